This is an optimization exercise on Yosys and OpenROAD, whose aim is small area, a short achievable clock period and few clock cycles per item, not a production implementation.
RTL that was checked went through simulation tests only; none was proved equivalent to the original.
The runs stand in the order in which they began. Some may have run side by side, so a run need not build on the results above it, and the first need not be the original design.
Not every run is shown, and edits may drop behaviour that the tests do not exercise.
The RTL of run 2 was laid out without a check of its function.
No activity file was given, so power comes from the tool's default toggle rates.

==> design.v <==
module CONVCOR(	
	clk, 
	rst_n, 
	in_valid, 
	in_a,
	in_b,
	in_mode,	
	out_valid, 
	out
);
input              clk;
input              rst_n;
input              in_valid;
input signed    [15:0]     in_a;
input signed	[15:0]     in_b;
input 	           in_mode;
output  reg        out_valid;
output  reg [35:0] out;
reg signed[7:0] at0[1:0],at1[1:0],at2[1:0];
reg signed[7:0] bt0[1:0],bt1[1:0],bt2[1:0];
reg [3:0] counter1,counter2,counter;
reg mode;
reg flag;
wire signed [17:0] out0_0 = (at0[0]*bt0[0])-(at0[1]*bt0[1]);
wire signed [17:0] out0_1 = (at0[0]*bt0[1])+(at0[1]*bt0[0]);
wire signed [17:0] out1_0 = ((at0[0]*bt1[0])-(at0[1]*bt1[1]))
			+((at1[0]*bt0[0])-(at1[1]*bt0[1]));
wire signed [17:0] out1_1 = ((at0[0]*bt1[1])+(at0[1]*bt1[0]))
			+((at1[0]*bt0[1])+(at1[1]*bt0[0]));
wire signed [17:0] out2_0 = ((at0[0]*bt2[0])-(at0[1]*bt2[1]))
			+((at1[0]*bt1[0])-(at1[1]*bt1[1]))
			+((at2[0]*bt0[0])-(at2[1]*bt0[1]));
wire signed [17:0] out2_1 = ((at0[0]*bt2[1])+(at0[1]*bt2[0]))
			+((at1[0]*bt1[1])+(at1[1]*bt1[0]))
			+((at2[0]*bt0[1])+(at2[1]*bt0[0]));
wire signed [17:0] out3_0 = ((at1[0]*bt2[0])-(at1[1]*bt2[1]))
			+((at2[0]*bt1[0])-(at2[1]*bt1[1]));
wire signed [17:0] out3_1 = ((at1[0]*bt2[1])+(at1[1]*bt2[0]))
			+((at2[0]*bt1[1])+(at2[1]*bt1[0]));
wire signed [17:0] out4_0 = (at2[0]*bt2[0])-(at2[1]*bt2[1]);
wire signed [17:0] out4_1 = (at2[0]*bt2[1])+(at2[1]*bt2[0]);
wire signed [17:0] outc_0 = (at0[0]*bt0[0])+(at0[1]*bt0[1])+(at1[0]*bt1[0])
			+(at1[1]*bt1[1])+(at2[0]*bt2[0])+(at2[1]*bt2[1]);
wire signed [17:0] outc_1 = (at0[1]*bt0[0])-(at0[0]*bt0[1])+(at1[1]*bt1[0])
			-(at1[0]*bt1[1])+(at2[1]*bt2[0])-(at2[0]*bt2[1]);
always@(posedge clk)
begin
	if(rst_n==0)
	begin
		out_valid<=1'b0;
		out<=36'd0;
		counter<=0;
		counter1<=0;
		counter2<=0;
		flag<=0;
	end
	else if(flag==0)
	begin
		if(in_mode==0)
		begin
		mode<=0;
		end
		else if(in_mode==1)
		begin
		mode<=1;
		end
		if(in_valid==1&&counter1==0)
		begin
		{at0[0],at0[1]}<=in_a;
		{bt0[0],bt0[1]}<=in_b;
		counter1<=counter1+1;
		end
		else if(in_valid==1&&counter1==1)
		begin
		{at1[0],at1[1]}<=in_a;
		{bt1[0],bt1[1]}<=in_b;
		counter1<=counter1+1;
		end
		else if(in_valid==1&&counter1==2)
		begin
		{at2[0],at2[1]}<=in_a;
		{bt2[0],bt2[1]}<=in_b;
		counter1<=counter1+1;
		flag<=1;
		end
	end
	else
	begin
		if(mode==0)
		begin
			if(in_valid==0&&counter2==0)
			begin
			out<={out0_0,out0_1};
			counter2<=counter2+1;
			out_valid<=1;
			end
			else if(in_valid==0&&counter2==1)
			begin
			out<={out1_0,out1_1};
			counter2<=counter2+1;
			out_valid<=1;
			end
			else if(in_valid==0&&counter2==2)
			begin
			out<={out2_0,out2_1};
			counter2<=counter2+1;
			out_valid<=1;
			end
			else if(in_valid==0&&counter2==3)
			begin
			out<={out3_0,out3_1};
			counter2<=counter2+1;
			out_valid<=1;
			end
			else if(in_valid==0&&counter2==4)
			begin
			out<={out4_0,out4_1};
			counter2<=counter2+1;
			out_valid<=1;
			end
			else if(counter2==5)
			begin
			out_valid<=0;
			counter<=0;
			out<=0;
			counter1<=0;
			counter2<=0;
			flag<=0;
			end
		end
		else if(mode==1)
		begin
			if(counter==0)
			begin
			out<={outc_0,outc_1};
			out_valid<=1;
			counter<=counter+1;
			end
			else if(counter==1)
			begin
			out_valid<=0;
			counter<=0;
			out<=0;
			counter1<=0;
			counter2<=0;
			flag<=0;
			end
		end
	end
end
endmodule
==> run.sh <==
#!/bin/bash
# synth_recipe.tcl (not shown) runs the flow's synth.tcl, then flattens the netlist and writes it again
# the make line also repeats each setting of config.mk as NAME=value (left out here)
make -C /OpenROAD-flow-scripts/flow DESIGN_CONFIG=/design/flow/config.mk WORK_HOME=/design/flow/orfs CLKGATE_MAP_FILE= SYNTH_SCRIPT=/design/flow/synth_recipe.tcl finish
==> config.mk <==
export PLATFORM = sky130hd
export DESIGN_NAME = CONVCOR
export DESIGN_NICKNAME = CONVCOR
export VERILOG_FILES = /design/flow/design.v
export SDC_FILE = /design/flow/constraint.sdc
export NUM_CORES = 4
export LEC_CHECK = 0
export CAP_MARGIN = 20
export CORE_MARGIN = 2
export CORE_UTILIZATION = 40
export PLACE_DENSITY = 0.6
export SLEW_MARGIN = 20
==> constraint.sdc <==
create_clock -name core_clock -period 13.0 [get_ports {clk}]
set_input_delay 2.6000 -clock core_clock [delete_from_list [all_inputs] [get_ports {clk}]]
set_output_delay 2.6000 -clock core_clock [all_outputs]
set_load 0.01 [all_outputs]
==> impl_metrics.toml, run 1 <==
[floorplan]
die_y_um = 529
num_io_pins = 73
std_cell_rows = 192
start_util_pct = 40.2
core_um2 = 274000
die-area_um2 = 280000
fp.dieW_um = 529

[final_layout]
layout-drive-gt1-share_pct = 2.48
regArea_um2 = 3910
nets = 15300
utilization_pct = 42.3
multi_input_area_um2 = 92600
area_delta_synth_final_pct = 5.19
fillCellCount = 26900

[sta]
setup_tns_ns = 0
rsz0062_at_grt = "no"
period_minus_slack_ns = 11.57
clock.fmax_ghz = 0.0865
finalSetupViolations = 0
finalHoldViolations = 0
tightestPinTransition_ns = 1.21
clock_skew_ns = 0.0290
final-max-slew-violation-count = 0
slew_headroom_pct = 19.3
finalCritPeriodShare_pct = 89.0

[grt]
first_global_vias = 81700
grt_max_degree = 51
antenna_found_initial = 39
grt_pass1_wl_um = 588000
grt_overflow = 0
grt_use_total_pct = 29.5

[flow_run]
drv_cap = 0

[clock_network]
cts_setup_buffers = 0
cts_buffer_depth = 2
numCtsBuffers = 17
cts_root_buf = "clkbuf_16"
htree_num_levels = 4
cts_sinks = 147
clk_pin_slew_ns = 0.10
cts_tree = "built"
cts.repair.resized = 0
insertion_delay_ns = 0.61
ctsHoldBuffers = 0

[synth]
synth.cell_area_um2 = 110000
syn_area_per_cell_um2 = 9.44
synth_fp_nets = 15600
synth_edf_count = 97
synthDistinctLibCells = 83
post-synth-top-count-cell = "inv_1"
ys_seq_elements = 147
ys_async_sr_fraction_pct = 0
synth.largest_area_cell = "fa_1"
synth_ff_type = "edfxtp_1"
synth_area_leaders = "fa_1 (50%), ha_1 (12%), inv_1 (11%), and2_1 (6.4%), nand2_1 (3.4%)"
yosys_warnings = 7
synth_cells = 11700
netlist_top_cells_count = "inv_1 (3,114), fa_1 (2,769), and2_1 (1,119), ha_1 (1,091), nand2_1 (1,008)"
yosys.area.top_type_share_pct = 50.3
ys_seq_area_share_pct = 3.55

[critical_path]
crit_path_end_kind = "register"
crit_type = "register to register"
critPathLaunchType = "register"
cp_slowest_cell = "edfxtp_1"
cp_max_fo = 15
crit_top_cell = "fa_1"
worstPathRequired_ns = 13.46
critPathMaxStageDelay_ns = 0.82
worst_ep_arrival_time_ns = 12.03

[route]
vias = 78900
finalWirelength_um = 398000
wl_per_cell_um = 26.4
drc = 0
antenna_left = 0
viasPerCell = 5.23
drtPass1Iterations = 6
drt-initial-drc-count = 8781

[placement]
hpwl_um = 316000
port_buffers = 72
routabilityCongestion = 1.02

[status]
run_status = "complete, no violations"

[worst_hold_path]
hold_path.class = "register to register"
[cell usage in the layout, fill, tap and decap left out, types with 20 or more instances in the layout]
cell type	count
a21o_1	78
a21oi_1	237
a221oi_1	21
a31oi_1	20
and2_1	1119
buf_4	187
clkdlybuf4s50_1	71
dfxtp_1	50
diode_2	27
edfxtp_1	97
fa_1	2769
ha_1	1091
inv_1	3112
nand2_1	1008
nand2b_1	211
nand3_1	38
nor2_1	235
nor2b_1	20
nor3_1	40
o211ai_1	23
o21a_1	34
o21ai_0	149
o21bai_1	70
xnor2_1	378
xor2_1	113
[critical path, delay by kind of cell, from the launching register on]
kind | cells | cell delay [ns]
AO/OA/AOI/OAI | 12 | 2.18
XOR/XNOR | 2 | 0.72
adder cells (fa/ha/maj) | 15 | 6.40
buffers and inverters | 6 | 0.61
flip-flops | 1 | 0.82
AND/OR/NAND/NOR | 4 | 0.66
[sequential cells by signal (all words and copies together) (netlist names)]
register / cells
mode: 1
out: 36
out_valid: 1
counter1: 4
counter: 4
bt1: 16
counter2: 4
at0: 16
bt2: 16
flag: 1
bt0: 16
at2: 16
at1: 16
[per-layer routing]
metal  up-vias  GRT usage (%)  part of all wire [%]
li1      33500              -                     -
met1     40500           41.3                    41
met2      4313           42.0                    41
met3       580           8.05                    12
met4        10           14.1                   5.9
met5         -          0.294                 0.014
[through the flow]
step	setup WS, ns	instances	hold WS, ns	instance area (um2)
5_1_grt	0.863	15000	0.503	116000
4_1_cts	1.42	15000	0.472	116000
6_report	1.43	15100	0.466	116000
2_1_floorplan	2.65	11700	0.437	110000
3_3_place_gp	1.45	15000	0.457	115000
3_5_place_dp	1.47	15000	0.462	115000
[logic make-up (layout without fill, tap and decap cells)]
family	Yosys count	after routing	share of synthesized area (%)
other	0	27	0
muxes	3	3	0.0273
xor gates and xnor gates	492	492	3.91
and+or+nand+nor	2738	2738	12.7
AOI/OAI and AO/OA	790	790	4.75
DFF	147	147	3.55
adders and majority gates	3860	3860	62.7
buffers and inverters	3638	3426	12.4
[path summary, 6_finish.rpt]
path                                  end                    start  cells past startpoint  slack (ns)
setup reg to reg     out[35]$_SDFFE_PN0P_      at1[0][1]$_DFFE_PP_                     39        1.43
setup / recovery     out[35]$_SDFFE_PN0P_      at1[0][1]$_DFFE_PP_                     39        1.43
hold / removal    counter[2]$_SDFFE_PN0P_  counter[2]$_SDFFE_PN0P_                      2        0.47
hold reg to reg   counter[2]$_SDFFE_PN0P_  counter[2]$_SDFFE_PN0P_                      2        0.47
[area by class of cell]
class,instances,share of cell area (%)
Clock buffer,17,0.367
Clock inverter,15,0.139
Inverter,3115,10.1
Sequential cell,147,3.38
Timing Repair Buffer,279,2.17
Multi-Input combinational cell,7883,79.9
Tap cell,3589,3.87
Antenna cell,27,0.0583
Testbench counts, summed over its fixed seeds: cycles 25,716, items 3,200.
Power of run 1 is left out: the tool's default activity adds up to more than one toggle a clock period on the data nets, which glitch-free logic cannot reach.
==> inputs of run 2 (changes only) <==
==> design.v (replaced) <==
module CONVCOR(
	clk,
	rst_n,
	in_valid,
	in_a,
	in_b,
	in_mode,
	out_valid,
	out
);
input              clk;
input              rst_n;
input              in_valid;
input      [15:0]  in_a;
input      [15:0]  in_b;
input              in_mode;
output reg         out_valid;
output reg [35:0]  out;
reg s0, s1, s2, s3, s4, s5, s6;
reg mode;
reg [15:0] a0, a1, a2;
reg [15:0] b0, b1, b2;      
reg signed [16:0] pre, pim;
wire [15:0] in_bx = {in_b[15:8], in_b[7:0] ^ {8{in_mode}}};
wire [15:0] m1a = (s1 | s3&~mode | s4)     ? a0 :
                  (s2 | s5)                ? a1 : a2;
wire [15:0] m1b = s1                       ? b0 :
                  (s2 | s3&~mode)          ? b1 : b2;
wire [15:0] m2a = (s3 & ~mode) ? a1 : (s4 | s5) ? a2 : 16'd0;
wire [15:0] m2b = s5 ? b1 : b0;
wire signed [7:0] m1ar = m1a[15:8], m1ai = m1a[7:0];
wire signed [7:0] m1br = m1b[15:8], m1bi = m1b[7:0];
wire signed [7:0] m2ar = m2a[15:8], m2ai = m2a[7:0];
wire signed [7:0] m2br = m2b[15:8], m2bi = m2b[7:0];
wire c = mode;
wire gp = (s2 & mode) | (s3 & mode) | s4;
wire signed [8:0]  c1r = c ? {m1ar[7], m1ar} : 9'sd0;
wire signed [8:0]  c1i = c ? {m1ai[7], m1ai} : 9'sd0;
wire signed [16:0] gpre = gp ? pre : 17'sd0;
wire signed [16:0] gpim = gp ? pim : 17'sd0;
wire signed [17:0] sre = m1ar*m1br - m1ai*m1bi - c1i + m2ar*m2br - m2ai*m2bi + gpre;
wire signed [17:0] sim = m1ar*m1bi + c1r + m1ai*m1br + m2ar*m2bi + m2ai*m2br + gpim;
always @(posedge clk) begin
	if (!rst_n) begin
		s0 <= 1'b1; s1 <= 1'b0; s2 <= 1'b0; s3 <= 1'b0;
		s4 <= 1'b0; s5 <= 1'b0; s6 <= 1'b0;
		out_valid <= 1'b0;
	end else begin
		s0 <= (s0 & ~in_valid) | (s3 & mode) | s6;
		s1 <= s0 & in_valid;
		s2 <= s1;
		s3 <= s2;
		s4 <= s3 & ~mode;
		s5 <= s4;
		s6 <= s5;
		out_valid <= (s2 & ~mode) | s3 | s4 | s5 | s6;
	end
end
always @(posedge clk) begin
	if (s0) begin
		a0 <= in_a; b0 <= in_bx; mode <= in_mode;
	end
	if (s1) begin
		a1 <= in_a; b1 <= in_bx;
	end
	if (s2) begin
		a2 <= in_a; b2 <= in_bx;
	end
	if (s1 | s2) begin
		pre <= sre[16:0];
		pim <= sim[16:0];
	end
	if (s2)
		out <= {{1{pre[16]}}, pre, {1{pim[16]}}, pim};
	else
		out <= {sre, sim};
end
endmodule
==> run 2 against run 1 <==
Still clean. Setup slack improved by 2.0 ns. Utilization up 1.8 points. Non-clock buffer count decreased by 158. Cell count decreased by 73%. Fmax increased by 21%. Clock skew shrank 0.0020 ns. Wire length down 77%.
==> impl_metrics.toml, run 2 <==
[status]
run_status = "complete, no violations"

[sta]
setup_tns_ns = 0
timing.hold.ws_ns = 0.484
finalCritPeriodShare_pct = 73.3
slew_headroom_pct = 20.2
rsz0062_at_grt = "no"
finalHoldViolations = 0
clock_skew_ns = 0.0271
period_minus_slack_ns = 9.52
final-max-slew-violation-count = 0
finalSetupViolations = 0
clock.fmax_ghz = 0.105
tightestPinTransition_ns = 1.17

[synth]
ys_async_sr_fraction_pct = 0
synth_area_leaders = "fa_1 (45%), edfxtp_1 (13%), inv_1 (10%), ha_1 (8.9%), nor2_1 (4.0%)"
ys_seq_elements = 175
synthDistinctLibCells = 67
yosys_warnings = 1
post-synth-top-count-cell = "inv_1"
synth.cell_area_um2 = 30800
yosys.area.top_type_share_pct = 45.3
synth.largest_area_cell = "fa_1"
syn_area_per_cell_um2 = 10.1
synth_cells = 3037
netlist_top_cells_count = "inv_1 (846), fa_1 (697), nor2_1 (329), nand2_1 (253), ha_1 (218)"
ys_seq_area_share_pct = 15.6
synth_ff_type = "edfxtp_1"
synth_fp_nets = 3988
synth_edf_count = 131

[grt]
first_global_vias = 21900
grt_use_total_pct = 25.3
grt_pass1_wl_um = 143000
grt_overflow = 0
antenna_found_initial = 3
grt_max_degree = 48

[clock_network]
ctsHoldBuffers = 0
htree_num_levels = 4
cts.repair.resized = 0
cts_root_buf = "clkbuf_16"
numCtsBuffers = 17
clk_pin_slew_ns = 0.09
cts_buffer_depth = 2
insertion_delay_ns = 0.53
cts_sinks = 175
cts_tree = "built"
cts_setup_buffers = 0

[worst_hold_path]
hp-start = "s6$_SDFF_PN0_"
hold_path.class = "register to register"
min_path_cells = 1
min_to = "s0$_SDFF_PN1_"

[floorplan]
std_cell_rows = 101
num_io_pins = 73
core_um2 = 76100
start_util_pct = 40.5
die_y_um = 282
fp.dieW_um = 282
die-area_um2 = 79300

[critical_path]
worst_ep_arrival_time_ns = 9.79
cp_max_fo = 46
crit_top_cell = "fa_1"
critPathLaunchType = "register"
reg2reg_depth = 28
reg2reg_from = "mode$_DFFE_PP_"
critPathMaxStageDelay_ns = 0.92
cp_slowest_cell = "nor2_1"
r2r-end = "pre[16]$_DFFE_PP_"
worstPathRequired_ns = 13.27
crit_type = "register to register"
crit_path_end_kind = "register"
r2r_slack_ns = 3.48

[route]
wl_per_cell_um = 22.6
drtPass1Iterations = 6
drc = 0
finalWirelength_um = 93500
antenna_left = 0
viasPerCell = 5.02
drt-initial-drc-count = 1677
vias = 20800

[final_layout]
layout_top_registers = "out x36, pim x17, pre x17"
area_delta_synth_final_pct = 8.84
regMostFlops = "out"
final_cell_mix = "inv_1 (846), fa_1 (697), nor2_1 (327), nand2_1 (253), ha_1 (218)"
utilization_pct = 44.1
antenna_cells = 0
layout-drive-gt1-share_pct = 5.72
largest_reg_flops = 36
nets = 4048
stdcell_area_um2 = 33500
layout_commonest_cell = "inv_1"

[placement]
place_area_um2 = 32900
hpwl_um = 73100
port_buffers = 72
routabilityCongestion = 1.05

[flow_run]
drv_cap = 0
==> run 2: cell types whose count changed in the layout (fill, tap and decap cells not counted), moves of 330 or more <==
cell | before | now
and2_1 | 1119 | 45
fa_1 | 2769 | 697
ha_1 | 1091 | 218
inv_1 | 3112 | 846
nand2_1 | 1008 | 253
xnor2_1 | 378 | 48
==> run 2: cell families (layout without fill, tap and decap cells) <==
logic type	count (synthesis)	after routing	synth area share (%)
flip-flops	175	175	15.6
XOR/XNOR	75	75	2.22
multiplexers	90	90	3.14
adder cells (fa/ha/maj)	915	915	54.1
buffers and inverters	928	1001	11.5
AND/OR/NAND/NOR	672	672	9.00
AO/OA/AOI/OAI	182	182	4.37
==> run 2: how the worst max path moves through the flow <==
stage                         startpoint                 to  depth (start not counted)
final                     mode$_DFFE_PP_  pre[16]$_DFFE_PP_                         28
after floorplan            s2$_SDFF_PN0_  pim[16]$_DFFE_PP_                         23
after global routing      mode$_DFFE_PP_  pre[16]$_DFFE_PP_                         28
after global placement    mode$_DFFE_PP_  pre[16]$_DFFE_PP_                         26
after CTS                 mode$_DFFE_PP_    out[32]$_DFF_P_                         26
after detailed placement  mode$_DFFE_PP_  pre[16]$_DFFE_PP_                         26
==> run 2: layout make-up <==
| type | count | area (um2) |
|---|---|---|
| Clock buffer | 18 | 429 |
| Tap cell | 1030 | 1290 |
| Sequential cell | 175 | 4820 |
| Timing Repair Buffer | 121 | 1090 |
| Inverter | 848 | 3180 |
| Clock inverter | 14 | 210 |
| Multi-Input combinational cell | 1934 | 22500 |
| Fill cell | 7373 | 42500 |
==> run 2: critical path: cells and delay by family, from the launching register on <==
kind	cells	cell delay, ns
adder cells (fa/ha/maj)	9	4.40
flip-flops	1	0.36
AND/OR/NAND/NOR	4	1.42
buffers and inverters	9	1.53
XOR/XNOR	1	0.12
AO/OA/AOI/OAI	5	1.43
==> run 2: per-stage QoR <==
step | worst slack [ns] | cells
after floorplan | 4.68 | 3037
after global placement | 3.73 | 4108
after detailed placement | 3.64 | 4108
after CTS | 3.60 | 4140
after global routing | 3.10 | 4140
final | 3.48 | 4140
==> run 2: layer usage <==
layer	vias up	global-route usage (%)	routed length, um
li1	9088	-	-
met5	-	0	11
met1	10600	34.8	37700
met3	177	6.71	9680
met2	914	38.1	41900
met4	2	10.3	4240
Power of run 2 is left out for the same reason.
==> inputs of run 3 (changes only) <==
==> design.v (replaced) <==
module CONVCOR(
	clk,
	rst_n,
	in_valid,
	in_a,
	in_b,
	in_mode,
	out_valid,
	out
);
input              clk;
input              rst_n;
input              in_valid;
input      [15:0]  in_a;
input      [15:0]  in_b;
input              in_mode;
output reg         out_valid;
output reg [35:0]  out;
reg s1, s2, s3, s4, s5, s6, s7, s8, s9, s10;
reg mode;
reg [15:0] a0, a1, a2, b0, b1, b2;
reg [15:0] xa, xb;
reg [17:0] pr_s, pr_c, pi_s, pi_c;
reg acc, vld;
wire [15:0] in_bx = {in_b[15:8], in_b[7:0] ^ {8{in_mode}}};
wire [7:0] xar = xa[15:8];
wire [7:0] xai = xa[7:0];
wire [7:0] xbr = xb[15:8];
wire [7:0] xbi = xb[7:0];
wire cj = mode;
wire tr_0 = (xar[0]&xbr[0]);
wire tr_1 = ~(xai[0]&xbi[0]);
wire tr_2 = ~(cj&xai[0]);
wire tr_3 = (xar[0]&xbr[1]);
wire tr_4 = (xar[1]&xbr[0]);
wire tr_5 = ~(xai[0]&xbi[1]);
wire tr_6 = ~(xai[1]&xbi[0]);
wire tr_7 = ~(cj&xai[1]);
wire tr_8 = (xar[0]&xbr[2]);
wire tr_9 = (xar[1]&xbr[1]);
wire tr_10 = (xar[2]&xbr[0]);
wire tr_11 = ~(xai[0]&xbi[2]);
wire tr_12 = ~(xai[1]&xbi[1]);
wire tr_13 = ~(xai[2]&xbi[0]);
wire tr_14 = ~(cj&xai[2]);
wire tr_15 = (xar[0]&xbr[3]);
wire tr_16 = (xar[1]&xbr[2]);
wire tr_17 = (xar[2]&xbr[1]);
wire tr_18 = (xar[3]&xbr[0]);
wire tr_19 = ~(xai[0]&xbi[3]);
wire tr_20 = ~(xai[1]&xbi[2]);
wire tr_21 = ~(xai[2]&xbi[1]);
wire tr_22 = ~(xai[3]&xbi[0]);
wire tr_23 = ~(cj&xai[3]);
wire tr_24 = (xar[0]&xbr[4]);
wire tr_25 = (xar[1]&xbr[3]);
wire tr_26 = (xar[2]&xbr[2]);
wire tr_27 = (xar[3]&xbr[1]);
wire tr_28 = (xar[4]&xbr[0]);
wire tr_29 = ~(xai[0]&xbi[4]);
wire tr_30 = ~(xai[1]&xbi[3]);
wire tr_31 = ~(xai[2]&xbi[2]);
wire tr_32 = ~(xai[3]&xbi[1]);
wire tr_33 = ~(xai[4]&xbi[0]);
wire tr_34 = ~(cj&xai[4]);
wire tr_35 = (xar[0]&xbr[5]);
wire tr_36 = (xar[1]&xbr[4]);
wire tr_37 = (xar[2]&xbr[3]);
wire tr_38 = (xar[3]&xbr[2]);
wire tr_39 = (xar[4]&xbr[1]);
wire tr_40 = (xar[5]&xbr[0]);
wire tr_41 = ~(xai[0]&xbi[5]);
wire tr_42 = ~(xai[1]&xbi[4]);
wire tr_43 = ~(xai[2]&xbi[3]);
wire tr_44 = ~(xai[3]&xbi[2]);
wire tr_45 = ~(xai[4]&xbi[1]);
wire tr_46 = ~(xai[5]&xbi[0]);
wire tr_47 = ~(cj&xai[5]);
wire tr_48 = (xar[0]&xbr[6]);
wire tr_49 = (xar[1]&xbr[5]);
wire tr_50 = (xar[2]&xbr[4]);
wire tr_51 = (xar[3]&xbr[3]);
wire tr_52 = (xar[4]&xbr[2]);
wire tr_53 = (xar[5]&xbr[1]);
wire tr_54 = (xar[6]&xbr[0]);
wire tr_55 = ~(xai[0]&xbi[6]);
wire tr_56 = ~(xai[1]&xbi[5]);
wire tr_57 = ~(xai[2]&xbi[4]);
wire tr_58 = ~(xai[3]&xbi[3]);
wire tr_59 = ~(xai[4]&xbi[2]);
wire tr_60 = ~(xai[5]&xbi[1]);
wire tr_61 = ~(xai[6]&xbi[0]);
wire tr_62 = ~(cj&xai[6]);
wire tr_63 = ~(xar[0]&xbr[7]);
wire tr_64 = (xar[1]&xbr[6]);
wire tr_65 = (xar[2]&xbr[5]);
wire tr_66 = (xar[3]&xbr[4]);
wire tr_67 = (xar[4]&xbr[3]);
wire tr_68 = (xar[5]&xbr[2]);
wire tr_69 = (xar[6]&xbr[1]);
wire tr_70 = ~(xar[7]&xbr[0]);
wire tr_71 = (xai[0]&xbi[7]);
wire tr_72 = ~(xai[1]&xbi[6]);
wire tr_73 = ~(xai[2]&xbi[5]);
wire tr_74 = ~(xai[3]&xbi[4]);
wire tr_75 = ~(xai[4]&xbi[3]);
wire tr_76 = ~(xai[5]&xbi[2]);
wire tr_77 = ~(xai[6]&xbi[1]);
wire tr_78 = (xai[7]&xbi[0]);
wire tr_79 = (cj&xai[7]);
wire tr_80 = ~(xar[1]&xbr[7]);
wire tr_81 = (xar[2]&xbr[6]);
wire tr_82 = (xar[3]&xbr[5]);
wire tr_83 = (xar[4]&xbr[4]);
wire tr_84 = (xar[5]&xbr[3]);
wire tr_85 = (xar[6]&xbr[2]);
wire tr_86 = ~(xar[7]&xbr[1]);
wire tr_87 = (xai[1]&xbi[7]);
wire tr_88 = ~(xai[2]&xbi[6]);
wire tr_89 = ~(xai[3]&xbi[5]);
wire tr_90 = ~(xai[4]&xbi[4]);
wire tr_91 = ~(xai[5]&xbi[3]);
wire tr_92 = ~(xai[6]&xbi[2]);
wire tr_93 = (xai[7]&xbi[1]);
wire tr_94 = ~(xar[2]&xbr[7]);
wire tr_95 = (xar[3]&xbr[6]);
wire tr_96 = (xar[4]&xbr[5]);
wire tr_97 = (xar[5]&xbr[4]);
wire tr_98 = (xar[6]&xbr[3]);
wire tr_99 = ~(xar[7]&xbr[2]);
wire tr_100 = (xai[2]&xbi[7]);
wire tr_101 = ~(xai[3]&xbi[6]);
wire tr_102 = ~(xai[4]&xbi[5]);
wire tr_103 = ~(xai[5]&xbi[4]);
wire tr_104 = ~(xai[6]&xbi[3]);
wire tr_105 = (xai[7]&xbi[2]);
wire tr_106 = ~(xar[3]&xbr[7]);
wire tr_107 = (xar[4]&xbr[6]);
wire tr_108 = (xar[5]&xbr[5]);
wire tr_109 = (xar[6]&xbr[4]);
wire tr_110 = ~(xar[7]&xbr[3]);
wire tr_111 = (xai[3]&xbi[7]);
wire tr_112 = ~(xai[4]&xbi[6]);
wire tr_113 = ~(xai[5]&xbi[5]);
wire tr_114 = ~(xai[6]&xbi[4]);
wire tr_115 = (xai[7]&xbi[3]);
wire tr_116 = ~(xar[4]&xbr[7]);
wire tr_117 = (xar[5]&xbr[6]);
wire tr_118 = (xar[6]&xbr[5]);
wire tr_119 = ~(xar[7]&xbr[4]);
wire tr_120 = (xai[4]&xbi[7]);
wire tr_121 = ~(xai[5]&xbi[6]);
wire tr_122 = ~(xai[6]&xbi[5]);
wire tr_123 = (xai[7]&xbi[4]);
wire tr_124 = ~(xar[5]&xbr[7]);
wire tr_125 = (xar[6]&xbr[6]);
wire tr_126 = ~(xar[7]&xbr[5]);
wire tr_127 = (xai[5]&xbi[7]);
wire tr_128 = ~(xai[6]&xbi[6]);
wire tr_129 = (xai[7]&xbi[5]);
wire tr_130 = ~(xar[6]&xbr[7]);
wire tr_131 = ~(xar[7]&xbr[6]);
wire tr_132 = (xai[6]&xbi[7]);
wire tr_133 = (xai[7]&xbi[6]);
wire tr_134 = (xar[7]&xbr[7]);
wire tr_135 = ~(xai[7]&xbi[7]);
wire tr_136 = tr_48 ^ tr_49 ^ tr_50;
wire tr_137 = (tr_48 & tr_49) | (tr_48 & tr_50) | (tr_49 & tr_50);
wire tr_138 = 1'b1 ^ tr_63 ^ tr_64;
wire tr_139 = (1'b1 & tr_63) | (1'b1 & tr_64) | (tr_63 & tr_64);
wire tr_140 = tr_65 ^ tr_66 ^ tr_67;
wire tr_141 = (tr_65 & tr_66) | (tr_65 & tr_67) | (tr_66 & tr_67);
wire tr_142 = tr_68 ^ tr_69 ^ tr_70;
wire tr_143 = (tr_68 & tr_69) | (tr_68 & tr_70) | (tr_69 & tr_70);
wire tr_144 = 1'b1 ^ tr_80 ^ tr_81;
wire tr_145 = (1'b1 & tr_80) | (1'b1 & tr_81) | (tr_80 & tr_81);
wire tr_146 = tr_82 ^ tr_83 ^ tr_84;
wire tr_147 = (tr_82 & tr_83) | (tr_82 & tr_84) | (tr_83 & tr_84);
wire tr_148 = tr_85 ^ tr_86;
wire tr_149 = tr_85 & tr_86;
wire tr_150 = tr_94 ^ tr_95 ^ tr_96;
wire tr_151 = (tr_94 & tr_95) | (tr_94 & tr_96) | (tr_95 & tr_96);
wire tr_152 = tr_24 ^ tr_25 ^ tr_26;
wire tr_153 = (tr_24 & tr_25) | (tr_24 & tr_26) | (tr_25 & tr_26);
wire tr_154 = tr_35 ^ tr_36 ^ tr_37;
wire tr_155 = (tr_35 & tr_36) | (tr_35 & tr_37) | (tr_36 & tr_37);
wire tr_156 = tr_38 ^ tr_39 ^ tr_40;
wire tr_157 = (tr_38 & tr_39) | (tr_38 & tr_40) | (tr_39 & tr_40);
wire tr_158 = tr_41 ^ tr_42;
wire tr_159 = tr_41 & tr_42;
wire tr_160 = tr_136 ^ tr_51 ^ tr_52;
wire tr_161 = (tr_136 & tr_51) | (tr_136 & tr_52) | (tr_51 & tr_52);
wire tr_162 = tr_53 ^ tr_54 ^ tr_55;
wire tr_163 = (tr_53 & tr_54) | (tr_53 & tr_55) | (tr_54 & tr_55);
wire tr_164 = tr_56 ^ tr_57 ^ tr_58;
wire tr_165 = (tr_56 & tr_57) | (tr_56 & tr_58) | (tr_57 & tr_58);
wire tr_166 = tr_59 ^ tr_60;
wire tr_167 = tr_59 & tr_60;
wire tr_168 = tr_137 ^ tr_138 ^ tr_140;
wire tr_169 = (tr_137 & tr_138) | (tr_137 & tr_140) | (tr_138 & tr_140);
wire tr_170 = tr_142 ^ tr_71 ^ tr_72;
wire tr_171 = (tr_142 & tr_71) | (tr_142 & tr_72) | (tr_71 & tr_72);
wire tr_172 = tr_73 ^ tr_74 ^ tr_75;
wire tr_173 = (tr_73 & tr_74) | (tr_73 & tr_75) | (tr_74 & tr_75);
wire tr_174 = tr_76 ^ tr_77 ^ tr_78;
wire tr_175 = (tr_76 & tr_77) | (tr_76 & tr_78) | (tr_77 & tr_78);
wire tr_176 = tr_139 ^ tr_141 ^ tr_143;
wire tr_177 = (tr_139 & tr_141) | (tr_139 & tr_143) | (tr_141 & tr_143);
wire tr_178 = tr_144 ^ tr_146 ^ tr_148;
wire tr_179 = (tr_144 & tr_146) | (tr_144 & tr_148) | (tr_146 & tr_148);
wire tr_180 = tr_87 ^ tr_88 ^ tr_89;
wire tr_181 = (tr_87 & tr_88) | (tr_87 & tr_89) | (tr_88 & tr_89);
wire tr_182 = tr_90 ^ tr_91 ^ tr_92;
wire tr_183 = (tr_90 & tr_91) | (tr_90 & tr_92) | (tr_91 & tr_92);
wire tr_184 = tr_145 ^ tr_147 ^ tr_149;
wire tr_185 = (tr_145 & tr_147) | (tr_145 & tr_149) | (tr_147 & tr_149);
wire tr_186 = tr_150 ^ tr_97 ^ tr_98;
wire tr_187 = (tr_150 & tr_97) | (tr_150 & tr_98) | (tr_97 & tr_98);
wire tr_188 = tr_99 ^ tr_100 ^ tr_101;
wire tr_189 = (tr_99 & tr_100) | (tr_99 & tr_101) | (tr_100 & tr_101);
wire tr_190 = tr_102 ^ tr_103 ^ tr_104;
wire tr_191 = (tr_102 & tr_103) | (tr_102 & tr_104) | (tr_103 & tr_104);
wire tr_192 = tr_151 ^ tr_106 ^ tr_107;
wire tr_193 = (tr_151 & tr_106) | (tr_151 & tr_107) | (tr_106 & tr_107);
wire tr_194 = tr_108 ^ tr_109 ^ tr_110;
wire tr_195 = (tr_108 & tr_109) | (tr_108 & tr_110) | (tr_109 & tr_110);
wire tr_196 = tr_111 ^ tr_112 ^ tr_113;
wire tr_197 = (tr_111 & tr_112) | (tr_111 & tr_113) | (tr_112 & tr_113);
wire tr_198 = tr_116 ^ tr_117 ^ tr_118;
wire tr_199 = (tr_116 & tr_117) | (tr_116 & tr_118) | (tr_117 & tr_118);
wire tr_200 = tr_8 ^ tr_9;
wire tr_201 = tr_8 & tr_9;
wire tr_202 = tr_15 ^ tr_16 ^ tr_17;
wire tr_203 = (tr_15 & tr_16) | (tr_15 & tr_17) | (tr_16 & tr_17);
wire tr_204 = tr_18 ^ tr_19 ^ tr_20;
wire tr_205 = (tr_18 & tr_19) | (tr_18 & tr_20) | (tr_19 & tr_20);
wire tr_206 = tr_152 ^ tr_27 ^ tr_28;
wire tr_207 = (tr_152 & tr_27) | (tr_152 & tr_28) | (tr_27 & tr_28);
wire tr_208 = tr_29 ^ tr_30 ^ tr_31;
wire tr_209 = (tr_29 & tr_30) | (tr_29 & tr_31) | (tr_30 & tr_31);
wire tr_210 = tr_32 ^ tr_33;
wire tr_211 = tr_32 & tr_33;
wire tr_212 = tr_153 ^ tr_154 ^ tr_156;
wire tr_213 = (tr_153 & tr_154) | (tr_153 & tr_156) | (tr_154 & tr_156);
wire tr_214 = tr_158 ^ tr_43 ^ tr_44;
wire tr_215 = (tr_158 & tr_43) | (tr_158 & tr_44) | (tr_43 & tr_44);
wire tr_216 = tr_45 ^ tr_46 ^ tr_47;
wire tr_217 = (tr_45 & tr_46) | (tr_45 & tr_47) | (tr_46 & tr_47);
wire tr_218 = tr_155 ^ tr_157 ^ tr_159;
wire tr_219 = (tr_155 & tr_157) | (tr_155 & tr_159) | (tr_157 & tr_159);
wire tr_220 = tr_160 ^ tr_162 ^ tr_164;
wire tr_221 = (tr_160 & tr_162) | (tr_160 & tr_164) | (tr_162 & tr_164);
wire tr_222 = tr_166 ^ tr_61 ^ tr_62;
wire tr_223 = (tr_166 & tr_61) | (tr_166 & tr_62) | (tr_61 & tr_62);
wire tr_224 = tr_161 ^ tr_163 ^ tr_165;
wire tr_225 = (tr_161 & tr_163) | (tr_161 & tr_165) | (tr_163 & tr_165);
wire tr_226 = tr_167 ^ tr_168 ^ tr_170;
wire tr_227 = (tr_167 & tr_168) | (tr_167 & tr_170) | (tr_168 & tr_170);
wire tr_228 = tr_172 ^ tr_174 ^ tr_79;
wire tr_229 = (tr_172 & tr_174) | (tr_172 & tr_79) | (tr_174 & tr_79);
wire tr_230 = tr_169 ^ tr_171 ^ tr_173;
wire tr_231 = (tr_169 & tr_171) | (tr_169 & tr_173) | (tr_171 & tr_173);
wire tr_232 = tr_175 ^ tr_176 ^ tr_178;
wire tr_233 = (tr_175 & tr_176) | (tr_175 & tr_178) | (tr_176 & tr_178);
wire tr_234 = tr_180 ^ tr_182 ^ tr_93;
wire tr_235 = (tr_180 & tr_182) | (tr_180 & tr_93) | (tr_182 & tr_93);
wire tr_236 = tr_177 ^ tr_179 ^ tr_181;
wire tr_237 = (tr_177 & tr_179) | (tr_177 & tr_181) | (tr_179 & tr_181);
wire tr_238 = tr_183 ^ tr_184 ^ tr_186;
wire tr_239 = (tr_183 & tr_184) | (tr_183 & tr_186) | (tr_184 & tr_186);
wire tr_240 = tr_188 ^ tr_190 ^ tr_105;
wire tr_241 = (tr_188 & tr_190) | (tr_188 & tr_105) | (tr_190 & tr_105);
wire tr_242 = tr_185 ^ tr_187 ^ tr_189;
wire tr_243 = (tr_185 & tr_187) | (tr_185 & tr_189) | (tr_187 & tr_189);
wire tr_244 = tr_191 ^ tr_192 ^ tr_194;
wire tr_245 = (tr_191 & tr_192) | (tr_191 & tr_194) | (tr_192 & tr_194);
wire tr_246 = tr_196 ^ tr_114 ^ tr_115;
wire tr_247 = (tr_196 & tr_114) | (tr_196 & tr_115) | (tr_114 & tr_115);
wire tr_248 = tr_193 ^ tr_195 ^ tr_197;
wire tr_249 = (tr_193 & tr_195) | (tr_193 & tr_197) | (tr_195 & tr_197);
wire tr_250 = tr_198 ^ tr_119 ^ tr_120;
wire tr_251 = (tr_198 & tr_119) | (tr_198 & tr_120) | (tr_119 & tr_120);
wire tr_252 = tr_121 ^ tr_122 ^ tr_123;
wire tr_253 = (tr_121 & tr_122) | (tr_121 & tr_123) | (tr_122 & tr_123);
wire tr_254 = tr_199 ^ tr_124 ^ tr_125;
wire tr_255 = (tr_199 & tr_124) | (tr_199 & tr_125) | (tr_124 & tr_125);
wire tr_256 = tr_126 ^ tr_127 ^ tr_128;
wire tr_257 = (tr_126 & tr_127) | (tr_126 & tr_128) | (tr_127 & tr_128);
wire tr_258 = tr_3 ^ tr_4;
wire tr_259 = tr_3 & tr_4;
wire tr_260 = tr_200 ^ tr_10 ^ tr_11;
wire tr_261 = (tr_200 & tr_10) | (tr_200 & tr_11) | (tr_10 & tr_11);
wire tr_262 = tr_12 ^ tr_13;
wire tr_263 = tr_12 & tr_13;
wire tr_264 = tr_201 ^ tr_202 ^ tr_204;
wire tr_265 = (tr_201 & tr_202) | (tr_201 & tr_204) | (tr_202 & tr_204);
wire tr_266 = tr_21 ^ tr_22 ^ tr_23;
wire tr_267 = (tr_21 & tr_22) | (tr_21 & tr_23) | (tr_22 & tr_23);
wire tr_268 = tr_203 ^ tr_205 ^ tr_206;
wire tr_269 = (tr_203 & tr_205) | (tr_203 & tr_206) | (tr_205 & tr_206);
wire tr_270 = tr_208 ^ tr_210 ^ tr_34;
wire tr_271 = (tr_208 & tr_210) | (tr_208 & tr_34) | (tr_210 & tr_34);
wire tr_272 = tr_207 ^ tr_209 ^ tr_211;
wire tr_273 = (tr_207 & tr_209) | (tr_207 & tr_211) | (tr_209 & tr_211);
wire tr_274 = tr_212 ^ tr_214 ^ tr_216;
wire tr_275 = (tr_212 & tr_214) | (tr_212 & tr_216) | (tr_214 & tr_216);
wire tr_276 = tr_213 ^ tr_215 ^ tr_217;
wire tr_277 = (tr_213 & tr_215) | (tr_213 & tr_217) | (tr_215 & tr_217);
wire tr_278 = tr_218 ^ tr_220 ^ tr_222;
wire tr_279 = (tr_218 & tr_220) | (tr_218 & tr_222) | (tr_220 & tr_222);
wire tr_280 = tr_219 ^ tr_221 ^ tr_223;
wire tr_281 = (tr_219 & tr_221) | (tr_219 & tr_223) | (tr_221 & tr_223);
wire tr_282 = tr_224 ^ tr_226 ^ tr_228;
wire tr_283 = (tr_224 & tr_226) | (tr_224 & tr_228) | (tr_226 & tr_228);
wire tr_284 = tr_225 ^ tr_227 ^ tr_229;
wire tr_285 = (tr_225 & tr_227) | (tr_225 & tr_229) | (tr_227 & tr_229);
wire tr_286 = tr_230 ^ tr_232 ^ tr_234;
wire tr_287 = (tr_230 & tr_232) | (tr_230 & tr_234) | (tr_232 & tr_234);
wire tr_288 = tr_231 ^ tr_233 ^ tr_235;
wire tr_289 = (tr_231 & tr_233) | (tr_231 & tr_235) | (tr_233 & tr_235);
wire tr_290 = tr_236 ^ tr_238 ^ tr_240;
wire tr_291 = (tr_236 & tr_238) | (tr_236 & tr_240) | (tr_238 & tr_240);
wire tr_292 = tr_237 ^ tr_239 ^ tr_241;
wire tr_293 = (tr_237 & tr_239) | (tr_237 & tr_241) | (tr_239 & tr_241);
wire tr_294 = tr_242 ^ tr_244 ^ tr_246;
wire tr_295 = (tr_242 & tr_244) | (tr_242 & tr_246) | (tr_244 & tr_246);
wire tr_296 = tr_243 ^ tr_245 ^ tr_247;
wire tr_297 = (tr_243 & tr_245) | (tr_243 & tr_247) | (tr_245 & tr_247);
wire tr_298 = tr_248 ^ tr_250 ^ tr_252;
wire tr_299 = (tr_248 & tr_250) | (tr_248 & tr_252) | (tr_250 & tr_252);
wire tr_300 = tr_249 ^ tr_251 ^ tr_253;
wire tr_301 = (tr_249 & tr_251) | (tr_249 & tr_253) | (tr_251 & tr_253);
wire tr_302 = tr_254 ^ tr_256 ^ tr_129;
wire tr_303 = (tr_254 & tr_256) | (tr_254 & tr_129) | (tr_256 & tr_129);
wire tr_304 = tr_255 ^ tr_257 ^ tr_130;
wire tr_305 = (tr_255 & tr_257) | (tr_255 & tr_130) | (tr_257 & tr_130);
wire tr_306 = tr_131 ^ tr_132 ^ tr_133;
wire tr_307 = (tr_131 & tr_132) | (tr_131 & tr_133) | (tr_132 & tr_133);
wire tr_308 = tr_258 ^ tr_5;
wire tr_309 = tr_258 & tr_5;
wire tr_310 = tr_259 ^ tr_260 ^ tr_262;
wire tr_311 = (tr_259 & tr_260) | (tr_259 & tr_262) | (tr_260 & tr_262);
wire tr_312 = tr_261 ^ tr_263 ^ tr_264;
wire tr_313 = (tr_261 & tr_263) | (tr_261 & tr_264) | (tr_263 & tr_264);
wire tr_314 = tr_265 ^ tr_267 ^ tr_268;
wire tr_315 = (tr_265 & tr_267) | (tr_265 & tr_268) | (tr_267 & tr_268);
wire tr_316 = tr_269 ^ tr_271 ^ tr_272;
wire tr_317 = (tr_269 & tr_271) | (tr_269 & tr_272) | (tr_271 & tr_272);
wire tr_318 = tr_273 ^ tr_275 ^ tr_276;
wire tr_319 = (tr_273 & tr_275) | (tr_273 & tr_276) | (tr_275 & tr_276);
wire tr_320 = tr_277 ^ tr_279 ^ tr_280;
wire tr_321 = (tr_277 & tr_279) | (tr_277 & tr_280) | (tr_279 & tr_280);
wire tr_322 = tr_281 ^ tr_283 ^ tr_284;
wire tr_323 = (tr_281 & tr_283) | (tr_281 & tr_284) | (tr_283 & tr_284);
wire tr_324 = tr_285 ^ tr_287 ^ tr_288;
wire tr_325 = (tr_285 & tr_287) | (tr_285 & tr_288) | (tr_287 & tr_288);
wire tr_326 = tr_289 ^ tr_291 ^ tr_292;
wire tr_327 = (tr_289 & tr_291) | (tr_289 & tr_292) | (tr_291 & tr_292);
wire tr_328 = tr_293 ^ tr_295 ^ tr_296;
wire tr_329 = (tr_293 & tr_295) | (tr_293 & tr_296) | (tr_295 & tr_296);
wire tr_330 = tr_297 ^ tr_299 ^ tr_300;
wire tr_331 = (tr_297 & tr_299) | (tr_297 & tr_300) | (tr_299 & tr_300);
wire tr_332 = tr_301 ^ tr_303 ^ tr_304;
wire tr_333 = (tr_301 & tr_303) | (tr_301 & tr_304) | (tr_303 & tr_304);
wire tr_334 = tr_305 ^ tr_307 ^ tr_134;
wire tr_335 = (tr_305 & tr_307) | (tr_305 & tr_134) | (tr_307 & tr_134);
wire tr_336 = tr_0 ^ tr_1;
wire tr_337 = tr_0 & tr_1;
wire tr_338 = tr_308 ^ tr_6 ^ tr_7;
wire tr_339 = (tr_308 & tr_6) | (tr_308 & tr_7) | (tr_6 & tr_7);
wire tr_340 = tr_309 ^ tr_310 ^ tr_14;
wire tr_341 = (tr_309 & tr_310) | (tr_309 & tr_14) | (tr_310 & tr_14);
wire tr_342 = tr_311 ^ tr_312 ^ tr_266;
wire tr_343 = (tr_311 & tr_312) | (tr_311 & tr_266) | (tr_312 & tr_266);
wire tr_344 = tr_313 ^ tr_314 ^ tr_270;
wire tr_345 = (tr_313 & tr_314) | (tr_313 & tr_270) | (tr_314 & tr_270);
wire tr_346 = tr_315 ^ tr_316 ^ tr_274;
wire tr_347 = (tr_315 & tr_316) | (tr_315 & tr_274) | (tr_316 & tr_274);
wire tr_348 = tr_317 ^ tr_318 ^ tr_278;
wire tr_349 = (tr_317 & tr_318) | (tr_317 & tr_278) | (tr_318 & tr_278);
wire tr_350 = tr_319 ^ tr_320 ^ tr_282;
wire tr_351 = (tr_319 & tr_320) | (tr_319 & tr_282) | (tr_320 & tr_282);
wire tr_352 = tr_321 ^ tr_322 ^ tr_286;
wire tr_353 = (tr_321 & tr_322) | (tr_321 & tr_286) | (tr_322 & tr_286);
wire tr_354 = tr_323 ^ tr_324 ^ tr_290;
wire tr_355 = (tr_323 & tr_324) | (tr_323 & tr_290) | (tr_324 & tr_290);
wire tr_356 = tr_325 ^ tr_326 ^ tr_294;
wire tr_357 = (tr_325 & tr_326) | (tr_325 & tr_294) | (tr_326 & tr_294);
wire tr_358 = tr_327 ^ tr_328 ^ tr_298;
wire tr_359 = (tr_327 & tr_328) | (tr_327 & tr_298) | (tr_328 & tr_298);
wire tr_360 = tr_329 ^ tr_330 ^ tr_302;
wire tr_361 = (tr_329 & tr_330) | (tr_329 & tr_302) | (tr_330 & tr_302);
wire tr_362 = tr_331 ^ tr_332 ^ tr_306;
wire tr_363 = (tr_331 & tr_332) | (tr_331 & tr_306) | (tr_332 & tr_306);
wire tr_364 = tr_333 ^ tr_334 ^ tr_135;
wire tr_365 = (tr_333 & tr_334) | (tr_333 & tr_135) | (tr_334 & tr_135);
wire ti_0 = (xar[0]&xbi[0]);
wire ti_1 = (xai[0]&xbr[0]);
wire ti_2 = (cj&xar[0]);
wire ti_3 = (xar[0]&xbi[1]);
wire ti_4 = (xar[1]&xbi[0]);
wire ti_5 = (xai[0]&xbr[1]);
wire ti_6 = (xai[1]&xbr[0]);
wire ti_7 = (cj&xar[1]);
wire ti_8 = (xar[0]&xbi[2]);
wire ti_9 = (xar[1]&xbi[1]);
wire ti_10 = (xar[2]&xbi[0]);
wire ti_11 = (xai[0]&xbr[2]);
wire ti_12 = (xai[1]&xbr[1]);
wire ti_13 = (xai[2]&xbr[0]);
wire ti_14 = (cj&xar[2]);
wire ti_15 = (xar[0]&xbi[3]);
wire ti_16 = (xar[1]&xbi[2]);
wire ti_17 = (xar[2]&xbi[1]);
wire ti_18 = (xar[3]&xbi[0]);
wire ti_19 = (xai[0]&xbr[3]);
wire ti_20 = (xai[1]&xbr[2]);
wire ti_21 = (xai[2]&xbr[1]);
wire ti_22 = (xai[3]&xbr[0]);
wire ti_23 = (cj&xar[3]);
wire ti_24 = (xar[0]&xbi[4]);
wire ti_25 = (xar[1]&xbi[3]);
wire ti_26 = (xar[2]&xbi[2]);
wire ti_27 = (xar[3]&xbi[1]);
wire ti_28 = (xar[4]&xbi[0]);
wire ti_29 = (xai[0]&xbr[4]);
wire ti_30 = (xai[1]&xbr[3]);
wire ti_31 = (xai[2]&xbr[2]);
wire ti_32 = (xai[3]&xbr[1]);
wire ti_33 = (xai[4]&xbr[0]);
wire ti_34 = (cj&xar[4]);
wire ti_35 = (xar[0]&xbi[5]);
wire ti_36 = (xar[1]&xbi[4]);
wire ti_37 = (xar[2]&xbi[3]);
wire ti_38 = (xar[3]&xbi[2]);
wire ti_39 = (xar[4]&xbi[1]);
wire ti_40 = (xar[5]&xbi[0]);
wire ti_41 = (xai[0]&xbr[5]);
wire ti_42 = (xai[1]&xbr[4]);
wire ti_43 = (xai[2]&xbr[3]);
wire ti_44 = (xai[3]&xbr[2]);
wire ti_45 = (xai[4]&xbr[1]);
wire ti_46 = (xai[5]&xbr[0]);
wire ti_47 = (cj&xar[5]);
wire ti_48 = (xar[0]&xbi[6]);
wire ti_49 = (xar[1]&xbi[5]);
wire ti_50 = (xar[2]&xbi[4]);
wire ti_51 = (xar[3]&xbi[3]);
wire ti_52 = (xar[4]&xbi[2]);
wire ti_53 = (xar[5]&xbi[1]);
wire ti_54 = (xar[6]&xbi[0]);
wire ti_55 = (xai[0]&xbr[6]);
wire ti_56 = (xai[1]&xbr[5]);
wire ti_57 = (xai[2]&xbr[4]);
wire ti_58 = (xai[3]&xbr[3]);
wire ti_59 = (xai[4]&xbr[2]);
wire ti_60 = (xai[5]&xbr[1]);
wire ti_61 = (xai[6]&xbr[0]);
wire ti_62 = (cj&xar[6]);
wire ti_63 = ~(xar[0]&xbi[7]);
wire ti_64 = (xar[1]&xbi[6]);
wire ti_65 = (xar[2]&xbi[5]);
wire ti_66 = (xar[3]&xbi[4]);
wire ti_67 = (xar[4]&xbi[3]);
wire ti_68 = (xar[5]&xbi[2]);
wire ti_69 = (xar[6]&xbi[1]);
wire ti_70 = ~(xar[7]&xbi[0]);
wire ti_71 = ~(xai[0]&xbr[7]);
wire ti_72 = (xai[1]&xbr[6]);
wire ti_73 = (xai[2]&xbr[5]);
wire ti_74 = (xai[3]&xbr[4]);
wire ti_75 = (xai[4]&xbr[3]);
wire ti_76 = (xai[5]&xbr[2]);
wire ti_77 = (xai[6]&xbr[1]);
wire ti_78 = ~(xai[7]&xbr[0]);
wire ti_79 = ~(cj&xar[7]);
wire ti_80 = ~(xar[1]&xbi[7]);
wire ti_81 = (xar[2]&xbi[6]);
wire ti_82 = (xar[3]&xbi[5]);
wire ti_83 = (xar[4]&xbi[4]);
wire ti_84 = (xar[5]&xbi[3]);
wire ti_85 = (xar[6]&xbi[2]);
wire ti_86 = ~(xar[7]&xbi[1]);
wire ti_87 = ~(xai[1]&xbr[7]);
wire ti_88 = (xai[2]&xbr[6]);
wire ti_89 = (xai[3]&xbr[5]);
wire ti_90 = (xai[4]&xbr[4]);
wire ti_91 = (xai[5]&xbr[3]);
wire ti_92 = (xai[6]&xbr[2]);
wire ti_93 = ~(xai[7]&xbr[1]);
wire ti_94 = ~(xar[2]&xbi[7]);
wire ti_95 = (xar[3]&xbi[6]);
wire ti_96 = (xar[4]&xbi[5]);
wire ti_97 = (xar[5]&xbi[4]);
wire ti_98 = (xar[6]&xbi[3]);
wire ti_99 = ~(xar[7]&xbi[2]);
wire ti_100 = ~(xai[2]&xbr[7]);
wire ti_101 = (xai[3]&xbr[6]);
wire ti_102 = (xai[4]&xbr[5]);
wire ti_103 = (xai[5]&xbr[4]);
wire ti_104 = (xai[6]&xbr[3]);
wire ti_105 = ~(xai[7]&xbr[2]);
wire ti_106 = ~(xar[3]&xbi[7]);
wire ti_107 = (xar[4]&xbi[6]);
wire ti_108 = (xar[5]&xbi[5]);
wire ti_109 = (xar[6]&xbi[4]);
wire ti_110 = ~(xar[7]&xbi[3]);
wire ti_111 = ~(xai[3]&xbr[7]);
wire ti_112 = (xai[4]&xbr[6]);
wire ti_113 = (xai[5]&xbr[5]);
wire ti_114 = (xai[6]&xbr[4]);
wire ti_115 = ~(xai[7]&xbr[3]);
wire ti_116 = ~(xar[4]&xbi[7]);
wire ti_117 = (xar[5]&xbi[6]);
wire ti_118 = (xar[6]&xbi[5]);
wire ti_119 = ~(xar[7]&xbi[4]);
wire ti_120 = ~(xai[4]&xbr[7]);
wire ti_121 = (xai[5]&xbr[6]);
wire ti_122 = (xai[6]&xbr[5]);
wire ti_123 = ~(xai[7]&xbr[4]);
wire ti_124 = ~(xar[5]&xbi[7]);
wire ti_125 = (xar[6]&xbi[6]);
wire ti_126 = ~(xar[7]&xbi[5]);
wire ti_127 = ~(xai[5]&xbr[7]);
wire ti_128 = (xai[6]&xbr[6]);
wire ti_129 = ~(xai[7]&xbr[5]);
wire ti_130 = ~(xar[6]&xbi[7]);
wire ti_131 = ~(xar[7]&xbi[6]);
wire ti_132 = ~(xai[6]&xbr[7]);
wire ti_133 = ~(xai[7]&xbr[6]);
wire ti_134 = (xar[7]&xbi[7]);
wire ti_135 = (xai[7]&xbr[7]);
wire ti_136 = ti_48 ^ ti_49 ^ ti_50;
wire ti_137 = (ti_48 & ti_49) | (ti_48 & ti_50) | (ti_49 & ti_50);
wire ti_138 = 1'b1 ^ ti_63 ^ ti_64;
wire ti_139 = (1'b1 & ti_63) | (1'b1 & ti_64) | (ti_63 & ti_64);
wire ti_140 = ti_65 ^ ti_66 ^ ti_67;
wire ti_141 = (ti_65 & ti_66) | (ti_65 & ti_67) | (ti_66 & ti_67);
wire ti_142 = ti_68 ^ ti_69 ^ ti_70;
wire ti_143 = (ti_68 & ti_69) | (ti_68 & ti_70) | (ti_69 & ti_70);
wire ti_144 = 1'b1 ^ ti_80 ^ ti_81;
wire ti_145 = (1'b1 & ti_80) | (1'b1 & ti_81) | (ti_80 & ti_81);
wire ti_146 = ti_82 ^ ti_83 ^ ti_84;
wire ti_147 = (ti_82 & ti_83) | (ti_82 & ti_84) | (ti_83 & ti_84);
wire ti_148 = ti_85 ^ ti_86;
wire ti_149 = ti_85 & ti_86;
wire ti_150 = ti_94 ^ ti_95 ^ ti_96;
wire ti_151 = (ti_94 & ti_95) | (ti_94 & ti_96) | (ti_95 & ti_96);
wire ti_152 = ti_24 ^ ti_25 ^ ti_26;
wire ti_153 = (ti_24 & ti_25) | (ti_24 & ti_26) | (ti_25 & ti_26);
wire ti_154 = ti_35 ^ ti_36 ^ ti_37;
wire ti_155 = (ti_35 & ti_36) | (ti_35 & ti_37) | (ti_36 & ti_37);
wire ti_156 = ti_38 ^ ti_39 ^ ti_40;
wire ti_157 = (ti_38 & ti_39) | (ti_38 & ti_40) | (ti_39 & ti_40);
wire ti_158 = ti_41 ^ ti_42;
wire ti_159 = ti_41 & ti_42;
wire ti_160 = ti_136 ^ ti_51 ^ ti_52;
wire ti_161 = (ti_136 & ti_51) | (ti_136 & ti_52) | (ti_51 & ti_52);
wire ti_162 = ti_53 ^ ti_54 ^ ti_55;
wire ti_163 = (ti_53 & ti_54) | (ti_53 & ti_55) | (ti_54 & ti_55);
wire ti_164 = ti_56 ^ ti_57 ^ ti_58;
wire ti_165 = (ti_56 & ti_57) | (ti_56 & ti_58) | (ti_57 & ti_58);
wire ti_166 = ti_59 ^ ti_60;
wire ti_167 = ti_59 & ti_60;
wire ti_168 = ti_137 ^ ti_138 ^ ti_140;
wire ti_169 = (ti_137 & ti_138) | (ti_137 & ti_140) | (ti_138 & ti_140);
wire ti_170 = ti_142 ^ ti_71 ^ ti_72;
wire ti_171 = (ti_142 & ti_71) | (ti_142 & ti_72) | (ti_71 & ti_72);
wire ti_172 = ti_73 ^ ti_74 ^ ti_75;
wire ti_173 = (ti_73 & ti_74) | (ti_73 & ti_75) | (ti_74 & ti_75);
wire ti_174 = ti_76 ^ ti_77 ^ ti_78;
wire ti_175 = (ti_76 & ti_77) | (ti_76 & ti_78) | (ti_77 & ti_78);
wire ti_176 = ti_139 ^ ti_141 ^ ti_143;
wire ti_177 = (ti_139 & ti_141) | (ti_139 & ti_143) | (ti_141 & ti_143);
wire ti_178 = ti_144 ^ ti_146 ^ ti_148;
wire ti_179 = (ti_144 & ti_146) | (ti_144 & ti_148) | (ti_146 & ti_148);
wire ti_180 = ti_87 ^ ti_88 ^ ti_89;
wire ti_181 = (ti_87 & ti_88) | (ti_87 & ti_89) | (ti_88 & ti_89);
wire ti_182 = ti_90 ^ ti_91 ^ ti_92;
wire ti_183 = (ti_90 & ti_91) | (ti_90 & ti_92) | (ti_91 & ti_92);
wire ti_184 = ti_145 ^ ti_147 ^ ti_149;
wire ti_185 = (ti_145 & ti_147) | (ti_145 & ti_149) | (ti_147 & ti_149);
wire ti_186 = ti_150 ^ ti_97 ^ ti_98;
wire ti_187 = (ti_150 & ti_97) | (ti_150 & ti_98) | (ti_97 & ti_98);
wire ti_188 = ti_99 ^ ti_100 ^ ti_101;
wire ti_189 = (ti_99 & ti_100) | (ti_99 & ti_101) | (ti_100 & ti_101);
wire ti_190 = ti_102 ^ ti_103 ^ ti_104;
wire ti_191 = (ti_102 & ti_103) | (ti_102 & ti_104) | (ti_103 & ti_104);
wire ti_192 = ti_151 ^ ti_106 ^ ti_107;
wire ti_193 = (ti_151 & ti_106) | (ti_151 & ti_107) | (ti_106 & ti_107);
wire ti_194 = ti_108 ^ ti_109 ^ ti_110;
wire ti_195 = (ti_108 & ti_109) | (ti_108 & ti_110) | (ti_109 & ti_110);
wire ti_196 = ti_111 ^ ti_112 ^ ti_113;
wire ti_197 = (ti_111 & ti_112) | (ti_111 & ti_113) | (ti_112 & ti_113);
wire ti_198 = ti_116 ^ ti_117 ^ ti_118;
wire ti_199 = (ti_116 & ti_117) | (ti_116 & ti_118) | (ti_117 & ti_118);
wire ti_200 = ti_8 ^ ti_9;
wire ti_201 = ti_8 & ti_9;
wire ti_202 = ti_15 ^ ti_16 ^ ti_17;
wire ti_203 = (ti_15 & ti_16) | (ti_15 & ti_17) | (ti_16 & ti_17);
wire ti_204 = ti_18 ^ ti_19 ^ ti_20;
wire ti_205 = (ti_18 & ti_19) | (ti_18 & ti_20) | (ti_19 & ti_20);
wire ti_206 = ti_152 ^ ti_27 ^ ti_28;
wire ti_207 = (ti_152 & ti_27) | (ti_152 & ti_28) | (ti_27 & ti_28);
wire ti_208 = ti_29 ^ ti_30 ^ ti_31;
wire ti_209 = (ti_29 & ti_30) | (ti_29 & ti_31) | (ti_30 & ti_31);
wire ti_210 = ti_32 ^ ti_33;
wire ti_211 = ti_32 & ti_33;
wire ti_212 = ti_153 ^ ti_154 ^ ti_156;
wire ti_213 = (ti_153 & ti_154) | (ti_153 & ti_156) | (ti_154 & ti_156);
wire ti_214 = ti_158 ^ ti_43 ^ ti_44;
wire ti_215 = (ti_158 & ti_43) | (ti_158 & ti_44) | (ti_43 & ti_44);
wire ti_216 = ti_45 ^ ti_46 ^ ti_47;
wire ti_217 = (ti_45 & ti_46) | (ti_45 & ti_47) | (ti_46 & ti_47);
wire ti_218 = ti_155 ^ ti_157 ^ ti_159;
wire ti_219 = (ti_155 & ti_157) | (ti_155 & ti_159) | (ti_157 & ti_159);
wire ti_220 = ti_160 ^ ti_162 ^ ti_164;
wire ti_221 = (ti_160 & ti_162) | (ti_160 & ti_164) | (ti_162 & ti_164);
wire ti_222 = ti_166 ^ ti_61 ^ ti_62;
wire ti_223 = (ti_166 & ti_61) | (ti_166 & ti_62) | (ti_61 & ti_62);
wire ti_224 = ti_161 ^ ti_163 ^ ti_165;
wire ti_225 = (ti_161 & ti_163) | (ti_161 & ti_165) | (ti_163 & ti_165);
wire ti_226 = ti_167 ^ ti_168 ^ ti_170;
wire ti_227 = (ti_167 & ti_168) | (ti_167 & ti_170) | (ti_168 & ti_170);
wire ti_228 = ti_172 ^ ti_174 ^ ti_79;
wire ti_229 = (ti_172 & ti_174) | (ti_172 & ti_79) | (ti_174 & ti_79);
wire ti_230 = ti_169 ^ ti_171 ^ ti_173;
wire ti_231 = (ti_169 & ti_171) | (ti_169 & ti_173) | (ti_171 & ti_173);
wire ti_232 = ti_175 ^ ti_176 ^ ti_178;
wire ti_233 = (ti_175 & ti_176) | (ti_175 & ti_178) | (ti_176 & ti_178);
wire ti_234 = ti_180 ^ ti_182 ^ ti_93;
wire ti_235 = (ti_180 & ti_182) | (ti_180 & ti_93) | (ti_182 & ti_93);
wire ti_236 = ti_177 ^ ti_179 ^ ti_181;
wire ti_237 = (ti_177 & ti_179) | (ti_177 & ti_181) | (ti_179 & ti_181);
wire ti_238 = ti_183 ^ ti_184 ^ ti_186;
wire ti_239 = (ti_183 & ti_184) | (ti_183 & ti_186) | (ti_184 & ti_186);
wire ti_240 = ti_188 ^ ti_190 ^ ti_105;
wire ti_241 = (ti_188 & ti_190) | (ti_188 & ti_105) | (ti_190 & ti_105);
wire ti_242 = ti_185 ^ ti_187 ^ ti_189;
wire ti_243 = (ti_185 & ti_187) | (ti_185 & ti_189) | (ti_187 & ti_189);
wire ti_244 = ti_191 ^ ti_192 ^ ti_194;
wire ti_245 = (ti_191 & ti_192) | (ti_191 & ti_194) | (ti_192 & ti_194);
wire ti_246 = ti_196 ^ ti_114 ^ ti_115;
wire ti_247 = (ti_196 & ti_114) | (ti_196 & ti_115) | (ti_114 & ti_115);
wire ti_248 = ti_193 ^ ti_195 ^ ti_197;
wire ti_249 = (ti_193 & ti_195) | (ti_193 & ti_197) | (ti_195 & ti_197);
wire ti_250 = ti_198 ^ ti_119 ^ ti_120;
wire ti_251 = (ti_198 & ti_119) | (ti_198 & ti_120) | (ti_119 & ti_120);
wire ti_252 = ti_121 ^ ti_122 ^ ti_123;
wire ti_253 = (ti_121 & ti_122) | (ti_121 & ti_123) | (ti_122 & ti_123);
wire ti_254 = ti_199 ^ ti_124 ^ ti_125;
wire ti_255 = (ti_199 & ti_124) | (ti_199 & ti_125) | (ti_124 & ti_125);
wire ti_256 = ti_126 ^ ti_127 ^ ti_128;
wire ti_257 = (ti_126 & ti_127) | (ti_126 & ti_128) | (ti_127 & ti_128);
wire ti_258 = ti_3 ^ ti_4;
wire ti_259 = ti_3 & ti_4;
wire ti_260 = ti_200 ^ ti_10 ^ ti_11;
wire ti_261 = (ti_200 & ti_10) | (ti_200 & ti_11) | (ti_10 & ti_11);
wire ti_262 = ti_12 ^ ti_13;
wire ti_263 = ti_12 & ti_13;
wire ti_264 = ti_201 ^ ti_202 ^ ti_204;
wire ti_265 = (ti_201 & ti_202) | (ti_201 & ti_204) | (ti_202 & ti_204);
wire ti_266 = ti_21 ^ ti_22 ^ ti_23;
wire ti_267 = (ti_21 & ti_22) | (ti_21 & ti_23) | (ti_22 & ti_23);
wire ti_268 = ti_203 ^ ti_205 ^ ti_206;
wire ti_269 = (ti_203 & ti_205) | (ti_203 & ti_206) | (ti_205 & ti_206);
wire ti_270 = ti_208 ^ ti_210 ^ ti_34;
wire ti_271 = (ti_208 & ti_210) | (ti_208 & ti_34) | (ti_210 & ti_34);
wire ti_272 = ti_207 ^ ti_209 ^ ti_211;
wire ti_273 = (ti_207 & ti_209) | (ti_207 & ti_211) | (ti_209 & ti_211);
wire ti_274 = ti_212 ^ ti_214 ^ ti_216;
wire ti_275 = (ti_212 & ti_214) | (ti_212 & ti_216) | (ti_214 & ti_216);
wire ti_276 = ti_213 ^ ti_215 ^ ti_217;
wire ti_277 = (ti_213 & ti_215) | (ti_213 & ti_217) | (ti_215 & ti_217);
wire ti_278 = ti_218 ^ ti_220 ^ ti_222;
wire ti_279 = (ti_218 & ti_220) | (ti_218 & ti_222) | (ti_220 & ti_222);
wire ti_280 = ti_219 ^ ti_221 ^ ti_223;
wire ti_281 = (ti_219 & ti_221) | (ti_219 & ti_223) | (ti_221 & ti_223);
wire ti_282 = ti_224 ^ ti_226 ^ ti_228;
wire ti_283 = (ti_224 & ti_226) | (ti_224 & ti_228) | (ti_226 & ti_228);
wire ti_284 = ti_225 ^ ti_227 ^ ti_229;
wire ti_285 = (ti_225 & ti_227) | (ti_225 & ti_229) | (ti_227 & ti_229);
wire ti_286 = ti_230 ^ ti_232 ^ ti_234;
wire ti_287 = (ti_230 & ti_232) | (ti_230 & ti_234) | (ti_232 & ti_234);
wire ti_288 = ti_231 ^ ti_233 ^ ti_235;
wire ti_289 = (ti_231 & ti_233) | (ti_231 & ti_235) | (ti_233 & ti_235);
wire ti_290 = ti_236 ^ ti_238 ^ ti_240;
wire ti_291 = (ti_236 & ti_238) | (ti_236 & ti_240) | (ti_238 & ti_240);
wire ti_292 = ti_237 ^ ti_239 ^ ti_241;
wire ti_293 = (ti_237 & ti_239) | (ti_237 & ti_241) | (ti_239 & ti_241);
wire ti_294 = ti_242 ^ ti_244 ^ ti_246;
wire ti_295 = (ti_242 & ti_244) | (ti_242 & ti_246) | (ti_244 & ti_246);
wire ti_296 = ti_243 ^ ti_245 ^ ti_247;
wire ti_297 = (ti_243 & ti_245) | (ti_243 & ti_247) | (ti_245 & ti_247);
wire ti_298 = ti_248 ^ ti_250 ^ ti_252;
wire ti_299 = (ti_248 & ti_250) | (ti_248 & ti_252) | (ti_250 & ti_252);
wire ti_300 = ti_249 ^ ti_251 ^ ti_253;
wire ti_301 = (ti_249 & ti_251) | (ti_249 & ti_253) | (ti_251 & ti_253);
wire ti_302 = ti_254 ^ ti_256 ^ ti_129;
wire ti_303 = (ti_254 & ti_256) | (ti_254 & ti_129) | (ti_256 & ti_129);
wire ti_304 = ti_255 ^ ti_257 ^ ti_130;
wire ti_305 = (ti_255 & ti_257) | (ti_255 & ti_130) | (ti_257 & ti_130);
wire ti_306 = ti_131 ^ ti_132 ^ ti_133;
wire ti_307 = (ti_131 & ti_132) | (ti_131 & ti_133) | (ti_132 & ti_133);
wire ti_308 = ti_258 ^ ti_5;
wire ti_309 = ti_258 & ti_5;
wire ti_310 = ti_259 ^ ti_260 ^ ti_262;
wire ti_311 = (ti_259 & ti_260) | (ti_259 & ti_262) | (ti_260 & ti_262);
wire ti_312 = ti_261 ^ ti_263 ^ ti_264;
wire ti_313 = (ti_261 & ti_263) | (ti_261 & ti_264) | (ti_263 & ti_264);
wire ti_314 = ti_265 ^ ti_267 ^ ti_268;
wire ti_315 = (ti_265 & ti_267) | (ti_265 & ti_268) | (ti_267 & ti_268);
wire ti_316 = ti_269 ^ ti_271 ^ ti_272;
wire ti_317 = (ti_269 & ti_271) | (ti_269 & ti_272) | (ti_271 & ti_272);
wire ti_318 = ti_273 ^ ti_275 ^ ti_276;
wire ti_319 = (ti_273 & ti_275) | (ti_273 & ti_276) | (ti_275 & ti_276);
wire ti_320 = ti_277 ^ ti_279 ^ ti_280;
wire ti_321 = (ti_277 & ti_279) | (ti_277 & ti_280) | (ti_279 & ti_280);
wire ti_322 = ti_281 ^ ti_283 ^ ti_284;
wire ti_323 = (ti_281 & ti_283) | (ti_281 & ti_284) | (ti_283 & ti_284);
wire ti_324 = ti_285 ^ ti_287 ^ ti_288;
wire ti_325 = (ti_285 & ti_287) | (ti_285 & ti_288) | (ti_287 & ti_288);
wire ti_326 = ti_289 ^ ti_291 ^ ti_292;
wire ti_327 = (ti_289 & ti_291) | (ti_289 & ti_292) | (ti_291 & ti_292);
wire ti_328 = ti_293 ^ ti_295 ^ ti_296;
wire ti_329 = (ti_293 & ti_295) | (ti_293 & ti_296) | (ti_295 & ti_296);
wire ti_330 = ti_297 ^ ti_299 ^ ti_300;
wire ti_331 = (ti_297 & ti_299) | (ti_297 & ti_300) | (ti_299 & ti_300);
wire ti_332 = ti_301 ^ ti_303 ^ ti_304;
wire ti_333 = (ti_301 & ti_303) | (ti_301 & ti_304) | (ti_303 & ti_304);
wire ti_334 = ti_305 ^ ti_307 ^ ti_134;
wire ti_335 = (ti_305 & ti_307) | (ti_305 & ti_134) | (ti_307 & ti_134);
wire ti_336 = ti_0 ^ ti_1;
wire ti_337 = ti_0 & ti_1;
wire ti_338 = ti_308 ^ ti_6 ^ ti_7;
wire ti_339 = (ti_308 & ti_6) | (ti_308 & ti_7) | (ti_6 & ti_7);
wire ti_340 = ti_309 ^ ti_310 ^ ti_14;
wire ti_341 = (ti_309 & ti_310) | (ti_309 & ti_14) | (ti_310 & ti_14);
wire ti_342 = ti_311 ^ ti_312 ^ ti_266;
wire ti_343 = (ti_311 & ti_312) | (ti_311 & ti_266) | (ti_312 & ti_266);
wire ti_344 = ti_313 ^ ti_314 ^ ti_270;
wire ti_345 = (ti_313 & ti_314) | (ti_313 & ti_270) | (ti_314 & ti_270);
wire ti_346 = ti_315 ^ ti_316 ^ ti_274;
wire ti_347 = (ti_315 & ti_316) | (ti_315 & ti_274) | (ti_316 & ti_274);
wire ti_348 = ti_317 ^ ti_318 ^ ti_278;
wire ti_349 = (ti_317 & ti_318) | (ti_317 & ti_278) | (ti_318 & ti_278);
wire ti_350 = ti_319 ^ ti_320 ^ ti_282;
wire ti_351 = (ti_319 & ti_320) | (ti_319 & ti_282) | (ti_320 & ti_282);
wire ti_352 = ti_321 ^ ti_322 ^ ti_286;
wire ti_353 = (ti_321 & ti_322) | (ti_321 & ti_286) | (ti_322 & ti_286);
wire ti_354 = ti_323 ^ ti_324 ^ ti_290;
wire ti_355 = (ti_323 & ti_324) | (ti_323 & ti_290) | (ti_324 & ti_290);
wire ti_356 = ti_325 ^ ti_326 ^ ti_294;
wire ti_357 = (ti_325 & ti_326) | (ti_325 & ti_294) | (ti_326 & ti_294);
wire ti_358 = ti_327 ^ ti_328 ^ ti_298;
wire ti_359 = (ti_327 & ti_328) | (ti_327 & ti_298) | (ti_328 & ti_298);
wire ti_360 = ti_329 ^ ti_330 ^ ti_302;
wire ti_361 = (ti_329 & ti_330) | (ti_329 & ti_302) | (ti_330 & ti_302);
wire ti_362 = ti_331 ^ ti_332 ^ ti_306;
wire ti_363 = (ti_331 & ti_332) | (ti_331 & ti_306) | (ti_332 & ti_306);
wire ti_364 = ti_333 ^ ti_334 ^ ti_135;
wire ti_365 = (ti_333 & ti_334) | (ti_333 & ti_135) | (ti_334 & ti_135);
wire [17:0] re_s = {1'b1, 1'b1, tr_365, tr_363, tr_361, tr_359, tr_357, tr_355, tr_353, tr_351, tr_349, tr_347, tr_345, tr_343, tr_341, tr_339, tr_337, tr_336};
wire [17:0] re_c = {1'b0, 1'b0, tr_335, tr_364, tr_362, tr_360, tr_358, tr_356, tr_354, tr_352, tr_350, tr_348, tr_346, tr_344, tr_342, tr_340, tr_338, tr_2};
wire [17:0] im_s = {1'b1, 1'b1, ti_365, ti_363, ti_361, ti_359, ti_357, ti_355, ti_353, ti_351, ti_349, ti_347, ti_345, ti_343, ti_341, ti_339, ti_337, ti_336};
wire [17:0] im_c = {1'b0, 1'b0, ti_335, ti_364, ti_362, ti_360, ti_358, ti_356, ti_354, ti_352, ti_350, ti_348, ti_346, ti_344, ti_342, ti_340, ti_338, ti_2};
localparam [17:0] RE_M0 = 18'h00000, RE_M1 = 18'h00000, RE_K = 18'h00000;
localparam [17:0] IM_M0 = 18'h00000, IM_M1 = 18'h00000, IM_K = 18'h00000;
wire xa_in = s1 | ((s2 | s3) & mode);
wire xa_0  = (s2 & ~mode) | s6;
wire xa_1  = (s3 & ~mode) | s4 | s7;
wire xb_in = s1 | s2 | (s3 & mode);
wire xb_0  = (s3 & ~mode) | s5;
wire xb_1  = s4 | s8;
wire [17:0] o_re = out[35:18];
wire [17:0] o_im = out[17:0];
wire [17:0] acc_re = acc ? o_re : 18'd0;
wire [17:0] acc_im = acc ? o_im : 18'd0;
always @(posedge clk) begin
	if (!rst_n) begin
		s1 <= 1'b1; s2 <= 1'b0; s3 <= 1'b0; s4 <= 1'b0; s5 <= 1'b0;
		s6 <= 1'b0; s7 <= 1'b0; s8 <= 1'b0; s9 <= 1'b0; s10 <= 1'b0;
		vld <= 1'b0;
		out_valid <= 1'b0;
	end else begin
		s1 <= (s1 & ~in_valid) | (s4 & mode) | s10;
		s2 <= s1 & in_valid;
		s3 <= s2;
		s4 <= s3;
		s5 <= s4 & ~mode;
		s6 <= s5;
		s7 <= s6;
		s8 <= s7;
		s9 <= s8;
		s10 <= s9;
		vld <= (s2 & ~mode) | s4 | s7 | s9 | s10;
		out_valid <= vld;
	end
end
always @(posedge clk) begin
	if (s1) begin
		a0 <= in_a; b0 <= in_bx; mode <= in_mode;
	end
	if (s2) begin
		a1 <= in_a; b1 <= in_bx;
	end
	if (s3) begin
		a2 <= in_a; b2 <= in_bx;
	end
	xa <= xa_in ? in_a : xa_0 ? a0 : xa_1 ? a1 : a2;
	xb <= xb_in ? in_bx : xb_0 ? b0 : xb_1 ? b1 : b2;
	acc <= (s3 & mode) | s4 | s6 | s7 | s9;
	pr_s <= re_s; pr_c <= re_c;
	pi_s <= im_s; pi_c <= im_c;
	out <= {(pr_s ^ RE_M0) + (pr_c ^ RE_M1) + RE_K + acc_re,
	        (pi_s ^ IM_M0) + (pi_c ^ IM_M1) + IM_K + acc_im};
end
endmodule
==> run 3 against run 2 <==
Non-clock buffer count decreased by 38. Clock skew decreased by 0.020 ns. Global-route usage decreased by 7.7 points. Setup slack improved by 5.3 ns. Area after synthesis decreased by 48%. Critical path type unchanged. Synthesized cell count decreased by 51%. First-iteration DRC count decreased by 68%. Still clean. Die area decreased by 47%. Largest cell class unchanged. Worst hold slack got worse by 0.031 ns. Critical endpoint is now pi_c[10]$_DFF_P_. Count of clock-buffer cells in the layout increased by 21. Critical path depth decreased by 17.
==> impl_metrics.toml, run 3 <==
[route]
vias = 10300
antenna_left = 0
finalWirelength_um = 35000
wl_per_cell_um = 16.6
drtPass1Iterations = 7
drt-initial-drc-count = 543
drc = 0
viasPerCell = 4.91

[final_layout]
area_delta_synth_final_pct = 13.1
final_cell_mix = "fa_1 (242), inv_1 (229), nand2_1 (208), and2_1 (179), dfxtp_1 (145)"
layout_commonest_cell = "fa_1"
multi_input_area_um2 = 9250
regMostFlops = "out"
layout-drive-gt1-share_pct = 3.74
fillCellCount = 3769
largest_reg_flops = 36
regArea_um2 = 5820
nets = 1889

[grt]
grt_use_total_pct = 17.6
grt_pass1_wl_um = 57700
grt_overflow = 0
antenna_found_initial = 0
grt_max_degree = 38
first_global_vias = 11000

[power]
power.density_nw_per_um2 = 239
ir_drop_v = 0.000127
power_uw = 4370
leakage_uw = 0.00796

[synth]
yosys_warnings = 1
yosys.area.top_type_share_pct = 30.0
synthMuxAreaShare_pct = 1.12
synth_edf_count = 97
ys_seq_elements = 242
synthSimpleGateAreaFrac_pct = 14.3
synth_area_leaders = "fa_1 (30%), edfxtp_1 (18%), dfxtp_1 (18%), and2_1 (6.9%), inv_1 (5.3%)"
synth-xor-area-share_pct = 1.74
synth.largest_area_cell = "fa_1"
synth.cell_area_um2 = 16100
synth_fp_nets = 1835
ys_seq_area_share_pct = 36.0
syn_area_per_cell_um2 = 10.7
synthAdderAreaFrac_pct = 34.2
ys_async_sr_fraction_pct = 0
post-synth-top-count-cell = "fa_1"
synth_cells = 1503
synth_top_family_by_area = "adder cells"
synth_ff_type = "dfxtp_1"
synthDistinctLibCells = 54
netlist_top_cells_count = "fa_1 (242), inv_1 (229), nand2_1 (208), and2_1 (179), dfxtp_1 (145)"
synth_compound_area_share_pct = 5.88

[flow_run]
drv_cap = 0

[floorplan]
start_util_pct = 40.5
std_cell_rows = 73
num_io_pins = 73
die-area_um2 = 42000
fp.dieW_um = 205
core_um2 = 39800
die_y_um = 205

[sta]
clock.fmax_ghz = 0.235
tightestPinTransition_ns = 1.05
rsz0062_at_grt = "no"
setup_tns_ns = 0
finalSetupViolations = 0
clock_skew_ns = 0.00732
finalCritPeriodShare_pct = 32.7
slew_headroom_pct = 30.3
period_minus_slack_ns = 4.26
final-max-slew-violation-count = 0
setup_ws_ns = 8.74
finalHoldViolations = 0

[clock_network]
insertion_delay_ns = 0.57
cts.repair.resized = 0
ctsHoldBuffers = 0
cts_tree = "built"
cts_sinks = 242
clk_pin_slew_ns = 0.06
cts_root_buf = "clkbuf_16"
htree_num_levels = 1
cts_setup_buffers = 0
cts_buffer_depth = 3
numCtsBuffers = 27

[placement]
hpwl_um = 24300
routabilityCongestion = 0.841
port_buffers = 72
dp_slack_ns = 8.75

[critical_path]
crit_path_end_kind = "register"
crit_top_cell = "fa_1"
crit_type = "register to register"
path_buf_inv = 4
path_cells = "nand2_1 -> fa_1 -> inv_1 -> fa_1 -> inv_1 -> fa_1 -> inv_1 -> fa_1 -> fa_1 -> inv_1 -> fa_1"
worst_ep_arrival_time_ns = 4.70
critPathLaunchType = "register"
worstPathRequired_ns = 13.44
critPathMaxStageDelay_ns = 0.79
cp_max_fo = 17
cp_slowest_cell = "dfxtp_1"
crit_family = "adder cells"

[status]
run_status = "complete, no violations"

[worst_hold_path]
hold_path.class = "register to register"
run 3: kinds of logic (layout without fill, tap and decap cells):
kind of cell | after synthesis | in the layout
muxes | 18 | 18
xor gates and xnor gates | 32 | 32
and+or+nand+nor | 469 | 469
DFF | 242 | 242
buffers and inverters | 287 | 362
AOI/OAI and AO/OA | 159 | 159
adders and majority gates | 296 | 296
other | 0 | 1
run 3: final cells by class:
| type | count | area share (%) |
|---|---|---|
| clock inverter | 11 | 0.596 |
| timing repair buffer | 83 | 4.40 |
| multi-input combinational | 974 | 50.7 |
| antenna | 1 | 0.0137 |
| sequential | 242 | 31.9 |
| inverter | 229 | 4.71 |
| tap | 525 | 3.60 |
| clock buffer | 39 | 4.17 |
run 3: report_power, final:
part	switching (uW)	leakage (uW)	total, uW	internal [uW]
combinational	1330	0.00541	2430	1100
clock	315	0.000405	744	429
sequential	156	0.00214	1200	1040
total	1800	0.00796	4370	2570
run 3: stage by stage:
stage                     cell area, um2  utilization (%)  hold slack (ns)  std cells
after global routing               18300             45.8            0.479       2103
after global placement             17400             43.6            0.436       2053
after floorplan                    16100                -            0.412       1503
after detailed placement           17400             43.6            0.440       2053
after CTS                          18300             45.8            0.457       2103
final                              18300             45.8            0.453       2104
run 3: final timing paths:
path | from | end | slack, ns | cells past startpoint
worst max register to register | xa[10]$_DFF_P_ | pi_c[10]$_DFF_P_ | 8.74 | 11
worst min register to register | vld$_SDFF_PN0_ | out_valid$_SDFF_PN0_ | 0.45 | 1
worst min-delay path | vld$_SDFF_PN0_ | out_valid$_SDFF_PN0_ | 0.45 | 1
worst max-delay path | xa[10]$_DFF_P_ | pi_c[10]$_DFF_P_ | 8.74 | 11
run 3: worst register-to-register path, stage by stage, from the launching register on:
cell,delay (ns)
dfxtp_1,0.79
nand2_1,0.19
fa_1,0.58
inv_1,0.06
fa_1,0.53
inv_1,0.05
fa_1,0.47
inv_1,0.05
fa_1,0.41
fa_1,0.51
inv_1,0.05
fa_1,0.43
run 3: metal layers:
metal  vias up  GRT usage (%)  part of all wire, %
li1       4789              -                    -
met1      5195           23.8                   45
met2       268           29.2                   47
met3        74           3.23                  5.8
met4         0           4.98                  2.7
met5         -              0                    0
Testbench counts for the RTL of run 3, summed over its fixed seeds: cycles 33,778, items 3,200.
==> inputs of run 4 (changes only) <==
--- a/config.mk
+++ b/config.mk
@@ -6,7 +6,7 @@
 export NUM_CORES = 4
 export LEC_CHECK = 0
-export CAP_MARGIN = 20
+export CAP_MARGIN = 80
 export CORE_MARGIN = 2
 export CORE_UTILIZATION = 40
 export PLACE_DENSITY = 0.6
-export SLEW_MARGIN = 20
+export SLEW_MARGIN = 80
==> run 4 against run 3 <==
Critical path depth up 3. Final area up 3.0%. Wire length down 0.23%. Count of clock-buffer cells in the layout down 1. Still clean on timing, DRC and antenna. Fmax down 14%. Cell count up 0.95%.
==> impl_metrics.toml, run 4 <==
[floorplan]
die_y_um = 205
die-area_um2 = 42000
core_um2 = 39800
num_io_pins = 73
std_cell_rows = 73
fp.dieW_um = 205
start_util_pct = 40.5

[power]
leakage_uw = 0.00815
ir_drop_v = 0.000105
power.density_nw_per_um2 = 238

[critical_path]
critPathMaxStageDelay_ns = 0.55
cp_max_fo = 36
cp_slowest_cell = "clkdlybuf4s50_1"
worstPathRequired_ns = 13.47
path_cells = "buf_8 -> and2_1 -> fa_1 -> ha_1 -> a211o_1 -> a2111oi_2 -> clkdlybuf4s50_1 -> clkdlybuf4s50_1 -> clkdlybuf4s50_1 -> clkdlybuf4s50_1 -> o311a_1 -> o21bai_1 -> a21oi_1 -> xnor2_1"
r2r-end = "out[14]$_DFF_P_"
reg2reg_from = "acc$_DFF_P_"
r2r_slack_ns = 8.06
crit_family = "buffers and inverters"
crit_path_end_kind = "register"
critPathLaunchType = "register"
worst_ep_arrival_time_ns = 5.41
reg2reg_depth = 14
crit_top_cell = "clkdlybuf4s50_1"
crit_type = "register to register"
path_buf_inv = 5

[synth]
syn_area_per_cell_um2 = 10.7
synth.largest_area_cell = "fa_1"
synth_ff_type = "dfxtp_1"
synthDistinctLibCells = 54
post-synth-top-count-cell = "fa_1"
synth_cells = 1503
yosys.area.top_type_share_pct = 30.0
ys_seq_elements = 242
ys_async_sr_fraction_pct = 0
netlist_top_cells_count = "fa_1 (242), inv_1 (229), nand2_1 (208), and2_1 (179), dfxtp_1 (145)"
yosys_warnings = 1
synth.cell_area_um2 = 16100
synth_area_leaders = "fa_1 (30%), edfxtp_1 (18%), dfxtp_1 (18%), and2_1 (6.9%), inv_1 (5.3%)"
synth_fp_nets = 1835
synth_edf_count = 97
ys_seq_area_share_pct = 36.0

[route]
viasPerCell = 4.89
vias = 10400
drt-initial-drc-count = 776
antenna_left = 0
drtPass1Iterations = 5
drc = 0
wl_per_cell_um = 16.4
finalWirelength_um = 34900

[sta]
clock.fmax_ghz = 0.202
final-max-slew-violation-count = 0
setup_ws_ns = 8.06
finalHoldViolations = 0
finalSetupViolations = 0
rsz0062_at_grt = "no"
tightestPinTransition_ns = 0.286
slew_headroom_pct = 80.8
clock_skew_ns = 0.0486
setup_tns_ns = 0
finalCritPeriodShare_pct = 38.0
period_minus_slack_ns = 4.94

[worst_hold_path]
min_to = "out_valid$_SDFF_PN0_"
min_path_cells = 1
hp-start = "vld$_SDFF_PN0_"
hold_path.class = "register to register"

[clock_network]
htree_num_levels = 1
cts_tree = "built"
insertion_delay_ns = 0.58
cts_buffer_depth = 3
cts_setup_buffers = 0
ctsHoldBuffers = 0
cts_root_buf = "clkbuf_16"
cts_sinks = 242
cts.repair.resized = 0
numCtsBuffers = 28
clk_pin_slew_ns = 0.06

[placement]
routabilityCongestion = 0.841
placedCellCount = 2070
port_buffers = 72
hpwl_um = 24900
dp_slack_ns = 8.06

[final_layout]
area_delta_synth_final_pct = 16.5
largest_reg_flops = 36
fillCellCount = 3674
final_cell_mix = "fa_1 (242), inv_1 (229), nand2_1 (208), and2_1 (179), dfxtp_1 (113)"
utilization_pct = 47.2
layout_commonest_cell = "fa_1"
nets = 1909
layout-drive-gt1-share_pct = 7.94
antenna_cells = 0
regMostFlops = "out"
finalNonFillerCells = 2124

[grt]
grt_overflow = 0
use_met1_pct = 23.6
grt_use_total_pct = 17.5
first_global_vias = 11000
grt_pass1_wl_um = 57500
busiest_layer = "met2"
use_met3_pct = 3.09
grt_max_degree = 37
antenna_found_initial = 0
use_met2_pct = 29.5

[flow_run]
drv_cap = 0

[status]
run_status = "complete, no violations"
run 4: cell types whose count changed in the layout (fill, tap and decap cells not counted), sizes merged, moves of 2 or more:
cell	previous run	this run
buf	11	23
clkdlybuf4s18	0	2
clkdlybuf4s50	72	76
clkinv	3	11
clkinvlp	6	1
run 4: routing by layer:
layer / wire (um) / up-vias
li1: - / 4830
met1: 15500 / 5241
met2: 16600 / 249
met3: 1990 / 67
met4: 836 / 0
met5: 0 / -
run 4: logic make-up (layout without fill, tap and decap cells):
family                   Yosys count  after routing  synth area share [%]
AO/OA/AOI/OAI                    159            159                  5.88
multiplexers                      18             18                  1.12
adder cells (fa/ha/maj)          296            296                  34.2
buffers and inverters            287            383                  6.68
AND/OR/NAND/NOR                  469            469                  14.3
flip-flops                       242            242                  36.0
XOR/XNOR                          32             32                  1.74
run 4: how the worst max path moves through the flow:
| stage | slack, ns | depth (start not counted) | start | endpoint |
|---|---|---|---|---|
| after global placement | 8.83 | 11 | xa[10]$_DFF_P_ | pi_c[10]$_DFF_P_ |
| after CTS | 7.98 | 14 | acc$_DFF_P_ | out[14]$_DFF_P_ |
| final | 8.06 | 14 | acc$_DFF_P_ | out[14]$_DFF_P_ |
| after floorplan | 9.07 | 12 | xa[10]$_DFF_P_ | pi_c[10]$_DFF_P_ |
| after global routing | 7.76 | 14 | acc$_DFF_P_ | out[14]$_DFF_P_ |
| after detailed placement | 8.06 | 14 | acc$_DFF_P_ | out[14]$_DFF_P_ |
run 4: worst register-to-register path: stages (launching register included):
cell and delay, ns:
dfxtp_1 0.34, buf_8 0.22, and2_1 0.24, fa_1 0.43, ha_1 0.31, a211o_1 0.34
a2111oi_2 0.30, clkdlybuf4s50_1 0.55, clkdlybuf4s50_1 0.48, clkdlybuf4s50_1 0.51, clkdlybuf4s50_1 0.49, o311a_1 0.22
o21bai_1 0.08, a21oi_1 0.19, xnor2_1 0.13
run 4: area by class of cell:
class | count | area [um2] | area share [%]
Multi-Input combinational cell | 974 | 9390 | 49.9
Sequential cell | 242 | 5940 | 31.6
Timing Repair Buffer | 102 | 1050 | 5.57
Inverter | 229 | 860 | 4.57
Clock buffer | 38 | 768 | 4.09
Tap cell | 525 | 657 | 3.49
Clock inverter | 14 | 148 | 0.785
run 4: stage by stage:
stage / hold slack, ns / area (um2) / total power (uW)
after global routing: 0.463 / 18800 / 5020
after detailed placement: 0.438 / 17800 / 3750
final: 0.446 / 18800 / 4470
after floorplan: 0.412 / 16100 / 2980
after CTS: 0.450 / 18700 / 4540
after global placement: 0.436 / 17400 / 3600
run 4: power by group:
group	switching (uW)	internal [uW]	leakage, uW
Sequential	152	1040	0.00215
Clock	313	455	0.000447
Combinational	1360	1150	0.00555
Total	1820	2640	0.00815
==> inputs of run 5 (changes only) <==
==> flow/run.sh (new file) <==
#!/bin/bash
# Standard ORFS layout, with repair_timing asked for a larger setup margin
# than the 13 ns clock needs, so that the resizer works on the critical paths.
set -euo pipefail
export SETUP_SLACK_MARGIN=${MARGIN:-9.5}
bash standard.sh > flow_standard.log 2>&1
==> standard.sh (new file) <==
#!/bin/bash
# synth_recipe.tcl (not shown) runs the flow's synth.tcl, then flattens the netlist and writes it again
# the make line also repeats each setting of config.mk as NAME=value (left out here)
make -C /OpenROAD-flow-scripts/flow DESIGN_CONFIG=/design/flow/config.mk WORK_HOME=/design/flow/orfs CLKGATE_MAP_FILE= SYNTH_SCRIPT=/design/flow/synth_recipe.tcl "${@:-finish}"
--- a/config.mk
+++ b/config.mk
@@ -6,7 +6,7 @@
 export NUM_CORES = 4
 export LEC_CHECK = 0
-export CAP_MARGIN = 80
+export CAP_MARGIN = 20
 export CORE_MARGIN = 2
 export CORE_UTILIZATION = 40
 export PLACE_DENSITY = 0.6
-export SLEW_MARGIN = 80
+export SLEW_MARGIN = 20
removed: run.sh
==> run 5 against run 4 <==
Count of clock-buffer cells in the layout shrank 1. Register-to-register slack gained 1.2 ns. Setup slack gained 1.2 ns. Area after synthesis is the same. Total power grew 6.8%. Critical path depth shrank 3. Flip-flop and latch count is the same. Highest routed layer unchanged. Final area grew 4.3%. Combinational power grew about 10%. Wire length grew 7.3%. Fmax grew 31%. Non-clock buffer count grew 73.
==> impl_metrics.toml, run 5 <==
[status]
run_status = "complete, no violations"

[power]
p_switching_uw = 1920
power_frac_clock_pct = 17.1
ir_drop_v = 0.000113
comb_power_share_pct = 57.8
internal-power_uw = 2850
power_uw = 4770
p_sw_share_pct = 40.2
leakage_uw = 0.00857
power.density_nw_per_um2 = 243
seqPwrFrac_pct = 25.1

[final_layout]
utilization_pct = 49.2
regMostFlops = "out"
fillCellCount = 3679
largest_reg_flops = 36
final_cell_mix = "nand2_1 (201), inv_1 (197), fa_1 (190), and2_1 (162), edfxtp_1 (97)"
nets = 1982
antenna_cells = 0
layout_commonest_cell = "nand2_1"
layout-drive-gt1-share_pct = 22.5
area_delta_synth_final_pct = 21.5
stdcell_area_um2 = 19600

[placement]
routabilityCongestion = 0.824
hpwl_um = 24600
place_area_um2 = 17500
port_buffers = 72

[clock_network]
cts_sinks = 242
cts_root_buf = "clkbuf_16"
insertion_delay_ns = 0.58
clk_pin_slew_ns = 0.06
numCtsBuffers = 28
htree_num_levels = 1
cts_buffer_depth = 3
cts_tree = "built"

[critical_path]
crit_family = "adder cells"
crit_path_end_kind = "register"
startpoint = "xa[10]$_DFF_P_"
cp_max_fo = 5
path_cells = "and2_4 -> fa_1 -> inv_1 -> fa_1 -> inv_2 -> fa_2 -> inv_2 -> fa_2 -> fa_2 -> inv_2 -> fa_2"
worst_ep_arrival_time_ns = 4.26
critPathMaxStageDelay_ns = 0.56
worstPathRequired_ns = 13.50
crit_type = "register to register"
path_buf_inv = 4
crit_top_cell = "fa_2"
critPathLaunchType = "register"
reg2reg_from = "xa[10]$_DFF_P_"
cp_slowest_cell = "fa_2"

[floorplan]
std_cell_rows = 73
num_io_pins = 73
fp.dieW_um = 205
start_util_pct = 40.5
core_um2 = 39800
die_y_um = 205
die-area_um2 = 42000

[synth]
synth_edf_count = 97
synth_fp_nets = 1835
ys_seq_area_share_pct = 36.0
synth.cell_area_um2 = 16100
synth.largest_area_cell = "fa_1"
yosys.area.top_type_share_pct = 30.0
post-synth-top-count-cell = "fa_1"
syn_area_per_cell_um2 = 10.7
netlist_top_cells_count = "fa_1 (242), inv_1 (229), nand2_1 (208), and2_1 (179), dfxtp_1 (145)"
synth_area_leaders = "fa_1 (30%), edfxtp_1 (18%), dfxtp_1 (18%), and2_1 (6.9%), inv_1 (5.3%)"
synth_ff_type = "dfxtp_1"
yosys_warnings = 1
ys_async_sr_fraction_pct = 0
synth_cells = 1503
ys_seq_elements = 242
synthDistinctLibCells = 54

[sta]
slew_headroom_pct = 31.9
clock_skew_ns = 0.0339
setup_tns_ns = 0
finalHoldViolations = 0
clock.fmax_ghz = 0.266
finalCritPeriodShare_pct = 29.0
finalSetupViolations = 0
period_minus_slack_ns = 3.77
tightestPinTransition_ns = 1.02
rsz0062_at_grt = "yes"
final-max-slew-violation-count = 0

[route]
viasPerCell = 4.90
drt-initial-drc-count = 483
drc = 0
antenna_left = 0
wl_per_cell_um = 17.0
drtPass1Iterations = 5
vias = 10800
finalWirelength_um = 37500

[grt]
grt_pass1_wl_um = 60100
antenna_found_initial = 0
grt_overflow = 0
grt_max_degree = 38
first_global_vias = 11400
grt_use_total_pct = 18.6

[worst_hold_path]
hold_path.class = "register to register"
hp-start = "vld$_SDFF_PN0_"

[flow_run]
drv_cap = 0
run 5: cell counts after synthesis:
Identical to the previous run, type by type.
run 5: stage by stage:
stage | worst slack [ns] | std cells | hold slack, ns
floorplan | 9.35 | 1503 | 0.412
global placement | 9.05 | 2051 | 0.428
detailed placement | 8.91 | 2051 | 0.429
CTS | 9.25 | 2174 | 0.445
global route | 9.16 | 2197 | 0.459
finish | 9.23 | 2197 | 0.444
run 5: final timing paths:
path | end | slack, ns | depth (start not counted)
worst min register to register | out_valid$_SDFF_PN0_ | 0.44 | 1
worst max-delay path | pi_c[7]$_DFF_P_ | 9.23 | 11
worst max register to register | pi_c[7]$_DFF_P_ | 9.23 | 11
worst min-delay path | out_valid$_SDFF_PN0_ | 0.44 | 1
run 5: layout make-up:
| class | instances | area, um2 | area share, % |
|---|---|---|---|
| clock buffers | 37 | 764 | 3.90 |
| flip-flops and latches | 242 | 5970 | 30.4 |
| repair buffers | 175 | 1630 | 8.33 |
| clock inverters | 15 | 210 | 1.07 |
| well taps | 525 | 657 | 3.35 |
| inverters | 229 | 860 | 4.38 |
| multi-input cells | 974 | 9510 | 48.5 |
run 5: worst reg2reg max path, stage by stage, from the launching register on:
cell and delay, ns:
dfxtp_4 0.38, and2_4 0.15, fa_1 0.54, inv_1 0.06, fa_1 0.50, inv_2 0.04
fa_2 0.52, inv_2 0.04, fa_2 0.34, fa_2 0.56, inv_2 0.05, fa_2 0.51
run 5: power groups by stage:
stage          Combinational, uW  Clock (uW)  Sequential (uW)
6_report                    2760         818             1200
5_1_grt                     3230         874             1220
4_1_cts                     2670         841             1200
3_5_place_dp                2500           0             1230
3_3_place_gp                2400           0             1220
2_1_floorplan               1830           0             1180
run 5: cells by family after synthesis:
logic type,count (synthesis),synth area share [%]
simple gates,469,14.3
xor+xnor,32,1.74
fa+ha+maj,296,34.2
compound gates,159,5.88
flops,242,36.0
mux,18,1.12
buf+inv,287,6.68
run 5: layer usage:
layer  share of wire (%)  up-vias  global-route usage [%]
met3                 6.1       66                    3.25
met5                   0        -                       0
met2                  47      297                    31.3
met4                 2.6        0                    5.04
li1                    -     4976                       -
met1                  44     5431                    24.8
run 5: timing repair:
action,in CTS,in global routing
hold buffers,0,0
endpoints found under the setup margin,83,72
cloned,1,0
setup buffers,70,23
hold endpoints to repair,0,0
resized for setup,302,65
pin swaps,26,44
==> inputs of run 6 (changes only) <==
==> flow/run.sh (replaced) <==
#!/bin/bash
set -euo pipefail
export SETUP_SLACK_MARGIN=9.6
bash standard.sh > flow_standard.log 2>&1
--- a/config.mk
+++ b/config.mk
@@ -9,4 +9,5 @@
 export CORE_MARGIN = 2
 export CORE_UTILIZATION = 40
+export CTS_BUF_LIST = sky130_fd_sc_hd__clkbuf_4 sky130_fd_sc_hd__clkbuf_8
 export PLACE_DENSITY = 0.6
 export SLEW_MARGIN = 20
==> run 6 against run 5 <==
Still clean on timing, DRC and antenna. Sequential share of layout area is 0.13 points higher. Count of clock-buffer cells in the layout is 28 higher. Die area stayed put. Via count is 0.62% lower. Clock power is 5.4% lower. Wire length is 1.9% lower. Global-route usage hardly changed. Flip-flop and latch count stayed put. Critical path type unchanged. Largest cell class unchanged.
==> impl_metrics.toml, run 6 <==
[route]
drtPass1Iterations = 5
finalWirelength_um = 36700
viasPerCell = 4.83
drc = 0
drt-initial-drc-count = 503
antenna_left = 0
vias = 10700
wl_per_cell_um = 16.6

[grt]
first_global_vias = 11600
grt_pass1_wl_um = 60300
grt_overflow = 0
grt_max_degree = 39
grt_use_total_pct = 18.6
antenna_found_initial = 0

[critical_path]
critPathLaunchType = "register"
path_buf_inv = 4
critPathMaxStageDelay_ns = 0.57
worst_ep_arrival_time_ns = 4.25
cp_slowest_cell = "fa_2"
reg2reg_from = "xa[10]$_DFF_P_"
crit_path_end_kind = "register"
crit_family = "adder cells"
worstPathRequired_ns = 13.47
cp_max_fo = 5
startpoint = "xa[10]$_DFF_P_"
crit_type = "register to register"
path_cells = "and2_4 -> fa_1 -> inv_1 -> fa_1 -> inv_1 -> fa_2 -> fa_2 -> inv_2 -> fa_2 -> inv_2 -> fa_1"

[final_layout]
area_delta_synth_final_pct = 21.0
final_cell_mix = "inv_1 (205), nand2_1 (199), fa_1 (190), and2_1 (164), edfxtp_1 (97)"
regMostFlops = "out"
antenna_cells = 0
layout-drive-gt1-share_pct = 23.3
utilization_pct = 49.1
largest_reg_flops = 36
nets = 1989
layout_commonest_cell = "inv_1"

[power]
comb_power_share_pct = 57.8
leakage_uw = 0.00856
ir_drop_v = 0.000100
power_frac_clock_pct = 16.5
seqPwrFrac_pct = 25.7
p_sw_share_pct = 40.6
p_switching_uw = 1900
power.density_nw_per_um2 = 240
power_uw = 4680
internal-power_uw = 2780

[floorplan]
std_cell_rows = 73
die_y_um = 205
core_um2 = 39800
start_util_pct = 40.5
die-area_um2 = 42000
num_io_pins = 73
fp.dieW_um = 205

[worst_hold_path]
hold_path.class = "register to register"
hp-start = "vld$_SDFF_PN0_"

[synth]
netlist_top_cells_count = "fa_1 (242), inv_1 (229), nand2_1 (208), and2_1 (179), dfxtp_1 (145)"
post-synth-top-count-cell = "fa_1"
syn_area_per_cell_um2 = 10.7
yosys.area.top_type_share_pct = 30.0
yosys_warnings = 1
ys_seq_elements = 242
synth_ff_type = "dfxtp_1"
synth_fp_nets = 1835
synth_cells = 1503
synth.largest_area_cell = "fa_1"
synth.cell_area_um2 = 16100
ys_seq_area_share_pct = 36.0
ys_async_sr_fraction_pct = 0
synth_area_leaders = "fa_1 (30%), edfxtp_1 (18%), dfxtp_1 (18%), and2_1 (6.9%), inv_1 (5.3%)"
synthDistinctLibCells = 54
synth_edf_count = 97

[sta]
setup_tns_ns = 0
finalHoldViolations = 0
clock.fmax_ghz = 0.264
slew_headroom_pct = 31.5
clock_skew_ns = 0.0425
tightestPinTransition_ns = 1.03
rsz0062_at_grt = "yes"
finalCritPeriodShare_pct = 29.1
finalSetupViolations = 0
period_minus_slack_ns = 3.79
final-max-slew-violation-count = 0

[clock_network]
insertion_delay_ns = 0.63
cts_root_buf = "clkbuf_8"
cts_tree = "built"
clk_pin_slew_ns = 0.07
numCtsBuffers = 43
htree_num_levels = 2
cts_buffer_depth = 3
cts_sinks = 242

[flow_run]
drv_cap = 0

[placement]
port_buffers = 72
hpwl_um = 24100
routabilityCongestion = 0.813

[status]
run_status = "complete, no violations"
run 6: logic make-up (layout without fill, tap and decap cells):
kind of cell / after synthesis / in the layout / share of synthesized area [%]
AO/OA/AOI/OAI: 159 / 159 / 5.88
XOR/XNOR: 32 / 32 / 1.74
adder cells (fa/ha/maj): 296 / 296 / 34.2
buffers and inverters: 287 / 475 / 6.68
flip-flops: 242 / 242 / 36.0
multiplexers: 18 / 18 / 1.12
AND/OR/NAND/NOR: 469 / 469 / 14.3
run 6: metrics by stage:
step	worst slack, ns	instances	instance area (um2)	hold WS [ns]
after floorplan	9.35	1503	16500	0.412
after global placement	9.02	2050	17500	0.432
after detailed placement	8.99	2050	17500	0.433
after CTS	9.22	2200	19300	0.441
after global routing	9.11	2216	19500	0.447
final	9.21	2216	19500	0.436
run 6: final timing paths:
path | end | slack, ns | cells past startpoint
worst min register to register | out_valid$_SDFF_PN0_ | 0.44 | 1
worst max-delay path | pi_c[7]$_DFF_P_ | 9.21 | 11
worst min-delay path | out_valid$_SDFF_PN0_ | 0.44 | 1
worst max register to register | pi_c[7]$_DFF_P_ | 9.21 | 11
run 6: layout make-up:
class | count | area [um2]
Clock buffer | 65 | 820
Clock inverter | 14 | 136
Fill cell | 3666 | 20300
Inverter | 229 | 860
Multi-Input combinational cell | 974 | 9510
Sequential cell | 242 | 5970
Tap cell | 525 | 657
Timing Repair Buffer | 167 | 1590
run 6: power groups by stage:
stage / registers, uW / clock network, uW / logic (uW)
CTS: 1210 / 801 / 2680
floorplan: 1180 / 0 / 1860
global route: 1220 / 833 / 3170
global placement: 1230 / 0 / 2410
finish: 1200 / 774 / 2710
detailed placement: 1230 / 0 / 2490
run 6: routing by layer:
| metal | GRT usage [%] | vias up | wire, um |
|---|---|---|---|
| li1 | - | 5000 | - |
| met1 | 24.5 | 5295 | 16100 |
| met2 | 30.6 | 324 | 17100 |
| met3 | 4.06 | 84 | 2480 |
| met4 | 6.06 | 0 | 1050 |
| met5 | 0 | - | 0 |
run 6: what timing repair did:
action / 4_1_cts / 5_1_grt
endpoints found under the setup margin: 86 / 83
pin swaps: 34 / 27
gates resized for setup: 303 / 33
hold endpoints to repair: 0 / 0
gates cloned: 1 / 0
buffers inserted: 70 / 16
hold buffers: 0 / 0

re-timing with driven ports:
No port has a modelled driver above. Below, the same layouts with a new extraction and two added sets of constraints. Step 1 (the two cells are an assumption about what drives the block):
set clk [get_ports {clk}]
set_driving_cell -lib_cell sky130_fd_sc_hd__clkbuf_16 $clk
set_driving_cell -lib_cell sky130_fd_sc_hd__buf_2 [delete_from_list [all_inputs] $clk]
Step 2 times the ports against the registers' clock, not the clock port: input delays grow and output delays shrink by t, the midpoint of the rising clock arrivals with the driver on. Three values: no drivers, after step 1, after step 2; two values: the first two.
run | shift t [ns] | setup slack, ns | worst setup path after step 2 | pins driven straight from the clock port
run 1 | 0.673 | 1.434 / 1.434 / 1.434 | register to register | 1
run 2 | 0.579 | 3.477 / 3.477 / 3.477 | register to register | 1
run 3 | 0.617 | 8.744 / 8.744 / 8.744 | register to register | 1
run 4 | 0.609 | 8.059 / 8.059 / 8.059 | register to register | 1
run 5 | 0.616 | 9.234 / 9.234 / 8.994 | input to register | 1
run 6 | 0.662 | 9.213 / 9.213 / 9.213 | register to register | 1
After both steps every run listed still meets setup and hold. The setup slack of run 5, which loses most, moves by 0.000 ns with the drivers and by -0.240 ns with both steps.
